From an optimization exercise on the open Yosys and OpenROAD flow, aimed at a short achievable clock period and few clock cycles; shortcuts taken in it are not production practice. Where RTL was checked, it was by simulation tests only, not by an equivalence proof against the original. Order is by start time. A run may have started before the one above it ended, and the first run may already hold edits. Some runs may be left out. An edit can pass the tests and still lose a function that they never use. Function not checked in run 2: the RTL went through the layout flow alone. No activity file was given, so power comes from the tool's default toggle rates.

==> design.v <==
module ctrol (OPCODE, MemRead, RegWrite, RegDst, ALUSrc, Branch, Brchne, MemWrite, MemtoReg, Jump, Jal, ALUOp);
	input wire [5:0] OPCODE;
	output reg [1:0] RegDst, ALUSrc;
	output reg MemtoReg, MemRead, RegWrite, Branch, Brchne, MemWrite, Jump, Jal;
	output reg [2:0] ALUOp;
	always @(*) begin
		RegWrite <= 1'b0;
		RegDst <= 2'b00;
		ALUSrc <= 2'b00;
		Branch <= 1'b0;
		Brchne <= 1'b0;
		MemWrite <= 1'b0;
		MemtoReg <= 1'b0;
		Jump <= 1'b0;
		Jal <= 1'b0;
		ALUOp <= 3'b000;
		MemRead <= 1'b0;
		case(OPCODE)
			0: begin
                RegWrite <= 1'b1;
                RegDst <= 2'b01;
                ALUSrc <= 2'b00;
                Branch <= 1'b0;
                Brchne <= 1'b0;
                MemWrite <= 1'b0;
                MemtoReg <= 1'b0;
                Jump <= 1'b0;
                Jal <= 1'b0;
                ALUOp <= 3'b110;
                MemRead <= 1'b0;
			end
			35: begin
                RegWrite <= 1'b1;
                RegDst <= 2'b00;
                ALUSrc <= 2'b01;
                Branch <= 1'b0;
                Brchne <= 1'b0;
                MemWrite <= 1'b0;
                MemtoReg <= 1'b1;
                Jump <= 1'b0;
                Jal <= 1'b0;
                ALUOp <= 3'b000;
                MemRead <= 1'b1;
			end
			43: begin
                RegWrite <= 1'b0;
                RegDst <= 2'b00;
                ALUSrc <= 2'b01;
                Branch <= 1'b0;
                Brchne <= 1'b0;
                MemWrite <= 1'b1;
                MemtoReg <= 1'b0;
                Jump <= 1'b0;
                Jal <= 1'b0;
                ALUOp <= 3'b000;
                MemRead <= 1'b0;
			end
			4: begin
                RegWrite <= 1'b0;
                RegDst <= 2'b00;
                ALUSrc <= 2'b00;
                Branch <= 1'b1;
                Brchne <= 1'b0;
                MemWrite <= 1'b0;
                MemtoReg <= 1'b0;
                Jump <= 1'b0;
                Jal <= 1'b0;
                ALUOp <= 3'b001;
                MemRead <= 1'b0;
			end
            5: begin
                RegWrite <= 1'b0;
                RegDst <= 2'b00;
                ALUSrc <= 2'b00;
                Branch <= 1'b0;
                Brchne <= 1'b1;
                MemWrite <= 1'b0;
                MemtoReg <= 1'b0;
                Jump <= 1'b0;
                Jal <= 1'b0;
                ALUOp <= 3'b001;
                MemRead <= 1'b0;
			end
            8: begin
                RegWrite <= 1'b1;
                RegDst <= 2'b00;
                ALUSrc <= 2'b01;
                Branch <= 1'b0;
                Brchne <= 1'b0;
                MemWrite <= 1'b0;
                MemtoReg <= 1'b0;
                Jump <= 1'b0;
                Jal <= 1'b0;
                ALUOp <= 3'b000;
                MemRead <= 1'b0;
			end
            2: begin
                RegWrite <= 1'b0;
                RegDst <= 2'b00;
                ALUSrc <= 2'b00;
                Branch <= 1'b0;
                Brchne <= 1'b0;
                MemWrite <= 1'b0;
                MemtoReg <= 1'b0;
                Jump <= 1'b1;
                Jal <= 1'b0;
                ALUOp <= 3'b000;
                MemRead <= 1'b0;
			end
            3: begin
                RegWrite <= 1'b1;
                RegDst <= 2'b10;
                ALUSrc <= 2'b00;
                Branch <= 1'b0;
                Brchne <= 1'b0;
                MemWrite <= 1'b0;
                MemtoReg <= 1'b0;
                Jump <= 1'b1;
                Jal <= 1'b1;
                ALUOp <= 3'b000;
                MemRead <= 1'b0;
			end
            12: begin
                RegWrite <= 1'b1;
                RegDst <= 2'b00;
                ALUSrc <= 2'b10;
                Branch <= 1'b0;
                Brchne <= 1'b0;
                MemWrite <= 1'b0;
                MemtoReg <= 1'b0;
                Jump <= 1'b0;
                Jal <= 1'b0;
                ALUOp <= 3'b010;
                MemRead <= 1'b0;
			end
            13: begin
                RegWrite <= 1'b1;
                RegDst <= 2'b00;
                ALUSrc <= 2'b10;
                Branch <= 1'b0;
                Brchne <= 1'b0;
                MemWrite <= 1'b0;
                MemtoReg <= 1'b0;
                Jump <= 1'b0;
                Jal <= 1'b0;
                ALUOp <= 3'b011;
                MemRead <= 1'b0;
			end
            14: begin
                RegWrite <= 1'b1;
                RegDst <= 2'b00;
                ALUSrc <= 2'b10;
                Branch <= 1'b0;
                Brchne <= 1'b0;
                MemWrite <= 1'b0;
                MemtoReg <= 1'b0;
                Jump <= 1'b0;
                Jal <= 1'b0;
                ALUOp <= 3'b100;
                MemRead <= 1'b0;
			end
            10: begin
                RegWrite <= 1'b1;
                RegDst <= 2'b00;
                ALUSrc <= 2'b01;
                Branch <= 1'b0;
                Brchne <= 1'b0;
                MemWrite <= 1'b0;
                MemtoReg <= 1'b0;
                Jump <= 1'b0;
                Jal <= 1'b0;
                ALUOp <= 3'b101;
                MemRead <= 1'b0;
			end
            11: begin
                RegWrite <= 1'b1;
                RegDst <= 2'b00;
                ALUSrc <= 2'b01;
                Branch <= 1'b0;
                Brchne <= 1'b0;
                MemWrite <= 1'b0;
                MemtoReg <= 1'b0;
                Jump <= 1'b0;
                Jal <= 1'b0;
                ALUOp <= 3'b101;
                MemRead <= 1'b0;
			end
            15: begin
                RegWrite <= 1'b1;
                RegDst <= 2'b00;
                ALUSrc <= 2'b11;
                Branch <= 1'b0;
                Brchne <= 1'b0;
                MemWrite <= 1'b0;
                MemtoReg <= 1'b0;
                Jump <= 1'b0;
                Jal <= 1'b0;
                ALUOp <= 3'b000;
                MemRead <= 1'b0;
			end
			default: ;
		endcase
	end
endmodule
module ulactrol(
        input wire [5:0] funct,
        input wire [2:0] ALUOp,
        output JR, shamt,
        output reg [3:0] OP);
    reg [3:0] operational;
    always @(*) begin
        case(funct)
            6'b100000: operational = 4'b0000; 
            6'b100010: operational = 4'b0001; 
            6'b100100: operational = 4'b0011; 
            6'b100111: operational = 4'b0100; 
            6'b100101: operational = 4'b0101; 
            6'b100110: operational = 4'b0110; 
            6'b000000: operational = 4'b0111; 
            6'b000100: operational = 4'b1000; 
            6'b000010:  operational = 4'b1001; 
            6'b000110: operational = 4'b1010; 
            6'b000011: operational = 4'b1100; 
            6'b000111: operational = 4'b1101;
            6'b101010: operational = 4'b1110; 
            6'b101011: operational = 4'b1111; 
            default: operational = 4'b0000;
        endcase
    end
    always @(*) begin
        case(ALUOp)
            3'b000: OP = 4'b0000; 
            3'b001: OP = 4'b0001; 
            3'b010: OP = 4'b0011; 
            3'b011: OP = 4'b0101; 
            3'b100: OP = 4'b0110; 
            3'b110: OP = operational; 
            3'b101: OP = 4'b1110; 
            3'b111: OP = 4'b1111; 
            default: OP = 4'b0000; 
        endcase
    end
    assign JR = (ALUOp == 3'b110) ? ((funct == 6'b001000) ? 1'b1 : 1'b0) : 1'b0;
    assign shamt = (ALUOp == 3'b110) ? ((funct == 6'b000000 || funct == 6'b000010 || funct == 6'b000011) ? 1'b1 : 1'b0) : 1'b0;
endmodule
module ula(
     	input		[3:0]		OP, 
		input		[4:0] 		shamt,
		input		[31:0]		In2,
		input		[31:0]		In1,
		output reg	[31:0]		result,
		output					Zero_flag
    );
	 reg signed [31:0]signed_In2, signed_In1;
    always @(*)
    begin
	 signed_In1 = In1;
	 signed_In2 = In2;
        case(OP)
				4'b0000: result <= (In1 + In2); 
            4'b0001: result <= (In1 - In2); 
            4'b0011: result <= (In1 & In2); 
				4'b0100: result <= ~(In1 | In2); 
				4'b0101: result <= (In1 | In2); 
				4'b0110: result <= (In1 ^ In2); 
				4'b0111: result <= (In2 << (In1)); 
				4'b1000: result <= (In1 << (In2)); 
				4'b1001: result <= (In2 >> (In1)); 
				4'b1010: result <= (In1 >> (In2)); 
				4'b1110: result <=  ((signed_In1 < signed_In2) ? 32'b1 : 32'b0); 
				4'b1111: result <= ((In1 < In2) ? 32'b1 : 32'b0) ; 
            default: result <= 32'b0;
        endcase
    end
	assign Zero_flag = (result == 32'b0);
endmodule
module regfile (
    input [4:0] ReadAddr1, ReadAddr2, WriteAddr,
	 input [31:0] WriteData,
    output reg [31:0] ReadData1, ReadData2, 
    input Clock, RegWrite, Reset
);
    reg [31:0] registradores [31:0];
	 integer i;
    always @(*) begin
        ReadData1 = registradores[ReadAddr1];
    end
    always @(*) begin
        ReadData2 = registradores[ReadAddr2];
    end
    always @(posedge Clock or posedge Reset) begin
        if (Reset) begin
            for(i=0;i<32;i=i+1) begin
            registradores[i] <= 32'b0;
            end
        end else begin
            if (RegWrite && WriteAddr != 32'b0) begin
                registradores[WriteAddr] <= WriteData;
            end
        end
    end
endmodule
module PC(
	input clock, 
	input reset,
	input [31:0] nextPC, 
	output reg [31:0] PC
);
	always @(posedge clock or posedge reset) begin
		if (reset) PC <= 32'b0;
		else PC <= nextPC;
	end
endmodule
module Mux_4x1_NBits #(
    parameter Bits = 2
)
(
    input [1:0] sel,
    input [(Bits - 1):0] in_0,
    input [(Bits - 1):0] in_1,
    input [(Bits - 1):0] in_2,
    input [(Bits - 1):0] in_3,
    output reg [(Bits - 1):0] out
);
    always @ (*) begin
        case (sel)
            2'h0: out = in_0;
            2'h1: out = in_1;
            2'h2: out = in_2;
            2'h3: out = in_3;
            default:
                out = 'h0;
        endcase
    end
endmodule
module Mux_2x1_NBits #(
    parameter Bits = 2
)
(
    input [0:0] sel,
    input [(Bits - 1):0] in_0,
    input [(Bits - 1):0] in_1,
    output reg [(Bits - 1):0] out
);
    always @ (*) begin
        case (sel)
            1'h0: out = in_0;
            1'h1: out = in_1;
            default:
                out = 'h0;
        endcase
    end
endmodule
module Addr32_0(
   input [31:0] a, 
   b,
   output [31:0] out);
   assign out = a + b;
endmodule
module DIG_BitExtender #(
    parameter inputBits = 2,
    parameter outputBits = 4
)
(
    input [(inputBits-1):0] in,
    output [(outputBits - 1):0] out
);
    assign out = {{(outputBits - inputBits){in[inputBits - 1]}}, in};
endmodule
module Shift32(
   input [31:0] a, 
   shamt,
   output [31:0] out);
   assign out = a << shamt;
endmodule
module Addr32_1(
   input [31:0] a, 
   b,
   output [31:0] out);
   assign out = a + b;
endmodule
module mips_verilog (
  input CLK,
  input RST,
  output [31:0] imem_addr,
  input [31:0] imem_data,
  output [31:0] dmem_addr,
  output [31:0] dmem_wdata,
  output dmem_we,
  input [31:0] dmem_rdata
);
  wire [31:0] PC_temp;
  wire [31:0] NextPC;
  wire [5:0] opcode;
  wire MemToReg;
  wire MemRead;
  wire RegWrite;
  wire Branch;
  wire BranchNe;
  wire MemWrite;
  wire Jump;
  wire Jal;
  wire [1:0] RegDst;
  wire [1:0] ALUSrc;
  wire [2:0] ALUOp;
  wire [31:0] instr;
  wire [25:0] j_address;
  wire [15:0] immediate;
  wire [4:0] s0;
  wire [4:0] s1;
  wire [5:0] funct;
  wire [4:0] shamt;
  wire [4:0] rd;
  wire [31:0] RegWD;
  wire [4:0] RegWAddr;
  wire [31:0] RegData1;
  wire [31:0] s2;
  wire [31:0] ALUResult_temp;
  wire [31:0] MemData_temp;
  wire PCSrc;
  wire [31:0] PCPlus4;
  wire [31:0] PCBranch;
  wire [31:0] NPC0;
  wire [31:0] PCJump;
  wire [31:0] NPC1;
  wire JumpRegister;
  wire [31:0] ALUMem;
  wire [31:0] In1;
  wire [31:0] In2;
  wire [3:0] Op;
  wire zero;
  wire UseShamt;
  wire [27:0] s_j_addr;
  wire [59:0] s3;
  wire [31:0] sign_imm;
  wire [31:0] zero_imm;
  wire [31:0] branch_offset;
  wire [31:0] upper_imm;
  wire [31:0] sign_shamt;
  regfile RegFile_i0 (
    .WriteData( RegWD ),
    .ReadAddr1( s1 ),
    .ReadAddr2( s0 ),
    .WriteAddr( RegWAddr ),
    .RegWrite( RegWrite ),
    .Clock( CLK ),
    .Reset( RST ),
    .ReadData1( RegData1 ),
    .ReadData2( s2 )
  );
  assign MemData_temp = MemRead ? dmem_rdata : 32'b0;
  Mux_4x1_NBits #(
    .Bits(32)
  )
  Mux_4x1_NBits_i2 (
    .sel( ALUSrc ),
    .in_0( s2 ),
    .in_1( sign_imm ),
    .in_2( zero_imm ),
    .in_3( upper_imm ),
    .out( In2 )
  );
  Mux_2x1_NBits #(
    .Bits(32)
  )
  Mux_2x1_NBits_i3 (
    .sel( UseShamt ),
    .in_0( RegData1 ),
    .in_1( sign_shamt ),
    .out( In1 )
  );
  ula Ula_i4 (
    .In1( In1 ),
    .In2( In2 ),
    .OP( Op ),
    .result( ALUResult_temp ),
    .Zero_flag( zero )
  );
  Mux_2x1_NBits #(
    .Bits(32)
  )
  Mux_2x1_NBits_i5 (
    .sel( MemToReg ),
    .in_0( ALUResult_temp ),
    .in_1( MemData_temp ),
    .out( ALUMem )
  );
  Mux_2x1_NBits #(
    .Bits(32)
  )
  Mux_2x1_NBits_i6 (
    .sel( JumpRegister ),
    .in_0( NPC1 ),
    .in_1( ALUMem ),
    .out( NextPC )
  );
  assign PCSrc = ((~ zero & BranchNe) | (zero & Branch));
  Mux_2x1_NBits #(
    .Bits(32)
  )
  Mux_2x1_NBits_i7 (
    .sel( Jal ),
    .in_0( ALUMem ),
    .in_1( PCPlus4 ),
    .out( RegWD )
  );
  PC PC_i8 (
    .clock( CLK ),
    .reset( RST ),
    .nextPC( NextPC ),
    .PC( PC_temp )
  );
  assign instr = imem_data;
  Addr32_0 Addr32_0_i10 (
    .a( PC_temp ),
    .b( 32'b1 ),
    .out( PCPlus4 )
  );
  assign j_address = instr[25:0];
  assign opcode = instr[31:26];
  ctrol Control_i11 (
    .OPCODE( opcode ),
    .MemtoReg( MemToReg ),
    .MemRead( MemRead ),
    .RegWrite( RegWrite ),
    .Branch( Branch ),
    .Brchne( BranchNe ),
    .MemWrite( MemWrite ),
    .Jump( Jump ),
    .Jal( Jal ),
    .RegDst( RegDst ),
    .ALUSrc( ALUSrc ),
    .ALUOp( ALUOp )
  );
  assign s_j_addr[25:0] = j_address;
  assign s_j_addr[27:26] = 2'b0;
  assign immediate = j_address[15:0];
  assign s0 = j_address[20:16];
  assign s1 = j_address[25:21];
  assign s3[27:0] = s_j_addr;
  assign s3[59:28] = PCPlus4;
  DIG_BitExtender #(
    .inputBits(16),
    .outputBits(32)
  )
  DIG_BitExtender_i12 (
    .in( immediate ),
    .out( sign_imm )
  );
  assign zero_imm[15:0] = immediate;
  assign zero_imm[31:16] = 16'b0;
  assign upper_imm[15:0] = immediate;
  assign upper_imm[31:16] = 16'b0;
  assign funct = immediate[5:0];
  assign shamt = immediate[10:6];
  assign rd = immediate[15:11];
  ulactrol UlaCtrl_i13 (
    .ALUOp( ALUOp ),
    .funct( funct ),
    .OP( Op ),
    .shamt( UseShamt ),
    .JR( JumpRegister )
  );
  Mux_4x1_NBits #(
    .Bits(5)
  )
  Mux_4x1_NBits_i14 (
    .sel( RegDst ),
    .in_0( s0 ),
    .in_1( rd ),
    .in_2( 5'b1 ),
    .in_3( 5'b0 ),
    .out( RegWAddr )
  );
  DIG_BitExtender #(
    .inputBits(5),
    .outputBits(32)
  )
  DIG_BitExtender_i15 (
    .in( shamt ),
    .out( sign_shamt )
  );
  Shift32 Shift32_i16 (
    .a( sign_imm ),
    .shamt( 32'b10 ),
    .out( branch_offset )
  );
  assign PCJump = {PCPlus4[31:26], j_address};
  Addr32_1 Addr32_1_i17 (
    .a( PCPlus4 ),
    .b( branch_offset ),
    .out( PCBranch )
  );
  Mux_2x1_NBits #(
    .Bits(32)
  )
  Mux_2x1_NBits_i18 (
    .sel( PCSrc ),
    .in_0( PCPlus4 ),
    .in_1( PCBranch ),
    .out( NPC0 )
  );
  Mux_2x1_NBits #(
    .Bits(32)
  )
  Mux_2x1_NBits_i19 (
    .sel( Jump ),
    .in_0( NPC0 ),
    .in_1( PCJump ),
    .out( NPC1 )
  );
  assign imem_addr = PC_temp;
  assign dmem_addr = ALUResult_temp;
  assign dmem_wdata = s2;
  assign dmem_we = MemWrite;
endmodule
==> run.sh <==
#!/bin/bash
# synth_recipe.tcl (not shown) runs the flow's synth.tcl, then flattens the netlist and writes it again
# the make line also repeats each setting of config.mk as NAME=value (left out here)
make -C /OpenROAD-flow-scripts/flow DESIGN_CONFIG=/design/flow/config.mk WORK_HOME=/design/flow/orfs CLKGATE_MAP_FILE= SYNTH_SCRIPT=/design/flow/synth_recipe.tcl finish
==> config.mk <==
export PLATFORM = sky130hd
export DESIGN_NAME = mips_verilog
export DESIGN_NICKNAME = mips_verilog
export VERILOG_FILES = /design/flow/design.v
export SDC_FILE = /design/flow/constraint.sdc
export NUM_CORES = 4
export LEC_CHECK = 0
export CAP_MARGIN = 20
export CELL_PAD_IN_SITES_DETAIL_PLACEMENT = 2
export CELL_PAD_IN_SITES_GLOBAL_PLACEMENT = 2
export CORE_MARGIN = 2
export CORE_UTILIZATION = 25
export GPL_ROUTABILITY_DRIVEN = 1
export PLACE_DENSITY = 0.35
export SETUP_SLACK_MARGIN = 0.3
export SLEW_MARGIN = 20
==> constraint.sdc <==
create_clock -name core_clock -period 13.0 [get_ports {CLK}]
set_input_delay 2.6000 -clock core_clock [delete_from_list [all_inputs] [get_ports {CLK}]]
set_output_delay 2.6000 -clock core_clock [all_outputs]
set_load 0.01 [all_outputs]
==> impl_metrics.env, run 1 <==
export IMPL_die_h_um=534
export IMPL_synth_area_um2=70100
export IMPL_drtPass1Iterations=6
export IMPL_synth_edf_count=0
export IMPL_final_cell_mix="1242 x nand2_1, 1123 x o21ai_0, 1056 x dfrtp_1, 787 x buf_4, 604 x and3_1"
export IMPL_cpMaxStageDelayCell="o22ai_1"
export IMPL_via_per_inst=6.27
export IMPL_fin_crit_sh_pct=97.9
export IMPL_cts_htree_levels=4
export IMPL_nNetsFinal=9117
export IMPL_globalRoute_totalOverflow=0
export IMPL_setup_tns_ns=0
export IMPL_final_antenna_net_count=0
export IMPL_worst_path_max_fanout=18
export IMPL_cpLargestDelayFamily="compound AO/OA/AOI/OAI gates"
export IMPL_crit_required_ns=10.40
export IMPL_place_ws_ns=-1.05
export IMPL_maxSlewViolCount=0
export IMPL_ioPinCount=163
export IMPL_wl_per_cell_um=46.7
export IMPL_cts_hold_buf=0
export IMPL_hold_class="register to register"
export IMPL_portBuffers=162
export IMPL_vias=80100
export IMPL_synth_seq_area_share_pct=37.7
export IMPL_critPathCaptureType="output pin"
export IMPL_grt_max_degree=133
export IMPL_place_congestion=1.02
export IMPL_cts_buffers=146
export IMPL_totalWireLength_um=597000
export IMPL_dp_cells=12500
export IMPL_drive_gt1_share_pct=16.1
export IMPL_syn_to_final_growth_pct=23.3
export IMPL_synth_compound_area_share_pct=22.8
export IMPL_finClkSkew_ns=0.0685
export IMPL_peakVddDrop_v=0.0000922
export IMPL_grt_pass1_vias=81900
export IMPL_yosys_warnings=9
export IMPL_clock_root_buffer="clkbuf_16"
export IMPL_critPathLaunchType="input port"
export IMPL_critical_path_class="input port to output pin"
export IMPL_period_needed_ns=12.73
export IMPL_arrival_ns=10.13
export IMPL_clock_sinks=1056
export IMPL_core_area_um2=279000
export IMPL_p_total_mw=13.4
export IMPL_start_util_pct=25.1
export IMPL_first_iter_violations=8562
export IMPL_rsz0062_at_grt="yes"
export IMPL_max_cap_violations=0
export IMPL_yosys_area_share_simple_pct=24.6
export IMPL_critPathMaxStageDelay_ns=0.91
export IMPL_power_leakage_nw=38.8
export IMPL_grt_usage_pct=40.8
export IMPL_hold_viol_final=0
export IMPL_synth_mux_area_share_pct=5.06
export IMPL_hpwl_um=431000
export IMPL_synth_main_ff_cell="dfrtp_1"
export IMPL_ys_types=109
export IMPL_cpMostUsedCell="buf_4"
export IMPL_tightest_slew_ns=1.34
export IMPL_die_area_um2=285000
export IMPL_slew_headroom_pct=10.0
export IMPL_clk_path_buf_depth=4
export IMPL_design_area_um2=86500
export IMPL_synthArstFlopShare_pct=100
export IMPL_finalSetupViolations=0
export IMPL_synthAdderAreaFrac_pct=2.44
export IMPL_detail_route_drc_violations=0
export IMPL_die_width_um=534
export IMPL_synthXorXnorAreaFrac_pct=1.34
export IMPL_status="complete, no violations"
export IMPL_clk_pin_slew_ns=0.05
export IMPL_final_common_cell="nand2_1"
export IMPL_ys_ff_latch=1056
export IMPL_instances_no_fill=12800
export IMPL_cts_tree="built"
export IMPL_synth_top_family_by_area="simple AND/OR/NAND/NOR gates"
export IMPL_fill_cells=31500
export IMPL_grt_pass1_wl_um=791000
export IMPL_rows=194
export IMPL_crit_buf_inv=11
export IMPL_clock_latency_ns=0.87
export IMPL_powerDensity_nw_per_um2=155
export IMPL_place_area_um2=81000
export IMPL_fmax_ghz=0.0786
export IMPL_syn_inst=8586
export IMPL_syn_avg_cell_area_um2=8.17
export IMPL_grt_antenna_before_repair=75
export IMPL_worst_slack_ns=0.272
[worst paths after layout]
check                                                       startpoint                                      endpoint  slack (ns)  cells past startpoint
min reg2reg                RegFile_i0.registradores[0][18]$_DFFE_PP0P_   RegFile_i0.registradores[0][18]$_DFFE_PP0P_        0.41                      0
max in group asynchronous                                          RST  RegFile_i0.registradores[10][13]$_DFFE_PP0P_        8.35                      5
min                        RegFile_i0.registradores[0][18]$_DFFE_PP0P_   RegFile_i0.registradores[0][18]$_DFFE_PP0P_        0.41                      0
min in group asynchronous                                          RST   RegFile_i0.registradores[9][27]$_DFFE_PP0P_        2.27                      3
max                                                      imem_data[24]                                 dmem_addr[26]        0.27                     29
max reg2reg                RegFile_i0.registradores[10][2]$_DFFE_PP0P_                        PC_i8.PC[18]$_DFF_PP0_        4.20                     33
[through the flow]
step / utilization (%) / hold slack [ns]
3_5_place_dp: 29.0 / 0.394
2_1_floorplan: - / 0.444
6_report: 31.0 / 0.405
5_1_grt: 30.9 / 0.420
3_3_place_gp: 29.0 / 0.385
4_1_cts: 30.9 / 0.407
[cell usage after synthesis (all sizes together), types with 19 or more instances]
cell / n / share of area, %
o21ai: 1138 / 8.1
and3: 608 / 5.4
nand3: 467 / 3.3
a21oi: 318 / 2.4
nor2b: 44 / 0.39
a221oi: 86 / 1.2
clkbuf: 562 / 3.0
nand4: 187 / 1.7
a221o: 19 / 0.27
o211ai: 37 / 0.40
a31oi: 34 / 0.32
a22oi: 285 / 3.1
a211oi: 40 / 0.43
and4: 48 / 0.60
ha: 132 / 2.4
nand2: 1280 / 6.9
xor2: 23 / 0.29
mux2i: 290 / 4.2
mux2: 40 / 0.65
nand3b: 36 / 0.39
nor4: 76 / 0.70
o21a: 29 / 0.31
inv: 124 / 0.66
xnor2: 84 / 1.0
buf: 279 / 2.4
dfrtp: 1056 / 38
o31ai: 24 / 0.26
and2: 32 / 0.29
o22ai: 62 / 0.56
or3: 39 / 0.35
a22o: 41 / 0.51
nor3: 99 / 0.72
or2: 21 / 0.19
o221ai: 24 / 0.30
nand2b: 39 / 0.35
a32oi: 24 / 0.30
or4: 26 / 0.28
a21o: 22 / 0.24
nor2: 411 / 2.2
a2111oi: 153 / 1.9
[power by group]
group	switching [mW]	leakage, nW	internal, mW
clock	1.75	2.34	2.44
sequential	0.551	14.4	3.70
combinational	3.35	22.0	1.57
[what timing repair did]
action / CTS / global route
resized for setup: 63 / 31
cloned: 0 / 0
pin swaps: 14 / 10
setup endpoints to repair: 10 / 4
setup buffers: 19 / 8
[kinds of logic after synthesis]
| family | count (synthesis) |
|---|---|
| AOI/OAI and AO/OA | 2504 |
| xor gates and xnor gates | 107 |
| adders and majority gates | 135 |
| buffers and inverters | 966 |
| DFF | 1056 |
| muxes | 337 |
| and+or+nand+nor | 3481 |
[final cells by class]
type	count	area [um2]	area share (%)
multi-input combinational	6564	41100	47.5
timing repair buffer	1023	8970	10.4
clock inverter	38	472	0.546
clock buffer	215	4290	4.96
tap	3724	4660	5.39
sequential	1056	26400	30.6
antenna	34	85.1	0.0984
inverter	125	474	0.548
[registers in the layout (all words and copies together), names as in the netlist]
register                  cells
PC_i8.PC                     32
RegFile_i0.registradores   1024
[routing by layer]
| metal | up-vias | wire length [um] | global-route usage, % |
|---|---|---|---|
| met5 | - | 186 | 0 |
| met4 | 28 | 49300 | 28.6 |
| met3 | 1392 | 41100 | 7.57 |
| met2 | 3878 | 267000 | 64.4 |
| met1 | 42600 | 239000 | 50.1 |
| li1 | 32200 | - | - |
Testbench counts, summed over its fixed seeds: cycles 13,195.
==> run 2, diff against run 1 <==
==> design.v (replaced) <==
module ctrol (
    input  [31:0] instr,
    output        is_j,         
    output        is_jal,
    output        is_jr,
    output        is_beq,
    output        is_bne,
    output        is_lw,
    output        is_sw,
    output        writes,       
    output [4:0]  wdst,
    output        a_rt,         
    output        a_pc,         
    output        b_imm,        
    output [31:0] imm,
    output        use_a,        
    output        use_b,        
    output        op_add, op_sub, op_and, op_or, op_xor, op_nor,
    output        op_slt, op_sltu, op_shl, op_shr
);
    wire [5:0] op = instr[31:26];
    wire [5:0] fn = instr[5:0];
    wire [4:0] rt = instr[20:16];
    wire [4:0] rd = instr[15:11];
    wire [15:0] i16 = instr[15:0];
    wire r     = (op == 6'd0);
    wire addi  = (op == 6'd8);
    wire andi  = (op == 6'd12);
    wire ori   = (op == 6'd13);
    wire xori  = (op == 6'd14);
    wire slti  = (op == 6'd10) | (op == 6'd11);
    wire lui   = (op == 6'd15);
    assign is_lw  = (op == 6'd35);
    assign is_sw  = (op == 6'd43);
    assign is_beq = (op == 6'd4);
    assign is_bne = (op == 6'd5);
    assign is_jal = (op == 6'd3);
    assign is_j   = (op == 6'd2) | is_jal;
    wire f_add  = (fn == 6'b100000);
    wire f_sub  = (fn == 6'b100010);
    wire f_and  = (fn == 6'b100100);
    wire f_or   = (fn == 6'b100101);
    wire f_xor  = (fn == 6'b100110);
    wire f_nor  = (fn == 6'b100111);
    wire f_slt  = (fn == 6'b101010);
    wire f_sltu = (fn == 6'b101011);
    wire f_sll  = (fn == 6'b000000);
    wire f_srl  = (fn == 6'b000010);
    wire f_sra  = (fn == 6'b000011);
    wire f_sllv = (fn == 6'b000100);
    wire f_srlv = (fn == 6'b000110);
    wire f_srav = (fn == 6'b000111);
    wire f_known = f_sub | f_and | f_or | f_xor | f_nor | f_slt | f_sltu |
                   f_sll | f_srl | f_sra | f_sllv | f_srlv | f_srav;
    assign is_jr = r & (fn == 6'b001000);
    wire imm_i = addi | andi | ori | xori | slti | lui | is_lw | is_sw;
    assign writes = r | addi | andi | ori | xori | slti | lui | is_lw | is_jal;
    assign wdst = r ? rd : is_jal ? 5'd1 : rt;
    wire sh_imm = r & (f_sll | f_srl);
    assign a_rt  = sh_imm;
    assign a_pc  = is_jal;
    assign b_imm = imm_i | sh_imm | is_jal;
    assign imm = is_jal ? 32'b0 :
                 sh_imm ? {{27{instr[10]}}, instr[10:6]} :
                 (andi | ori | xori | lui) ? {16'b0, i16} :
                 {{16{i16[15]}}, i16};
    assign use_a = ~is_j & (r | imm_i | is_beq | is_bne);
    assign use_b = (r & ~sh_imm) | is_beq | is_bne;
    assign op_sub  = r & f_sub;
    assign op_and  = (r & f_and) | andi;
    assign op_or   = (r & f_or) | ori;
    assign op_xor  = (r & f_xor) | xori;
    assign op_nor  = r & f_nor;
    assign op_slt  = (r & f_slt) | slti;
    assign op_sltu = r & f_sltu;
    assign op_shl  = r & (f_sll | f_sllv);
    assign op_shr  = r & (f_srl | f_srlv);
    assign op_add  = (r & ~f_known) | addi | lui | is_lw | is_sw | is_jal;
endmodule
module ulactrol #(
    parameter CB = 7
)
(
    input         clock,
    input         reset,
    input  [7:0]  fill_addr,
    input  [31:0] fill_data,
    input  [7:0]  ra0,
    output        hit0,
    output [35:0] rd0,
    input  [7:0]  ra1,
    output        hit1,
    output [35:0] rd1,
    input  [7:0]  ra2,
    output        hit2,
    output [35:0] rd2
);
    localparam N = 1 << CB;
    reg          cv [0:N-1];
    reg [7-CB:0] ct [0:N-1];
    reg [35:0]   cd [0:N-1];
    integer i;
    wire [5:0] op = fill_data[31:26];
    wire p_j   = (op[5:1] == 5'b00001);
    wire p_jal = (op == 6'd3);
    wire p_jr  = (op == 6'd0) & (fill_data[5:0] == 6'b001000);
    wire p_br  = (op[5:1] == 5'b00010);
    always @(posedge clock or posedge reset) begin
        if (reset) begin
            for (i = 0; i < N; i = i + 1) begin
                cv[i] <= 1'b0;
                ct[i] <= 0;
            end
        end else begin
            for (i = 0; i < N; i = i + 1)
                if (fill_addr[CB-1:0] == i) begin
                    cv[i] <= 1'b1;
                    ct[i] <= fill_addr[7:CB];
                end
        end
    end
    always @(posedge clock) begin
        cd[fill_addr[CB-1:0]] <= {p_j, p_jal, p_jr, p_br, fill_data};
    end
    assign hit0 = cv[ra0[CB-1:0]] & (ct[ra0[CB-1:0]] == ra0[7:CB]);
    assign rd0  = cd[ra0[CB-1:0]];
    assign hit1 = cv[ra1[CB-1:0]] & (ct[ra1[CB-1:0]] == ra1[7:CB]);
    assign rd1  = cd[ra1[CB-1:0]];
    assign hit2 = cv[ra2[CB-1:0]] & (ct[ra2[CB-1:0]] == ra2[7:CB]);
    assign rd2  = cd[ra2[CB-1:0]];
endmodule
module ula (
    input  [31:0] a,
    input  [31:0] b,
    input         op_add,
    input         op_sub,
    input         op_and,
    input         op_or,
    input         op_xor,
    input         op_nor,
    input         op_slt,
    input         op_sltu,
    input         op_shl,
    input         op_shr,
    output [31:0] result,
    output [31:0] sum
);
    wire [32:0] diff = {1'b0, a} - {1'b0, b};
    wire        lt_s = (a[31] ^ b[31]) ? a[31] : diff[31];
    wire        lt_u = diff[32];
    wire        big  = |b[31:5];
    wire [31:0] shl  = big ? 32'b0 : (a << b[4:0]);
    wire [31:0] shr  = big ? 32'b0 : (a >> b[4:0]);
    assign sum = a + b;
    assign result = ({32{op_add}}  & sum)
                  | ({32{op_sub}}  & diff[31:0])
                  | ({32{op_and}}  & (a & b))
                  | ({32{op_or}}   & (a | b))
                  | ({32{op_xor}}  & (a ^ b))
                  | ({32{op_nor}}  & ~(a | b))
                  | {31'b0, (op_slt & lt_s) | (op_sltu & lt_u)}
                  | ({32{op_shl}}  & shl)
                  | ({32{op_shr}}  & shr);
endmodule
module regfile (
    input         Clock,
    input         Reset,
    input  [4:0]  ra0, ra1, ra2, ra3,
    output [31:0] rd0, rd1, rd2, rd3,
    input         we0,
    input  [4:0]  wa0,
    input  [31:0] wd0,
    input         we1,
    input  [4:0]  wa1,
    input  [31:0] wd1
);
    reg [31:0] registradores [1:31];
    integer i;
    always @(posedge Clock or posedge Reset) begin
        if (Reset) begin
            for (i = 1; i < 32; i = i + 1)
                registradores[i] <= 32'b0;
        end else begin
            for (i = 1; i < 32; i = i + 1) begin
                if (we1 && wa1 == i)
                    registradores[i] <= wd1;
                else if (we0 && wa0 == i)
                    registradores[i] <= wd0;
            end
        end
    end
    function [31:0] rd_port(input [4:0] a);
        begin
            if (a == 5'd0) rd_port = 32'b0;
            else if (we1 && wa1 == a) rd_port = wd1;
            else if (we0 && wa0 == a) rd_port = wd0;
            else rd_port = registradores[a];
        end
    endfunction
    assign rd0 = rd_port(ra0);
    assign rd1 = rd_port(ra1);
    assign rd2 = rd_port(ra2);
    assign rd3 = rd_port(ra3);
endmodule
module PC #(
    parameter IB = 4,             
    parameter TB = 8              
)
(
    input         clock,
    input         reset,
    input  [7:0]  rpc0,
    output        hit0,
    output [31:0] tgt0,
    input  [7:0]  rpc1,
    output        hit1,
    output [31:0] tgt1,
    input  [7:0]  rpc2,
    output        hit2,
    output [31:0] tgt2,
    input         w,
    input         w_v,
    input  [7:0]  w_pc,
    input  [31:0] w_tgt
);
    localparam N = 1 << IB;
    reg             v   [0:N-1];
    reg [TB-IB-1:0] tag [0:N-1];
    reg [31:0]      tgt [0:N-1];
    integer i;
    assign hit0 = v[rpc0[IB-1:0]] & (tag[rpc0[IB-1:0]] == rpc0[TB-1:IB]);
    assign tgt0 = tgt[rpc0[IB-1:0]];
    assign hit1 = v[rpc1[IB-1:0]] & (tag[rpc1[IB-1:0]] == rpc1[TB-1:IB]);
    assign tgt1 = tgt[rpc1[IB-1:0]];
    assign hit2 = v[rpc2[IB-1:0]] & (tag[rpc2[IB-1:0]] == rpc2[TB-1:IB]);
    assign tgt2 = tgt[rpc2[IB-1:0]];
    always @(posedge clock or posedge reset) begin
        if (reset) begin
            for (i = 0; i < N; i = i + 1) begin
                v[i]   <= 1'b0;
                tag[i] <= 0;
                tgt[i] <= 32'b0;
            end
        end else if (w) begin
            for (i = 0; i < N; i = i + 1) begin
                if (w_pc[IB-1:0] == i) begin
                    v[i]   <= w_v;
                    tag[i] <= w_pc[TB-1:IB];
                    tgt[i] <= w_tgt;
                end
            end
        end
    end
endmodule
module mips_verilog (
  input CLK,
  input RST,
  output [31:0] imem_addr,
  input [31:0] imem_data,
  output [31:0] dmem_addr,
  output [31:0] dmem_wdata,
  output dmem_we,
  input [31:0] dmem_rdata
);
  localparam PFW = 4;                    
  localparam QN = 6;                     
  reg [31:0] f_pc;
  reg [7:0]  pf;                          
  reg [31:0] ras;                         
  reg [2:0]  q_n;                         
  reg [31:0] q_ir [0:QN-1];
  reg [7:0]  q_pc [0:QN-1];               
  reg [31:0] q_pp [0:QN-1];               
  reg [31:0] q_pn [0:QN-1];               
  reg        e_v0, e_v1;
  reg [31:0] e_a0, e_b0, e_s0, e_a1, e_b1, e_s1;
  reg [3:0]  e_fa0, e_fb0, e_fs0, e_fa1, e_fb1, e_fs1;    
  reg [7:0]  e_pc0, e_pc1;
  reg [31:0] e_pp0, e_bt0, e_pn0, e_pp1, e_bt1, e_pn1;
  reg        e_beq0, e_bne0, e_jr0, e_lw0, e_sw0, e_wr0;
  reg        e_beq1, e_bne1, e_jr1, e_lw1, e_sw1, e_wr1;
  reg [4:0]  e_rd0, e_rd1;
  reg [9:0]  e_op0, e_op1;
  reg        e_ctl1, e_mem1;
  reg [31:0] m_res0, m_res1, m_addr, m_sd;
  reg        m_we, m_lw0, m_lw1, m_wr0, m_wr1;
  reg [4:0]  m_rd0, m_rd1;
  reg        r_v;                         
  reg [31:0] r_pc;
  reg [31:0] w_val0, w_val1;
  reg        w_wr0, w_wr1;
  reg [4:0]  w_rd0, w_rd1;
  wire [31:0] f_p1 = f_pc + 32'd1;
  wire [31:0] f_p2 = f_pc + 32'd2;
  wire [31:0] f_p3 = f_pc + 32'd3;
  wire        c_hit0, c_hit1, c_hit2;
  wire [35:0] c_w0c, c_w1, c_w2;
  ulactrol icache (
    .clock(CLK), .reset(RST),
    .fill_addr(pf), .fill_data(imem_data),
    .ra0(f_pc[7:0]), .hit0(c_hit0), .rd0(c_w0c),
    .ra1(f_p1[7:0]), .hit1(c_hit1), .rd1(c_w1),
    .ra2(f_p2[7:0]), .hit2(c_hit2), .rd2(c_w2)
  );
  assign imem_addr = {24'b0, pf};
  wire [5:0]  i_op = imem_data[31:26];
  wire [35:0] i_w = {(i_op[5:1] == 5'b00001), (i_op == 6'd3),
                     (i_op == 6'd0) & (imem_data[5:0] == 6'b001000),
                     (i_op[5:1] == 5'b00010), imem_data};
  wire        f_byp = (pf == f_pc[7:0]);
  wire [35:0] c_w0 = c_hit0 ? c_w0c : i_w;
  wire        b_hit0, b_hit1, b_hit2;
  wire [31:0] b_tgt0, b_tgt1, b_tgt2;
  wire        bw, bw_v;
  wire [7:0]  bw_pc;
  wire [31:0] bw_tgt;
  PC btb (
    .clock(CLK), .reset(RST),
    .rpc0(f_pc[7:0]), .hit0(b_hit0), .tgt0(b_tgt0),
    .rpc1(f_p1[7:0]), .hit1(b_hit1), .tgt1(b_tgt1),
    .rpc2(f_p2[7:0]), .hit2(b_hit2), .tgt2(b_tgt2),
    .w(bw), .w_v(bw_v), .w_pc(bw_pc), .w_tgt(bw_tgt)
  );
  function [31:0] fpred(input [35:0] w, input bh, input [31:0] bt,
                        input [31:0] pp);
    fpred = w[35] ? {pp[31:26], w[25:0]} : w[33] ? ras : (w[32] & bh) ? bt : pp;
  endfunction
  wire ctl0 = c_w0[35] | c_w0[33] | c_w0[32];
  wire ctl1 = c_w1[35] | c_w1[33] | c_w1[32];
  wire g0 = c_hit0 | f_byp;
  wire g1 = g0 & ~ctl0 & c_hit1;
  wire g2 = g1 & ~ctl1 & c_hit2;
  wire [31:0] pred0 = fpred(c_w0, b_hit0, b_tgt0, f_p1);
  wire [31:0] pred1 = fpred(c_w1, b_hit1, b_tgt1, f_p2);
  wire [31:0] pred2 = fpred(c_w2, b_hit2, b_tgt2, f_p3);
  wire [31:0] f_pred = g2 ? pred2 : g1 ? pred1 : pred0;
  wire [35:0] f_last = g2 ? c_w2 : g1 ? c_w1 : c_w0;
  wire f_nonseq = f_last[35] | f_last[33] |
                  (f_last[32] & (g2 ? b_hit2 : g1 ? b_hit1 : b_hit0));
  wire [31:0] f_lastp1 = g2 ? f_p3 : g1 ? f_p2 : f_p1;
  wire [1:0]  f_m = {1'b0, g0} + {1'b0, g1} + {1'b0, g2};
  wire d_v0 = (q_n != 3'd0);
  wire d_v1 = (q_n > 3'd1);
  wire [31:0] d_ir0 = q_ir[0], d_ir1 = q_ir[1];
  wire [31:0] d_pp0 = q_pp[0], d_pp1 = q_pp[1];
  wire [31:0] d_pn0 = q_pn[0], d_pn1 = q_pn[1];
  wire d0_j, d0_jal, d0_jr, d0_beq, d0_bne, d0_lw, d0_sw, d0_writes;
  wire [4:0] d0_wdst;
  wire d0_a_rt, d0_a_pc, d0_b_imm, d0_use_a, d0_use_b;
  wire [31:0] d0_imm;
  wire [9:0] d0_op;
  ctrol dec0 (
    .instr(d_ir0), .is_j(d0_j), .is_jal(d0_jal), .is_jr(d0_jr),
    .is_beq(d0_beq), .is_bne(d0_bne), .is_lw(d0_lw), .is_sw(d0_sw),
    .writes(d0_writes), .wdst(d0_wdst), .a_rt(d0_a_rt), .a_pc(d0_a_pc),
    .b_imm(d0_b_imm), .imm(d0_imm), .use_a(d0_use_a), .use_b(d0_use_b),
    .op_add(d0_op[0]), .op_sub(d0_op[1]), .op_and(d0_op[2]), .op_or(d0_op[3]),
    .op_xor(d0_op[4]), .op_nor(d0_op[5]), .op_slt(d0_op[6]),
    .op_sltu(d0_op[7]), .op_shl(d0_op[8]), .op_shr(d0_op[9])
  );
  wire d1_j, d1_jal, d1_jr, d1_beq, d1_bne, d1_lw, d1_sw, d1_writes;
  wire [4:0] d1_wdst;
  wire d1_a_rt, d1_a_pc, d1_b_imm, d1_use_a, d1_use_b;
  wire [31:0] d1_imm;
  wire [9:0] d1_op;
  ctrol dec1 (
    .instr(d_ir1), .is_j(d1_j), .is_jal(d1_jal), .is_jr(d1_jr),
    .is_beq(d1_beq), .is_bne(d1_bne), .is_lw(d1_lw), .is_sw(d1_sw),
    .writes(d1_writes), .wdst(d1_wdst), .a_rt(d1_a_rt), .a_pc(d1_a_pc),
    .b_imm(d1_b_imm), .imm(d1_imm), .use_a(d1_use_a), .use_b(d1_use_b),
    .op_add(d1_op[0]), .op_sub(d1_op[1]), .op_and(d1_op[2]), .op_or(d1_op[3]),
    .op_xor(d1_op[4]), .op_nor(d1_op[5]), .op_slt(d1_op[6]),
    .op_sltu(d1_op[7]), .op_shl(d1_op[8]), .op_shr(d1_op[9])
  );
  wire [4:0] d0_rt = d_ir0[20:16];
  wire [4:0] d0_ra = d0_a_rt ? d0_rt : d_ir0[25:21];
  wire [4:0] d1_rt = d_ir1[20:16];
  wire [4:0] d1_ra = d1_a_rt ? d1_rt : d_ir1[25:21];
  wire d0_br = d0_beq | d0_bne;
  wire d1_br = d1_beq | d1_bne;
  wire d0_ctl = d0_j | d0_jr | d0_br;
  wire d1_ctl = d1_j | d1_jr | d1_br;
  wire d0_wr = d0_writes & (d0_wdst != 5'd0);
  wire d1_wr = d1_writes & (d1_wdst != 5'd0);
  wire d0_ub = d0_use_b | d0_sw;         
  wire d1_ub = d1_use_b | d1_sw;
  wire [31:0] rf_a0, rf_b0, rf_a1, rf_b1;
  regfile rf (
    .Clock(CLK), .Reset(RST),
    .ra0(d0_ra), .rd0(rf_a0), .ra1(d0_rt), .rd1(rf_b0),
    .ra2(d1_ra), .rd2(rf_a1), .ra3(d1_rt), .rd3(rf_b1),
    .we0(w_wr0), .wa0(w_rd0), .wd0(w_val0),
    .we1(w_wr1), .wa1(w_rd1), .wd1(w_val1)
  );
  function ld_hz(input [4:0] r);
    ld_hz = (e_v0 & e_lw0 & e_wr0 & (e_rd0 == r)) |
            (e_v1 & e_lw1 & e_wr1 & (e_rd1 == r));
  endfunction
  wire hz0 = (d0_use_a & ld_hz(d0_ra)) | (d0_ub & ld_hz(d0_rt));
  wire hz1 = (d1_use_a & ld_hz(d1_ra)) | (d1_ub & ld_hz(d1_rt));
  wire split = (d0_wr & ((d1_use_a & (d1_ra == d0_wdst)) | (d1_ub & (d1_rt == d0_wdst)))) |
               ((d0_lw | d0_sw) & (d1_lw | d1_sw)) | (d0_ctl & d1_ctl);
  wire [31:0] d_bt0 = d_pp0 + {d0_imm[29:0], 2'b00};
  wire [31:0] d_bt1 = d_pp1 + {d1_imm[29:0], 2'b00};
  wire [31:0] d_jt0 = {d_pp0[31:26], d_ir0[25:0]};
  wire [31:0] d_jt1 = {d_pp1[31:26], d_ir1[25:0]};
  wire d_st0 = d0_br & (d_pn0 == d_pp0) & d_ir0[15];
  wire d_st1 = d1_br & (d_pn1 == d_pp1) & d_ir1[15];
  wire need0 = d_st0 | (d0_j & (d_pn0 != d_jt0)) | (d0_jr & (d_pn0 != ras));
  wire need1 = d_st1 | (d1_j & (d_pn1 != d_jt1)) | (d1_jr & (d_pn1 != ras));
  wire [31:0] d_exp0 = d0_j ? d_jt0 : d0_jr ? ras : d_st0 ? d_bt0 : d_pp0;
  wire [31:0] d_exp1 = d1_j ? d_jt1 : d1_jr ? ras : d_st1 ? d_bt1 : d_pp1;
  wire iss0 = d_v0 & ~hz0;
  wire iss1 = iss0 & d_v1 & ~hz1 & ~split & ~need0;
  wire [1:0] d_n = {1'b0, iss0} + {1'b0, iss1};
  wire redir_e = r_v;
  wire [31:0] redir_e_pc = r_pc;
  wire redir_d = ~redir_e & ((iss0 & need0) | (iss1 & need1));
  wire [31:0] redir_d_pc = need0 ? d_exp0 : d_exp1;
  function [3:0] fsel(input [4:0] r, input u);
    reg a, b, c, d;
    begin
      a = e_v1 & e_wr1 & (e_rd1 == r);
      b = e_v0 & e_wr0 & (e_rd0 == r);
      c = m_wr1 & (m_rd1 == r);
      d = m_wr0 & (m_rd0 == r);
      fsel = u ? {a, b & ~a, c & ~a & ~b, d & ~a & ~b & ~c} : 4'b0;
    end
  endfunction
  function [31:0] fwd(input [3:0] s, input [31:0] v);
    fwd = s[3] ? m_res1 : s[2] ? m_res0 : s[1] ? w_val1 : s[0] ? w_val0 : v;
  endfunction
  wire [31:0] ea0 = fwd(e_fa0, e_a0), eb0 = fwd(e_fb0, e_b0), es0 = fwd(e_fs0, e_s0);
  wire [31:0] ea1 = fwd(e_fa1, e_a1), eb1 = fwd(e_fb1, e_b1), es1 = fwd(e_fs1, e_s1);
  wire [31:0] e_res0, e_sum0, e_res1, e_sum1;
  ula alu0 (
    .a(ea0), .b(eb0),
    .op_add(e_op0[0]), .op_sub(e_op0[1]), .op_and(e_op0[2]), .op_or(e_op0[3]),
    .op_xor(e_op0[4]), .op_nor(e_op0[5]), .op_slt(e_op0[6]),
    .op_sltu(e_op0[7]), .op_shl(e_op0[8]), .op_shr(e_op0[9]),
    .result(e_res0), .sum(e_sum0)
  );
  ula alu1 (
    .a(ea1), .b(eb1),
    .op_add(e_op1[0]), .op_sub(e_op1[1]), .op_and(e_op1[2]), .op_or(e_op1[3]),
    .op_xor(e_op1[4]), .op_nor(e_op1[5]), .op_slt(e_op1[6]),
    .op_sltu(e_op1[7]), .op_shl(e_op1[8]), .op_shr(e_op1[9]),
    .result(e_res1), .sum(e_sum1)
  );
  function add_eq(input [31:0] a, input [31:0] b, input [31:0] k);
    reg [31:0] co;
    begin
      co = (a & b) | ((a ^ b) & ~k);
      add_eq = ((a ^ b ^ k) == {co[30:0], 1'b0});
    end
  endfunction
  wire e_eq0 = (ea0 == eb0);
  wire e_tk0 = (e_beq0 & e_eq0) | (e_bne0 & ~e_eq0);
  wire e_ok0 = (e_beq0 | e_bne0) ? (e_tk0 ? (e_bt0 == e_pn0) : (e_pp0 == e_pn0)) :
               e_jr0 ? add_eq(ea0, eb0, e_pn0) : 1'b1;
  wire e_eq1 = (ea1 == eb1);
  wire e_tk1 = (e_beq1 & e_eq1) | (e_bne1 & ~e_eq1);
  wire e_ok1 = (e_beq1 | e_bne1) ? (e_tk1 ? (e_bt1 == e_pn1) : (e_pp1 == e_pn1)) :
               e_jr1 ? add_eq(ea1, eb1, e_pn1) : 1'b1;
  wire ev0 = e_v0 & ~r_v;
  wire ev1 = e_v1 & ~r_v;
  wire e_r0 = ev0 & ~e_ok0;              
  wire e_r1 = ev1 & ~e_ok1;
  wire [31:0] e_rpc = e_ctl1 ? (e_jr1 ? e_sum1 : e_tk1 ? e_bt1 : e_pp1)
                             : (e_jr0 ? e_sum0 : e_tk0 ? e_bt0 : e_pp0);
  assign bw = e_ctl1 ? (ev1 & (e_beq1 | e_bne1)) : (ev0 & (e_beq0 | e_bne0));
  assign bw_v = e_ctl1 ? e_tk1 : e_tk0;
  assign bw_pc = e_ctl1 ? e_pc1 : e_pc0;
  assign bw_tgt = e_ctl1 ? e_bt1 : e_bt0;
  wire f_take = g0 & (q_n <= QN - 3);    
  wire [31:0] f_next = redir_e ? redir_e_pc : redir_d ? redir_d_pc :
                       f_take ? f_pred : f_pc;
  wire [7:0] pf_d = pf - f_pc[7:0];
  wire [7:0] pf_next = redir_e ? redir_e_pc[7:0] :
                       redir_d ? redir_d_pc[7:0] :
                       (f_take & f_nonseq) ? f_pred[7:0] :
                       (~g0) ? f_pc[7:0] :
                       pf_d[7] ? f_p3[7:0] :
                       (pf_d < PFW) ? pf + 8'd1 : pf;
  reg [31:0] nq_ir [0:QN-1];
  reg [7:0]  nq_pc [0:QN-1];
  reg [31:0] nq_pp [0:QN-1];
  reg [31:0] nq_pn [0:QN-1];
  reg [2:0]  nq_n;
  integer i, j, k;
  always @(*) begin
    for (i = 0; i < QN; i = i + 1) begin
      j = i + d_n;
      k = i + d_n - q_n;
      nq_ir[i] = q_ir[i]; nq_pc[i] = q_pc[i]; nq_pp[i] = q_pp[i]; nq_pn[i] = q_pn[i];
      if (j < q_n) begin
        nq_ir[i] = q_ir[j]; nq_pc[i] = q_pc[j]; nq_pp[i] = q_pp[j]; nq_pn[i] = q_pn[j];
      end else if (k == 0) begin
        nq_ir[i] = c_w0[31:0]; nq_pc[i] = f_pc[7:0]; nq_pp[i] = f_p1;
        nq_pn[i] = g1 ? f_p1 : pred0;
      end else if (k == 1) begin
        nq_ir[i] = c_w1[31:0]; nq_pc[i] = f_p1[7:0]; nq_pp[i] = f_p2;
        nq_pn[i] = g2 ? f_p2 : pred1;
      end else if (k == 2) begin
        nq_ir[i] = c_w2[31:0]; nq_pc[i] = f_p2[7:0]; nq_pp[i] = f_p3;
        nq_pn[i] = pred2;
      end
    end
    nq_n = (redir_e | redir_d) ? 3'd0 :
           q_n - {1'b0, d_n} + (f_take ? {1'b0, f_m} : 3'd0);
  end
  always @(posedge CLK) begin
    for (i = 0; i < QN; i = i + 1) begin
      q_ir[i] <= nq_ir[i]; q_pc[i] <= nq_pc[i]; q_pp[i] <= nq_pp[i]; q_pn[i] <= nq_pn[i];
    end
  end
  always @(posedge CLK or posedge RST) begin
    if (RST) begin
      f_pc <= 32'b0; ras <= 32'b0; q_n <= 3'd0; r_v <= 1'b0; r_pc <= 32'b0;
      e_v0 <= 1'b0; e_v1 <= 1'b0;
      e_a0 <= 32'b0; e_b0 <= 32'b0; e_s0 <= 32'b0;
      e_a1 <= 32'b0; e_b1 <= 32'b0; e_s1 <= 32'b0;
      e_fa0 <= 4'b0; e_fb0 <= 4'b0; e_fs0 <= 4'b0;
      e_fa1 <= 4'b0; e_fb1 <= 4'b0; e_fs1 <= 4'b0;
      e_pc0 <= 8'b0; e_pp0 <= 32'b0; e_bt0 <= 32'b0; e_pn0 <= 32'b0;
      e_pc1 <= 8'b0; e_pp1 <= 32'b0; e_bt1 <= 32'b0; e_pn1 <= 32'b0;
      e_beq0 <= 1'b0; e_bne0 <= 1'b0; e_jr0 <= 1'b0; e_lw0 <= 1'b0; e_sw0 <= 1'b0; e_wr0 <= 1'b0;
      e_beq1 <= 1'b0; e_bne1 <= 1'b0; e_jr1 <= 1'b0; e_lw1 <= 1'b0; e_sw1 <= 1'b0; e_wr1 <= 1'b0;
      e_rd0 <= 5'b0; e_rd1 <= 5'b0; e_op0 <= 10'b0; e_op1 <= 10'b0;
      e_ctl1 <= 1'b0; e_mem1 <= 1'b0;
      m_res0 <= 32'b0; m_res1 <= 32'b0;
      m_lw0 <= 1'b0; m_lw1 <= 1'b0; m_wr0 <= 1'b0; m_wr1 <= 1'b0;
      m_rd0 <= 5'b0; m_rd1 <= 5'b0;
      w_val0 <= 32'b0; w_val1 <= 32'b0; w_wr0 <= 1'b0; w_wr1 <= 1'b0;
      w_rd0 <= 5'b0; w_rd1 <= 5'b0;
    end else begin
      f_pc <= f_next;
      q_n <= nq_n;
      r_v <= e_r0 | e_r1;
      r_pc <= e_rpc;
      if (f_take & f_last[34] & ~redir_e & ~redir_d) ras <= f_lastp1;
      e_v0 <= iss0 & ~redir_e;
      e_a0 <= d0_a_pc ? d_pp0 : rf_a0;
      e_b0 <= d0_b_imm ? d0_imm : rf_b0;
      e_s0 <= rf_b0;
      e_fa0 <= fsel(d0_ra, d0_use_a);
      e_fb0 <= fsel(d0_rt, d0_use_b);
      e_fs0 <= fsel(d0_rt, d0_sw);
      e_pc0 <= q_pc[0]; e_pp0 <= d_pp0; e_bt0 <= d_bt0;
      e_pn0 <= need0 ? d_exp0 : d_pn0;
      e_beq0 <= d0_beq; e_bne0 <= d0_bne; e_jr0 <= d0_jr;
      e_lw0 <= d0_lw; e_sw0 <= d0_sw; e_wr0 <= d0_wr; e_rd0 <= d0_wdst;
      e_op0 <= d0_op;
      e_v1 <= iss1 & ~redir_e;
      e_a1 <= d1_a_pc ? d_pp1 : rf_a1;
      e_b1 <= d1_b_imm ? d1_imm : rf_b1;
      e_s1 <= rf_b1;
      e_fa1 <= fsel(d1_ra, d1_use_a);
      e_fb1 <= fsel(d1_rt, d1_use_b);
      e_fs1 <= fsel(d1_rt, d1_sw);
      e_pc1 <= q_pc[1]; e_pp1 <= d_pp1; e_bt1 <= d_bt1;
      e_pn1 <= need1 ? d_exp1 : d_pn1;
      e_beq1 <= d1_beq; e_bne1 <= d1_bne; e_jr1 <= d1_jr;
      e_lw1 <= d1_lw; e_sw1 <= d1_sw; e_wr1 <= d1_wr; e_rd1 <= d1_wdst;
      e_op1 <= d1_op;
      e_ctl1 <= iss1 & d1_ctl;
      e_mem1 <= d1_lw | d1_sw;
      m_res0 <= e_res0; m_res1 <= e_res1;
      m_lw0 <= e_lw0; m_lw1 <= e_lw1;
      m_wr0 <= ev0 & e_wr0; m_wr1 <= ev1 & e_wr1 & ~e_r0;
      m_rd0 <= e_rd0; m_rd1 <= e_rd1;
      w_val0 <= m_lw0 ? dmem_rdata : m_res0;
      w_val1 <= m_lw1 ? dmem_rdata : m_res1;
      w_wr0 <= m_wr0; w_wr1 <= m_wr1;
      w_rd0 <= m_rd0; w_rd1 <= m_rd1;
    end
  end
  always @(posedge CLK) begin
    pf <= RST ? 8'b0 : pf_next;
    m_we <= ~RST & ((ev0 & e_sw0) | (ev1 & e_sw1 & ~e_r0));
    m_addr <= (e_v1 & e_mem1) ? e_res1 : e_res0;
    m_sd <= (e_v1 & e_mem1) ? es1 : es0;
  end
  assign dmem_addr = m_addr;
  assign dmem_wdata = m_sd;
  assign dmem_we = m_we;
endmodule
==> flow/run.sh (new file) <==
#!/bin/bash
bash standard.sh SETUP_SLACK_MARGIN=8.8 finish > standard_flow.log 2>&1
==> standard.sh (new file) <==
#!/bin/bash
# synth_recipe.tcl (not shown) runs the flow's synth.tcl, then flattens the netlist and writes it again
# the make line also repeats each setting of config.mk as NAME=value (left out here)
make -C /OpenROAD-flow-scripts/flow DESIGN_CONFIG=/design/flow/config.mk WORK_HOME=/design/flow/orfs CLKGATE_MAP_FILE= SYNTH_SCRIPT=/design/flow/synth_recipe.tcl "${@:-finish}"
==> config.mk (replaced) <==
export PLATFORM = sky130hd
export DESIGN_NAME = mips_verilog
export DESIGN_NICKNAME = mips_verilog
export VERILOG_FILES = /design/flow/design.v
export SDC_FILE = /design/flow/constraint.sdc
export NUM_CORES = 4
export LEC_CHECK = 0
export ABC_CLOCK_PERIOD_IN_PS = 3000
export CAP_MARGIN = 20
export CORE_MARGIN = 2
export CORE_UTILIZATION = 35
export GPL_ROUTABILITY_DRIVEN = 1
export GPL_TIMING_DRIVEN = 1
export PLACE_DENSITY = 0.5
export SETUP_SLACK_MARGIN = 0.3
export SLEW_MARGIN = 20
export SYNTH_MEMORY_MAX_BITS = 8192
removed: run.sh
==> impl_metrics.env, run 2 <==
export IMPL_ys_types=113
export IMPL_ys_ff_latch=7865
export IMPL_error="[ERROR GRT-0232] Routing congestion too high. Check the congestion heatmap in the GUI."
export IMPL_clock_root_buffer="clkbuf_16"
export IMPL_synth_seq_area_share_pct=46.0
export IMPL_clock_sinks=7865
export IMPL_yosys_area_top_type="edfxtp_1"
export IMPL_cts_hold_buf=0
export IMPL_portBuffers=138
export IMPL_synth_area_leaders="edfxtp_1 32%, mux4_2 16%, dfrtp_1 13%, mux2i_1 5.6%, a21oi_1 3.0%"
export IMPL_grt_usage_pct=48.6
export IMPL_syn_inst=41600
export IMPL_yosysTopAreaCellShare_pct=32.5
export IMPL_yosys_cell_count_top_type="edfxtp_1"
export IMPL_place_congestion=1.08
export IMPL_hpwl_um=2010000
export IMPL_syn_avg_cell_area_um2=11.6
export IMPL_stop_stage="global routing (5_1_grt)"
export IMPL_status="did not finish"
export IMPL_rows=432
export IMPL_clk_path_buf_depth=5
export IMPL_place_ws_ns=2.30
export IMPL_yosys_warnings=50
export IMPL_synth_area_um2=484000
export IMPL_die_h_um=1180
export IMPL_cts_htree_levels=6
export IMPL_dp_cells=58100
export IMPL_grt_max_degree=177
export IMPL_ioPinCount=163
export IMPL_synth_common_cells="5232 x edfxtp_1, 3551 x nand2_1, 3507 x mux4_2"
export IMPL_cts_buffers=923
export IMPL_start_util_pct=35.1
export IMPL_place_area_um2=515000
export IMPL_synth_edf_count=5232
export IMPL_globalRoute_totalOverflow=3
export IMPL_synthArstFlopShare_pct=32.5
export IMPL_die_width_um=1180
export IMPL_synth_main_ff_cell="edfxtp_1"
-- run 2: cell count changes after synthesis, moves of 2192 or more --
cell / delta
mux4_2: +3500
edfxtp_1: +5232
clkbuf_1: +2192
nand2_1: +2273
mux2i_1: +2414
a21oi_1: +2631
nor2_1: +2772
-- run 2: what timing repair did --
action	4_1_cts
gates cloned	516
hold endpoints to repair	0
buffers inserted	2033
pin swaps	1484
setup endpoints to repair	4475
gates resized for setup	6779
-- run 2: worst min path at each step --
stage | to | slack (ns) | cells past startpoint
2_1_floorplan | m_rd0[0]$_DFF_PP0_ | 0.35 | 0
3_5_place_dp | e_pc1[7]$_DFF_PP0_ | 0.39 | 0
4_1_cts | e_pc1[7]$_DFF_PP0_ | 0.40 | 0
3_3_place_gp | e_pc1[7]$_DFF_PP0_ | 0.39 | 0
-- run 2: cells by family after synthesis --
| family | count (synthesis) | share of synthesized area (%) |
|---|---|---|
| AOI/OAI and AO/OA | 11600 | 15.7 |
| xor gates and xnor gates | 726 | 1.32 |
| adders and majority gates | 370 | 1.08 |
| buffers and inverters | 4658 | 4.03 |
| DFF | 7865 | 46.0 |
| muxes | 6666 | 23.0 |
| other | 1 | 0.000775 |
| and+or+nand+nor | 9704 | 8.87 |
-- run 2: power groups by stage --
| stage | Combinational [mW] | Clock [mW] | Sequential, mW |
|---|---|---|---|
| CTS | 169 | 27.7 | 39.7 |
| detailed placement | 125 | 0 | 40.5 |
| global placement | 125 | 0 | 40.5 |
| floorplan | 66.7 | 0 | 37.0 |
-- run 2: routing by layer --
metal / global-route usage [%] / overflow
met3: 26.9 / 1
met5: 8.01 / 0
met2: 63.8 / 0
met4: 47.7 / 2
met1: 53.6 / 0
==> run 3, diff against run 2 <==
==> design.v (replaced) <==
module ctrol (
    input  [31:0] instr,
    output        is_j,         
    output        is_jal,
    output        is_jr,
    output        is_beq,
    output        is_bne,
    output        is_lw,
    output        is_sw,
    output        writes,       
    output [4:0]  wdst,
    output        a_rt,         
    output        a_pc,         
    output        b_imm,        
    output [31:0] imm,
    output        use_a,        
    output        use_b,        
    output        op_add, op_sub, op_and, op_or, op_xor, op_nor,
    output        op_slt, op_sltu, op_shl, op_shr
);
    wire [5:0] op = instr[31:26];
    wire [5:0] fn = instr[5:0];
    wire [4:0] rt = instr[20:16];
    wire [4:0] rd = instr[15:11];
    wire [15:0] i16 = instr[15:0];
    wire r     = (op == 6'd0);
    wire addi  = (op == 6'd8);
    wire andi  = (op == 6'd12);
    wire ori   = (op == 6'd13);
    wire xori  = (op == 6'd14);
    wire slti  = (op == 6'd10) | (op == 6'd11);
    wire lui   = (op == 6'd15);
    assign is_lw  = (op == 6'd35);
    assign is_sw  = (op == 6'd43);
    assign is_beq = (op == 6'd4);
    assign is_bne = (op == 6'd5);
    assign is_jal = (op == 6'd3);
    assign is_j   = (op == 6'd2) | is_jal;
    wire f_add  = (fn == 6'b100000);
    wire f_sub  = (fn == 6'b100010);
    wire f_and  = (fn == 6'b100100);
    wire f_or   = (fn == 6'b100101);
    wire f_xor  = (fn == 6'b100110);
    wire f_nor  = (fn == 6'b100111);
    wire f_slt  = (fn == 6'b101010);
    wire f_sltu = (fn == 6'b101011);
    wire f_sll  = (fn == 6'b000000);
    wire f_srl  = (fn == 6'b000010);
    wire f_sra  = (fn == 6'b000011);
    wire f_sllv = (fn == 6'b000100);
    wire f_srlv = (fn == 6'b000110);
    wire f_srav = (fn == 6'b000111);
    wire f_known = f_sub | f_and | f_or | f_xor | f_nor | f_slt | f_sltu |
                   f_sll | f_srl | f_sra | f_sllv | f_srlv | f_srav;
    assign is_jr = r & (fn == 6'b001000);
    wire imm_i = addi | andi | ori | xori | slti | lui | is_lw | is_sw;
    assign writes = r | addi | andi | ori | xori | slti | lui | is_lw | is_jal;
    assign wdst = r ? rd : is_jal ? 5'd1 : rt;
    wire sh_imm = r & (f_sll | f_srl);
    assign a_rt  = sh_imm;
    assign a_pc  = is_jal;
    assign b_imm = imm_i | sh_imm | is_jal;
    assign imm = is_jal ? 32'b0 :
                 sh_imm ? {{27{instr[10]}}, instr[10:6]} :
                 (andi | ori | xori | lui) ? {16'b0, i16} :
                 {{16{i16[15]}}, i16};
    assign use_a = ~is_j & (r | imm_i | is_beq | is_bne);
    assign use_b = (r & ~sh_imm) | is_beq | is_bne;
    assign op_sub  = r & f_sub;
    assign op_and  = (r & f_and) | andi;
    assign op_or   = (r & f_or) | ori;
    assign op_xor  = (r & f_xor) | xori;
    assign op_nor  = r & f_nor;
    assign op_slt  = (r & f_slt) | slti;
    assign op_sltu = r & f_sltu;
    assign op_shl  = r & (f_sll | f_sllv);
    assign op_shr  = r & (f_srl | f_srlv);
    assign op_add  = (r & ~f_known) | addi | lui | is_lw | is_sw | is_jal;
endmodule
module ula (
    input  [31:0] a,
    input  [31:0] b,
    input         op_add,
    input         op_sub,
    input         op_and,
    input         op_or,
    input         op_xor,
    input         op_nor,
    input         op_slt,
    input         op_sltu,
    input         op_shl,
    input         op_shr,
    output [31:0] result,
    output [31:0] sum
);
    wire [32:0] diff = {1'b0, a} - {1'b0, b};
    wire        lt_s = (a[31] ^ b[31]) ? a[31] : diff[31];
    wire        lt_u = diff[32];
    wire        big  = |b[31:5];
    wire [31:0] shl  = big ? 32'b0 : (a << b[4:0]);
    wire [31:0] shr  = big ? 32'b0 : (a >> b[4:0]);
    assign sum = a + b;
    assign result = ({32{op_add}}  & sum)
                  | ({32{op_sub}}  & diff[31:0])
                  | ({32{op_and}}  & (a & b))
                  | ({32{op_or}}   & (a | b))
                  | ({32{op_xor}}  & (a ^ b))
                  | ({32{op_nor}}  & ~(a | b))
                  | {31'b0, (op_slt & lt_s) | (op_sltu & lt_u)}
                  | ({32{op_shl}}  & shl)
                  | ({32{op_shr}}  & shr);
endmodule
module regfile (
    input         Clock,
    input         Reset,
    input  [4:0]  ReadAddr1,
    input  [4:0]  ReadAddr2,
    input  [4:0]  WriteAddr,
    input  [31:0] WriteData,
    input         RegWrite,
    output [31:0] ReadData1,
    output [31:0] ReadData2
);
    reg [31:0] registradores [1:31];
    integer i;
    always @(posedge Clock or posedge Reset) begin
        if (Reset) begin
            for (i = 1; i < 32; i = i + 1)
                registradores[i] <= 32'b0;
        end else if (RegWrite && WriteAddr != 5'd0) begin
            registradores[WriteAddr] <= WriteData;
        end
    end
    function [31:0] rd_port(input [4:0] a);
        begin
            if (a == 5'd0) rd_port = 32'b0;
            else if (RegWrite && WriteAddr == a) rd_port = WriteData;
            else rd_port = registradores[a];
        end
    endfunction
    assign ReadData1 = rd_port(ReadAddr1);
    assign ReadData2 = rd_port(ReadAddr2);
endmodule
module PC #(
    parameter IB = 5,             
    parameter TB = 8              
)
(
    input         clock,
    input         reset,
    input  [31:0] fpc,            
    output        hit,
    output [31:0] hit_tgt,
    input         w0,
    input         w0_v,
    input  [31:0] w0_pc,
    input  [31:0] w0_tgt,
    input         w1,
    input         w1_v,
    input  [31:0] w1_pc,
    input  [31:0] w1_tgt
);
    localparam N = 1 << IB;
    reg            v   [0:N-1];
    reg [TB-IB-1:0] tag [0:N-1];
    reg [31:0]     tgt [0:N-1];
    integer i;
    wire [IB-1:0] fi = fpc[IB-1:0];
    assign hit     = v[fi] & (tag[fi] == fpc[TB-1:IB]);
    assign hit_tgt = tgt[fi];
    always @(posedge clock or posedge reset) begin
        if (reset) begin
            for (i = 0; i < N; i = i + 1) begin
                v[i]   <= 1'b0;
                tag[i] <= 0;
                tgt[i] <= 32'b0;
            end
        end else begin
            for (i = 0; i < N; i = i + 1) begin
                if (w0 && w0_pc[IB-1:0] == i) begin
                    v[i]   <= w0_v;
                    tag[i] <= w0_pc[TB-1:IB];
                    tgt[i] <= w0_tgt;
                end else if (w1 && w1_pc[IB-1:0] == i) begin
                    v[i]   <= w1_v;
                    tag[i] <= w1_pc[TB-1:IB];
                    tgt[i] <= w1_tgt;
                end
            end
        end
    end
endmodule
module mips_verilog (
  input CLK,
  input RST,
  output [31:0] imem_addr,
  input [31:0] imem_data,
  output [31:0] dmem_addr,
  output [31:0] dmem_wdata,
  output dmem_we,
  input [31:0] dmem_rdata
);
  reg [31:0] f_pc;
  reg        d_v;
  reg [31:0] d_ir, d_pc, d_pcp1, d_pred;
  reg        e_v;
  reg [31:0] e_a, e_b, e_sd, e_pcp1, e_bt, e_pred, e_pc;
  reg [1:0]  e_fa, e_fb, e_fs;           
  reg        e_beq, e_bne, e_jr, e_lw, e_sw, e_wr;
  reg [4:0]  e_rd;
  reg        e_op_add, e_op_sub, e_op_and, e_op_or, e_op_xor, e_op_nor;
  reg        e_op_slt, e_op_sltu, e_op_shl, e_op_shr;
  reg [31:0] m_res, m_sd;
  reg        m_we, m_lw, m_wr;
  reg [4:0]  m_rd;
  reg [31:0] w_val;
  reg        w_wr;
  reg [4:0]  w_rd;
  reg [31:0] ras;
  reg        r_v;                         
  reg [31:0] r_pc;
  reg [31:0] f_pco;                       
  wire [31:0] f_pcp1 = f_pc + 32'd1;
  wire        btb_hit;
  wire [31:0] btb_tgt;
  wire [5:0]  f_op = imem_data[31:26];
  wire        f_isj = (f_op[5:1] == 5'b00001);
  wire        f_isjr = (f_op == 6'd0) & (imem_data[5:0] == 6'b001000);
  wire [31:0] f_bpred = btb_hit ? btb_tgt : f_pcp1;
  wire [31:0] f_pred = f_isj ? {f_pcp1[31:26], imem_data[25:0]} :
                       f_isjr ? ras : f_bpred;
  assign imem_addr = f_pco;
  wire d_is_j, d_is_jal, d_is_jr, d_beq, d_bne, d_lw, d_sw, d_writes;
  wire [4:0] d_wdst;
  wire d_a_rt, d_a_pc, d_b_imm, d_use_a, d_use_b;
  wire [31:0] d_imm;
  wire d_op_add, d_op_sub, d_op_and, d_op_or, d_op_xor, d_op_nor;
  wire d_op_slt, d_op_sltu, d_op_shl, d_op_shr;
  ctrol dec (
    .instr(d_ir), .is_j(d_is_j), .is_jal(d_is_jal), .is_jr(d_is_jr),
    .is_beq(d_beq), .is_bne(d_bne), .is_lw(d_lw), .is_sw(d_sw),
    .writes(d_writes), .wdst(d_wdst), .a_rt(d_a_rt), .a_pc(d_a_pc),
    .b_imm(d_b_imm), .imm(d_imm), .use_a(d_use_a), .use_b(d_use_b),
    .op_add(d_op_add), .op_sub(d_op_sub), .op_and(d_op_and), .op_or(d_op_or),
    .op_xor(d_op_xor), .op_nor(d_op_nor), .op_slt(d_op_slt),
    .op_sltu(d_op_sltu), .op_shl(d_op_shl), .op_shr(d_op_shr)
  );
  wire [4:0] d_rs = d_ir[25:21];
  wire [4:0] d_rt = d_ir[20:16];
  wire [4:0] d_ra = d_a_rt ? d_rt : d_rs;      
  wire [31:0] rf_a, rf_b;
  regfile rf (
    .Clock(CLK), .Reset(RST),
    .ReadAddr1(d_ra), .ReadAddr2(d_rt),
    .WriteAddr(w_rd), .WriteData(w_val), .RegWrite(w_wr),
    .ReadData1(rf_a), .ReadData2(rf_b)
  );
  wire d_br = d_beq | d_bne;
  wire d_wr = d_writes & (d_wdst != 5'd0);
  wire d_use_s = d_sw;                           
  wire e_ld_hz = e_v & e_lw & e_wr;
  wire stall = d_v & e_ld_hz &
               ((d_use_a & (d_ra == e_rd)) |
                ((d_use_b | d_use_s) & (d_rt == e_rd)));
  wire [31:0] d_jt = {d_pcp1[31:26], d_ir[25:0]};
  wire        d_st = d_br & (d_pred == d_pcp1) & d_ir[15];
  wire [31:0] d_bt = d_pcp1 + {d_imm[29:0], 2'b00};
  wire [31:0] d_exp = d_is_j ? d_jt : d_is_jr ? ras : d_st ? d_bt : d_pcp1;
  wire        d_miss = d_st | (d_is_j ? (d_pred != d_jt) :
                               d_is_jr ? (d_pred != ras) : (~d_br & (d_pred != d_pcp1)));
  wire redir_e = r_v;
  wire [31:0] redir_e_pc = r_pc;
  wire redir_d = d_v & ~stall & ~redir_e & d_miss;
  wire [31:0] w_fwd = w_val;
  wire [31:0] ea = e_fa[1] ? m_res : e_fa[0] ? w_fwd : e_a;
  wire [31:0] eb = e_fb[1] ? m_res : e_fb[0] ? w_fwd : e_b;
  wire [31:0] es = e_fs[1] ? m_res : e_fs[0] ? w_fwd : e_sd;
  wire [31:0] e_res, e_sum;
  ula alu (
    .a(ea), .b(eb),
    .op_add(e_op_add), .op_sub(e_op_sub), .op_and(e_op_and), .op_or(e_op_or),
    .op_xor(e_op_xor), .op_nor(e_op_nor), .op_slt(e_op_slt),
    .op_sltu(e_op_sltu), .op_shl(e_op_shl), .op_shr(e_op_shr),
    .result(e_res), .sum(e_sum)
  );
  wire e_eq = (ea == eb);
  wire e_taken = (e_beq & e_eq) | (e_bne & ~e_eq);
  wire [31:0] e_k = e_pred;
  wire [31:0] e_co = (ea & eb) | (~(ea ^ eb) & 32'b0) | ((ea ^ eb) & ~e_k);
  wire [31:0] e_req = ea ^ eb ^ e_k;             
  wire e_jr_ok = (e_req == {e_co[30:0], 1'b0});
  wire e_br_ok = e_taken ? (e_bt == e_pred) : (e_pcp1 == e_pred);
  wire ev = e_v & ~r_v;
  wire e_redir = ev & (((e_beq | e_bne) & ~e_br_ok) | (e_jr & ~e_jr_ok));
  wire [31:0] e_rpc = e_jr ? e_sum : e_taken ? e_bt : e_pcp1;
  wire bw0 = ev & (e_beq | e_bne);
  wire bw1 = d_v & ~d_br & d_miss;
  PC btb (
    .clock(CLK), .reset(RST), .fpc(f_pc),
    .hit(btb_hit), .hit_tgt(btb_tgt),
    .w0(bw0), .w0_v(e_taken), .w0_pc(e_pc), .w0_tgt(e_bt),
    .w1(bw1), .w1_v(1'b0), .w1_pc(d_pc), .w1_tgt(d_jt)
  );
  wire [31:0] f_next = redir_e ? redir_e_pc : redir_d ? d_exp : stall ? f_pc : f_pred;
  always @(posedge CLK or posedge RST) begin
    if (RST) begin
      f_pc <= 32'b0;
      d_v <= 1'b0; d_ir <= 32'b0; d_pc <= 32'b0; d_pcp1 <= 32'b0; d_pred <= 32'b0;
      e_v <= 1'b0; e_a <= 32'b0; e_b <= 32'b0; e_sd <= 32'b0; e_pcp1 <= 32'b0;
      e_bt <= 32'b0; e_pred <= 32'b0; e_pc <= 32'b0;
      e_fa <= 2'b0; e_fb <= 2'b0; e_fs <= 2'b0;
      e_beq <= 1'b0; e_bne <= 1'b0; e_jr <= 1'b0; e_lw <= 1'b0; e_sw <= 1'b0;
      e_wr <= 1'b0; e_rd <= 5'b0;
      e_op_add <= 1'b0; e_op_sub <= 1'b0; e_op_and <= 1'b0; e_op_or <= 1'b0;
      e_op_xor <= 1'b0; e_op_nor <= 1'b0; e_op_slt <= 1'b0; e_op_sltu <= 1'b0;
      e_op_shl <= 1'b0; e_op_shr <= 1'b0;
      m_res <= 32'b0; m_lw <= 1'b0; m_wr <= 1'b0;
      m_rd <= 5'b0;
      w_val <= 32'b0; w_wr <= 1'b0; w_rd <= 5'b0;
      ras <= 32'b0;
      r_v <= 1'b0; r_pc <= 32'b0;
    end else begin
      r_v <= e_redir;
      r_pc <= e_rpc;
      f_pc <= f_next;
      if (redir_e | redir_d) d_v <= 1'b0;
      else if (~stall) d_v <= 1'b1;
      if (~stall) begin
        d_ir <= imem_data;
        d_pc <= f_pc;
        d_pcp1 <= f_pcp1;
        d_pred <= f_pred;
      end
      if (d_v & d_is_jal & ~redir_e & ~stall) ras <= d_pcp1;
      e_v <= d_v & ~stall & ~redir_e;
      e_a <= d_a_pc ? d_pcp1 : rf_a;
      e_b <= d_b_imm ? d_imm : rf_b;
      e_sd <= rf_b;
      e_fa <= {d_use_a & m_wr_n(d_ra, 1'b1), d_use_a & m_wr_n(d_ra, 1'b0)};
      e_fb <= {d_use_b & m_wr_n(d_rt, 1'b1), d_use_b & m_wr_n(d_rt, 1'b0)};
      e_fs <= {d_use_s & m_wr_n(d_rt, 1'b1), d_use_s & m_wr_n(d_rt, 1'b0)};
      e_pcp1 <= d_pcp1;
      e_bt <= d_bt;
      e_pred <= (d_br & ~d_st) ? d_pred : d_exp;
      e_pc <= d_pc;
      e_beq <= d_beq; e_bne <= d_bne; e_jr <= d_is_jr;
      e_lw <= d_lw; e_sw <= d_sw;
      e_wr <= d_wr; e_rd <= d_wdst;
      e_op_add <= d_op_add; e_op_sub <= d_op_sub; e_op_and <= d_op_and;
      e_op_or <= d_op_or; e_op_xor <= d_op_xor; e_op_nor <= d_op_nor;
      e_op_slt <= d_op_slt; e_op_sltu <= d_op_sltu;
      e_op_shl <= d_op_shl; e_op_shr <= d_op_shr;
      m_res <= e_res;
      m_lw <= e_lw;
      m_wr <= ev & e_wr;
      m_rd <= e_rd;
      w_val <= m_lw ? dmem_rdata : m_res;
      w_wr <= m_wr;
      w_rd <= m_rd;
    end
  end
  function m_wr_n(input [4:0] r, input from_e);
    begin
      if (from_e) m_wr_n = e_v & e_wr & (e_rd == r);
      else        m_wr_n = m_wr & (m_rd == r) & ~(e_v & e_wr & (e_rd == r));
    end
  endfunction
  reg [31:0] m_addr;
  always @(posedge CLK) begin
    f_pco <= RST ? 32'b0 : f_next;
    m_we <= ~RST & ev & e_sw;
    m_addr <= e_res;
    m_sd <= es;
  end
  assign dmem_addr = m_addr;
  assign dmem_wdata = m_sd;
  assign dmem_we = m_we;
endmodule
==> flow/run.sh (replaced) <==
#!/bin/bash
bash standard.sh SETUP_SLACK_MARGIN=8.7 ROUTING_LAYER_ADJUSTMENT=0.4 finish > standard_flow.log 2>&1
--- a/config.mk
+++ b/config.mk
@@ -14,4 +14,3 @@
 export PLACE_DENSITY = 0.5
 export SETUP_SLACK_MARGIN = 0.3
 export SLEW_MARGIN = 20
-export SYNTH_MEMORY_MAX_BITS = 8192
==> impl_metrics.env, run 3 <==
export IMPL_ff2ff_path_depth=22
export IMPL_largest_register="btb.tgt"
export IMPL_synth_area_leaders="dfrtp_1 45%, mux2_2 8.8%, mux2i_1 8.2%, a22oi_1 3.9%, nor2_1 3.8%"
export IMPL_reg_top3="btb.tgt (1024), rf.registradores (992), btb.tag (96)"
export IMPL_rsz0062_at_grt="yes"
export IMPL_fin_crit_sh_pct=37.5
export IMPL_wl_per_cell_um=40.4
export IMPL_place_ws_ns=6.19
export IMPL_yosys_cell_count_top_type="dfrtp_1"
export IMPL_period_needed_ns=4.87
export IMPL_grt_max_degree=158
export IMPL_fill_cells=40900
export IMPL_rr_startpoint="e_fb[0]$_DFF_PP0_"
export IMPL_clock_latency_ns=1.02
export IMPL_max_cap_violations=0
export IMPL_hold_viol_final=0
export IMPL_tightest_slew_ns=1.31
export IMPL_largest_register_ffs=1024
export IMPL_synth_common_cells="2649 x dfrtp_1, 1488 x nor2_1, 1225 x clkbuf_1"
export IMPL_fmax_ghz=0.205
export IMPL_ys_ff_latch=2746
export IMPL_place_area_um2=156000
export IMPL_synth_seq_area_share_pct=46.1
export IMPL_rows=238
export IMPL_die_h_um=654
export IMPL_seq_area_um2=68400
export IMPL_grt_antenna_before_repair=59
export IMPL_drtPass1Iterations=9
export IMPL_dp_cells=19600
export IMPL_grt_pass1_vias=128000
export IMPL_clock_sinks=2746
export IMPL_clock_root_buffer="clkbuf_16"
export IMPL_power_leakage_nw=79.6
export IMPL_hpwl_um=494000
export IMPL_via_per_inst=6.69
export IMPL_worstSetupStartpoint="e_fb[0]$_DFF_PP0_"
export IMPL_critPathCaptureType="register"
export IMPL_cts_buffers=328
export IMPL_syn_avg_cell_area_um2=9.98
export IMPL_synth_mux_area_share_pct=17.3
export IMPL_yosysTopAreaCellShare_pct=44.8
export IMPL_synthAdderAreaFrac_pct=1.59
export IMPL_reg2reg_to="m_res[30]$_DFF_PP0_"
export IMPL_final_common_cell="dfrtp_1"
export IMPL_fin_util_pct=42.2
export IMPL_syn_to_final_growth_pct=19.9
export IMPL_place_congestion=1.00
export IMPL_synth_compound_area_share_pct=18.0
export IMPL_first_iter_violations=22600
export IMPL_drive_gt1_share_pct=23.5
export IMPL_ys_types=117
export IMPL_yosys_warnings=7
export IMPL_final_cell_mix="2602 x dfrtp_1, 1402 x nor2_1, 1157 x mux2i_1, 1146 x mux2_2, 984 x nand2_1"
export IMPL_arrival_ns=5.76
export IMPL_core_area_um2=420000
export IMPL_synth_main_ff_cell="dfrtp_1"
export IMPL_cts_htree_levels=5
export IMPL_multi_input_area_um2=78200
export IMPL_nNetsFinal=15000
export IMPL_detail_route_drc_violations=0
export IMPL_setup_worst_path_end="m_res[30]$_DFF_PP0_"
export IMPL_synth_top_family_by_area="compound AO/OA/AOI/OAI gates"
export IMPL_totalWireLength_um=836000
export IMPL_synthArstFlopShare_pct=96.5
export IMPL_status="complete, no violations"
export IMPL_ioPinCount=163
export IMPL_worst_slack_ns=8.13
export IMPL_vias=138000
export IMPL_die_area_um2=428000
export IMPL_yosys_area_share_simple_pct=10.7
export IMPL_maxSlewViolCount=0
export IMPL_yosys_area_top_type="dfrtp_1"
export IMPL_grt_usage_pct=37.3
export IMPL_portBuffers=162
export IMPL_synth_area_um2=148000
export IMPL_hold_class="register to register"
export IMPL_syn_inst=14800
export IMPL_synthXorXnorAreaFrac_pct=1.66
export IMPL_start_util_pct=35.2
export IMPL_r2r_slack_ns=8.13
export IMPL_globalRoute_totalOverflow=0
export IMPL_peakVddDrop_v=0.000237
export IMPL_grt_pass1_wl_um=1110000
export IMPL_crit_required_ns=13.89
export IMPL_synth_edf_count=0
export IMPL_worst_path_max_fanout=6
export IMPL_clk_path_buf_depth=4
export IMPL_clk_pin_slew_ns=0.06
export IMPL_finClkSkew_ns=0.0840
export IMPL_powerDensity_nw_per_um2=192
export IMPL_instances_no_fill=20700
export IMPL_critical_path_class="register to register"
export IMPL_critPathLaunchType="register"
export IMPL_die_width_um=654
export IMPL_slew_headroom_pct=12.5
export IMPL_setup_tns_ns=0
export IMPL_finalSetupViolations=0
export IMPL_design_area_um2=177000
export IMPL_final_antenna_net_count=0
export IMPL_cts_tree="built"
[run 3: worst min path at each step]
stage	cells after the start	from	end	slack, ns
2_1_floorplan	0	d_pc[4]$_DFFE_PP0N_	e_pc[4]$_DFF_PP0_	0.35
3_3_place_gp	0	e_lw$_DFF_PP0_	m_lw$_DFF_PP0_	0.40
3_5_place_dp	0	e_lw$_DFF_PP0_	m_lw$_DFF_PP0_	0.39
4_1_cts	0	e_lw$_DFF_PP0_	m_lw$_DFF_PP0_	0.41
5_1_grt	0	e_lw$_DFF_PP0_	m_lw$_DFF_PP0_	0.42
6_report	0	e_lw$_DFF_PP0_	m_lw$_DFF_PP0_	0.40
[run 3: cells by family (layout without fill, tap and decap cells)]
family,after synthesis,count (layout)
multiplexers,2406,2407
adder cells (fa/ha/maj),167,167
other,0,61
AO/OA/AOI/OAI,3932,3936
flip-flops,2746,2746
AND/OR/NAND/NOR,3526,3531
buffers and inverters,1757,1920
XOR/XNOR,279,279
[run 3: layout make-up]
cell class | count | area share, %
antenna | 61 | 0.0861
clock inverter | 111 | 0.741
inverter | 207 | 0.461
multi-input combinational | 10300 | 44.1
sequential | 2746 | 38.5
clock buffer | 476 | 5.42
tap | 5640 | 3.98
timing repair buffer | 1126 | 6.66
[run 3: per-layer routing]
layer | share of wire [%] | track usage, % | vias up
met5 | 0.035 | 0 | -
met4 | 8.1 | 23.8 | 42
met3 | 14 | 13.4 | 3013
met2 | 40 | 51.9 | 11000
met1 | 38 | 48.7 | 70300
li1 | - | - | 54100
[run 3: what timing repair did]
item                       in CTS  in global routing
gates cloned                   27                 19
hold endpoints to repair        0                  0
setup buffers                 208                186
resized for setup             903                526
setup endpoints to repair    1818               1878
pin swaps                     134                225
hold buffers                    0                  0
[run 3: through the flow]
step | hold slack, ns | power [mW]
floorplan | 0.352 | 17.4
global placement | 0.397 | 22.2
detailed placement | 0.386 | 22.3
CTS | 0.405 | 32.7
global route | 0.419 | 34.7
finish | 0.401 | 34.0
[run 3: critical path, cell delays in order, from the launching register on]
cell and delay (ns):
dfrtp_2 0.46, buf_12 0.16, mux2_4 0.30, mux2i_4 0.22, buf_12 0.16, clkinvlp_4 0.10, buf_12 0.14, buf_6 0.13
ha_4 0.17, fa_2 0.36, a21o_1 0.22, a21o_1 0.19, a2111oi_4 0.47, o311ai_4 0.18, a221oi_4 0.31, buf_12 0.16
o31ai_2 0.07, buf_4 0.17, o41ai_4 0.24, buf_4 0.18, nand4_1 0.12, o41ai_2 0.10, or3_1 0.18
[run 3: power breakdown]
group / total, mW / switching [mW] / internal (mW) / leakage (nW)
clock: 9.68 / 4.09 / 5.59 / 5.41
sequential: 12.4 / 1.73 / 10.7 / 35.4
combinational: 11.9 / 7.99 / 3.89 / 38.8
Testbench counts for the RTL of run 3, summed over its fixed seeds: cycles 13,684.
==> run 4, diff against run 3 <==
--- a/design.v
+++ b/design.v
@@ -77,6 +77,35 @@
     assign op_shr  = r & (f_srl | f_srlv);
     assign op_add  = (r & ~f_known) | addi | lui | is_lw | is_sw | is_jal;
 endmodule
+module ks_add (
+    input  [31:0] a,
+    input  [31:0] b,
+    input         cin,
+    output [31:0] s,
+    output        cout
+);
+    reg [31:0] g, p;
+    reg [31:0] gn, pn;
+    reg [32:0] c;
+    integer i, d;
+    always @(*) begin
+        g = a & b;
+        p = a ^ b;
+        g[0] = g[0] | (p[0] & cin);
+        for (d = 1; d < 32; d = d * 2) begin
+            gn = g; pn = p;
+            for (i = d; i < 32; i = i + 1) begin
+                gn[i] = g[i] | (p[i] & g[i - d]);
+                pn[i] = p[i] & p[i - d];
+            end
+            g = gn; p = pn;
+        end
+        c[0] = cin;
+        for (i = 1; i <= 32; i = i + 1) c[i] = g[i - 1];
+    end
+    assign s = a ^ b ^ c[31:0];
+    assign cout = c[32];
+endmodule
 module ula (
     input  [31:0] a,
     input  [31:0] b,
@@ -93,22 +122,23 @@
     output [31:0] result,
     output [31:0] sum
 );
-    wire [32:0] diff = {1'b0, a} - {1'b0, b};
+    wire [32:0] d33 = {1'b0, a} - {1'b0, b};
+    wire [31:0] diff = d33[31:0];
+    wire        no_borrow = ~d33[32];
+    assign sum = a + b;
     wire        lt_s = (a[31] ^ b[31]) ? a[31] : diff[31];
-    wire        lt_u = diff[32];
+    wire        lt_u = ~no_borrow;
     wire        big  = |b[31:5];
     wire [31:0] shl  = big ? 32'b0 : (a << b[4:0]);
     wire [31:0] shr  = big ? 32'b0 : (a >> b[4:0]);
-    assign sum = a + b;
-    assign result = ({32{op_add}}  & sum)
-                  | ({32{op_sub}}  & diff[31:0])
-                  | ({32{op_and}}  & (a & b))
-                  | ({32{op_or}}   & (a | b))
-                  | ({32{op_xor}}  & (a ^ b))
-                  | ({32{op_nor}}  & ~(a | b))
-                  | {31'b0, (op_slt & lt_s) | (op_sltu & lt_u)}
-                  | ({32{op_shl}}  & shl)
-                  | ({32{op_shr}}  & shr);
+    wire [31:0] quick = ({32{op_and}}  & (a & b))
+                      | ({32{op_or}}   & (a | b))
+                      | ({32{op_xor}}  & (a ^ b))
+                      | ({32{op_nor}}  & ~(a | b))
+                      | ({32{op_shl}}  & shl)
+                      | ({32{op_shr}}  & shr);
+    assign result = ({32{op_add}} & sum) | ({32{op_sub}} & diff)
+                  | {31'b0, (op_slt & lt_s) | (op_sltu & lt_u)} | quick;
 endmodule
 module regfile (
     input         Clock,
@@ -205,7 +235,8 @@
   reg [31:0] d_ir, d_pc, d_pcp1, d_pred;
   reg        e_v;
   reg [31:0] e_a, e_b, e_sd, e_pcp1, e_bt, e_pred, e_pc;
-  reg [1:0]  e_fa, e_fb, e_fs;           
+  reg        e_fa, e_fb, e_fs;           
+  reg        e_eqt, e_eqn;               
   reg        e_beq, e_bne, e_jr, e_lw, e_sw, e_wr;
   reg [4:0]  e_rd;
   reg        e_op_add, e_op_sub, e_op_and, e_op_or, e_op_xor, e_op_nor;
@@ -220,7 +251,8 @@
   reg        r_v;                         
   reg [31:0] r_pc;
   reg [31:0] f_pco;                       
-  wire [31:0] f_pcp1 = f_pc + 32'd1;
+  wire [31:0] f_pcp1;
+  ks_add inc1 (.a(f_pc), .b(32'd1), .cin(1'b0), .s(f_pcp1), .cout());
   wire        btb_hit;
   wire [31:0] btb_tgt;
   wire [5:0]  f_op = imem_data[31:26];
@@ -264,17 +296,17 @@
                 ((d_use_b | d_use_s) & (d_rt == e_rd)));
   wire [31:0] d_jt = {d_pcp1[31:26], d_ir[25:0]};
   wire        d_st = d_br & (d_pred == d_pcp1) & d_ir[15];
-  wire [31:0] d_bt = d_pcp1 + {d_imm[29:0], 2'b00};
+  wire [31:0] d_bt;
+  ks_add bta (.a(d_pcp1), .b({d_imm[29:0], 2'b00}), .cin(1'b0), .s(d_bt), .cout());
   wire [31:0] d_exp = d_is_j ? d_jt : d_is_jr ? ras : d_st ? d_bt : d_pcp1;
   wire        d_miss = d_st | (d_is_j ? (d_pred != d_jt) :
                                d_is_jr ? (d_pred != ras) : (~d_br & (d_pred != d_pcp1)));
   wire redir_e = r_v;
   wire [31:0] redir_e_pc = r_pc;
   wire redir_d = d_v & ~stall & ~redir_e & d_miss;
-  wire [31:0] w_fwd = w_val;
-  wire [31:0] ea = e_fa[1] ? m_res : e_fa[0] ? w_fwd : e_a;
-  wire [31:0] eb = e_fb[1] ? m_res : e_fb[0] ? w_fwd : e_b;
-  wire [31:0] es = e_fs[1] ? m_res : e_fs[0] ? w_fwd : e_sd;
+  wire [31:0] ea = e_fa ? m_res : e_a;
+  wire [31:0] eb = e_fb ? m_res : e_b;
+  wire [31:0] es = e_fs ? m_res : e_sd;
   wire [31:0] e_res, e_sum;
   ula alu (
     .a(ea), .b(eb),
@@ -289,7 +321,7 @@
   wire [31:0] e_co = (ea & eb) | (~(ea ^ eb) & 32'b0) | ((ea ^ eb) & ~e_k);
   wire [31:0] e_req = ea ^ eb ^ e_k;             
   wire e_jr_ok = (e_req == {e_co[30:0], 1'b0});
-  wire e_br_ok = e_taken ? (e_bt == e_pred) : (e_pcp1 == e_pred);
+  wire e_br_ok = e_taken ? e_eqt : e_eqn;
   wire ev = e_v & ~r_v;
   wire e_redir = ev & (((e_beq | e_bne) & ~e_br_ok) | (e_jr & ~e_jr_ok));
   wire [31:0] e_rpc = e_jr ? e_sum : e_taken ? e_bt : e_pcp1;
@@ -308,7 +340,8 @@
       d_v <= 1'b0; d_ir <= 32'b0; d_pc <= 32'b0; d_pcp1 <= 32'b0; d_pred <= 32'b0;
       e_v <= 1'b0; e_a <= 32'b0; e_b <= 32'b0; e_sd <= 32'b0; e_pcp1 <= 32'b0;
       e_bt <= 32'b0; e_pred <= 32'b0; e_pc <= 32'b0;
-      e_fa <= 2'b0; e_fb <= 2'b0; e_fs <= 2'b0;
+      e_fa <= 1'b0; e_fb <= 1'b0; e_fs <= 1'b0;
+      e_eqt <= 1'b0; e_eqn <= 1'b0;
       e_beq <= 1'b0; e_bne <= 1'b0; e_jr <= 1'b0; e_lw <= 1'b0; e_sw <= 1'b0;
       e_wr <= 1'b0; e_rd <= 5'b0;
       e_op_add <= 1'b0; e_op_sub <= 1'b0; e_op_and <= 1'b0; e_op_or <= 1'b0;
@@ -333,15 +366,17 @@
       end
       if (d_v & d_is_jal & ~redir_e & ~stall) ras <= d_pcp1;
       e_v <= d_v & ~stall & ~redir_e;
-      e_a <= d_a_pc ? d_pcp1 : rf_a;
-      e_b <= d_b_imm ? d_imm : rf_b;
-      e_sd <= rf_b;
-      e_fa <= {d_use_a & m_wr_n(d_ra, 1'b1), d_use_a & m_wr_n(d_ra, 1'b0)};
-      e_fb <= {d_use_b & m_wr_n(d_rt, 1'b1), d_use_b & m_wr_n(d_rt, 1'b0)};
-      e_fs <= {d_use_s & m_wr_n(d_rt, 1'b1), d_use_s & m_wr_n(d_rt, 1'b0)};
+      e_a <= d_a_pc ? d_pcp1 : m_wr_n(d_ra, 1'b0) ? m_val : rf_a;
+      e_b <= d_b_imm ? d_imm : m_wr_n(d_rt, 1'b0) ? m_val : rf_b;
+      e_sd <= m_wr_n(d_rt, 1'b0) ? m_val : rf_b;
+      e_fa <= d_use_a & m_wr_n(d_ra, 1'b1);
+      e_fb <= d_use_b & m_wr_n(d_rt, 1'b1);
+      e_fs <= d_use_s & m_wr_n(d_rt, 1'b1);
       e_pcp1 <= d_pcp1;
       e_bt <= d_bt;
       e_pred <= (d_br & ~d_st) ? d_pred : d_exp;
+      e_eqt <= d_st | add_eq(d_pcp1, {d_imm[29:0], 2'b00}, d_pred);
+      e_eqn <= ~d_st & (d_pcp1 == d_pred);
       e_pc <= d_pc;
       e_beq <= d_beq; e_bne <= d_bne; e_jr <= d_is_jr;
       e_lw <= d_lw; e_sw <= d_sw;
@@ -354,11 +389,19 @@
       m_lw <= e_lw;
       m_wr <= ev & e_wr;
       m_rd <= e_rd;
-      w_val <= m_lw ? dmem_rdata : m_res;
+      w_val <= m_val;
       w_wr <= m_wr;
       w_rd <= m_rd;
     end
   end
+  function add_eq(input [31:0] a, input [31:0] b, input [31:0] k);
+    reg [31:0] co;
+    begin
+      co = (a & b) | ((a ^ b) & ~k);
+      add_eq = ((a ^ b ^ k) == {co[30:0], 1'b0});
+    end
+  endfunction
+  wire [31:0] m_val = m_lw ? dmem_rdata : m_res;
   function m_wr_n(input [4:0] r, input from_e);
     begin
       if (from_e) m_wr_n = e_v & e_wr & (e_rd == r);
@@ -369,7 +412,7 @@
   always @(posedge CLK) begin
     f_pco <= RST ? 32'b0 : f_next;
     m_we <= ~RST & ev & e_sw;
-    m_addr <= e_res;
+    m_addr <= e_sum;                      
     m_sd <= es;
   end
   assign dmem_addr = m_addr;
--- a/config.mk
+++ b/config.mk
@@ -5,6 +5,7 @@
 export SDC_FILE = /design/flow/constraint.sdc
 export NUM_CORES = 4
 export LEC_CHECK = 0
+export ABC_AREA = 1
 export ABC_CLOCK_PERIOD_IN_PS = 3000
 export CAP_MARGIN = 20
 export CORE_MARGIN = 2
==> impl_metrics.env, run 4 <==
export IMPL_fill_cells=45700
export IMPL_critPathLaunchType="register"
export IMPL_synth_main_ff_cell="dfrtp_1"
export IMPL_rows=243
export IMPL_grt_usage_pct=37.9
export IMPL_rr_startpoint="d_pcp1[31]$_DFFE_PP0N_"
export IMPL_grt_pass1_vias=144000
export IMPL_seqPwrFrac_pct=36.1
export IMPL_finalSetupViolations=0
export IMPL_synthAdderAreaFrac_pct=1.93
export IMPL_yosys_warnings=8
export IMPL_hp_start="e_lw$_DFF_PP0_"
export IMPL_ioPinCount=163
export IMPL_syn_to_final_growth_pct=15.1
export IMPL_clock_root_buffer="clkbuf_16"
export IMPL_wl_per_cell_um=31.9
export IMPL_p_int_mw=18.9
export IMPL_portBuffers=162
export IMPL_maxSlewViolCount=0
export IMPL_critPathCaptureType="register"
export IMPL_clock_sinks=2745
export IMPL_switching_share_pct=41.0
export IMPL_die_width_um=666
export IMPL_cts_tree="built"
export IMPL_hold_end="m_lw$_DFF_PP0_"
export IMPL_final_cell_mix="6874 x nand2_1, 3737 x o21ai_0, 2595 x dfrtp_1, 1902 x inv_1, 1111 x nor2_1"
export IMPL_core_area_um2=437000
export IMPL_critical_path_class="register to register"
export IMPL_synth_area_um2=153000
export IMPL_worst_path_max_fanout=34
export IMPL_design_area_um2=177000
export IMPL_synth_edf_count=0
export IMPL_largest_register_ffs=1024
export IMPL_vias=160000
export IMPL_synth_area_leaders="dfrtp_1 43%, nand2_1 17%, o21ai_0 12%, inv_1 4.8%, nor2_1 3.0%"
export IMPL_synthXorXnorAreaFrac_pct=0.919
export IMPL_die_area_um2=444000
export IMPL_peakVddDrop_v=0.000134
export IMPL_reg_top3="btb.tgt (1024), rf.registradores (992), btb.tag (96)"
export IMPL_via_per_inst=5.88
export IMPL_globalRoute_totalOverflow=0
export IMPL_place_ws_ns=7.11
export IMPL_nNetsFinal=21300
export IMPL_ff2ff_path_depth=12
export IMPL_start_util_pct=35.1
export IMPL_synth_seq_area_share_pct=44.4
export IMPL_instances_no_fill=27200
export IMPL_largest_register="btb.tgt"
export IMPL_rsz0062_at_grt="yes"
export IMPL_finClkSkew_ns=0.118
export IMPL_clk_pin_slew_ns=0.06
export IMPL_yosysTopAreaCellShare_pct=43.2
export IMPL_cts_htree_levels=5
export IMPL_clkPwrFrac_pct=31.3
export IMPL_synth_compound_area_share_pct=18.7
export IMPL_synth_top_family_by_area="simple AND/OR/NAND/NOR gates"
export IMPL_synthArstFlopShare_pct=96.5
export IMPL_totalWireLength_um=868000
export IMPL_whs_path_depth=0
export IMPL_worstSetupStartpoint="d_pcp1[31]$_DFFE_PP0N_"
export IMPL_die_h_um=666
export IMPL_power_frac_comb_pct=32.7
export IMPL_worst_slack_ns=8.32
export IMPL_reg2reg_to="e_pred[4]$_DFF_PP0_"
export IMPL_p_switching_mw=13.2
export IMPL_syn_avg_cell_area_um2=7.13
export IMPL_tightest_slew_ns=1.32
export IMPL_hold_viol_final=0
export IMPL_fmax_ghz=0.214
export IMPL_synth_mux_area_share_pct=0.0130
export IMPL_powerDensity_nw_per_um2=182
export IMPL_fin_crit_sh_pct=36.0
export IMPL_yosys_area_share_simple_pct=24.8
export IMPL_drtPass1Iterations=9
export IMPL_yosys_cell_count_top_type="nand2_1"
export IMPL_dp_cells=26400
export IMPL_place_area_um2=160000
export IMPL_final_antenna_net_count=0
export IMPL_grt_pass1_wl_um=1190000
export IMPL_r2r_slack_ns=8.32
export IMPL_arrival_ns=5.46
export IMPL_setup_tns_ns=0
export IMPL_clock_latency_ns=1.07
export IMPL_first_iter_violations=25000
export IMPL_drive_gt1_share_pct=8.78
export IMPL_detail_route_drc_violations=0
export IMPL_yosys_area_top_type="dfrtp_1"
export IMPL_crit_required_ns=13.79
export IMPL_place_congestion=1.03
export IMPL_period_needed_ns=4.68
export IMPL_ys_types=76
export IMPL_hpwl_um=547000
export IMPL_slew_headroom_pct=11.8
export IMPL_synth_common_cells="7018 x nand2_1, 3816 x o21ai_0, 2648 x dfrtp_1"
export IMPL_grt_max_degree=152
export IMPL_cts_buffers=331
export IMPL_hold_class="register to register"
export IMPL_final_common_cell="nand2_1"
export IMPL_syn_inst=21500
export IMPL_power_leakage_nw=82.2
export IMPL_clk_path_buf_depth=4
export IMPL_ys_ff_latch=2745
export IMPL_status="complete, no violations"
export IMPL_grt_antenna_before_repair=103
export IMPL_max_cap_violations=0
## run 4: routing by layer
metal	vias up	global-route usage, %	part of all wire [%]
met5	-	0	0.024
met4	26	27.6	8.8
met3	2965	11.4	12
met2	11100	53.9	41
met1	76700	48.5	38
li1	69000	-	-
## run 4: kinds of logic after synthesis
family | count (synthesis)
simple gates | 9531
compound gates | 5298
buf+inv | 3597
flops | 2745
fa+ha+maj | 198
xor+xnor | 161
mux | 2
## run 4: final cells by class
class / instances / area, um2 / share of cell area [%]
multi-input combinational: 15200 / 74100 / 41.9
antenna: 98 / 245 / 0.139
clock inverter: 127 / 1770 / 1.00
tap: 5757 / 7200 / 4.08
clock buffer: 483 / 9690 / 5.48
sequential: 2745 / 68300 / 38.7
inverter: 2024 / 7730 / 4.38
timing repair buffer: 747 / 7620 / 4.31
## run 4: worst max path at each step
| stage | endpoint | slack, ns | cells past startpoint |
|---|---|---|---|
| after floorplan | f_pco[27]$_SDFF_PP0_ | -27.51 | 4 |
| after global placement | rf.registradores[23][17]$_DFFE_PP0P_ | 7.10 | 6 |
| after detailed placement | rf.registradores[3][18]$_DFFE_PP0P_ | 7.11 | 6 |
| after CTS | f_pco[30]$_SDFF_PP0_ | 8.62 | 23 |
| after global routing | e_pred[3]$_DFF_PP0_ | 8.42 | 12 |
| final | e_pred[4]$_DFF_PP0_ | 8.32 | 12 |
## run 4: power by group through the flow
stage	registers (mW)	logic, mW	clock network [mW]
3_5_place_dp	11.7	9.56	0
4_1_cts	11.5	9.86	10.1
5_1_grt	11.7	11.1	10.4
2_1_floorplan	11.5	5.36	0
6_report	11.6	10.5	10.0
3_3_place_gp	11.6	9.53	0
## run 4: repair_timing
item	4_1_cts	5_1_grt
setup buffers	48	47
pin swaps	34	35
setup endpoints to repair	3212	2201
hold buffers	0	0
cloned	17	10
resized for setup	633	328
## run 4: critical path: stages, from the launching register on
cell        delay (ns)
dfrtp_2           0.50
xor2_1            0.61
nor2_1            0.08
nand2_1           0.28
inv_1             0.16
nand2_1           0.10
nor2_1            0.05
nand4_1           0.16
inv_1             0.13
nor2_2            0.09
buf_4             0.42
clkinvlp_4        0.70
o21ai_0           1.14
## run 4: stage by stage
stage / hold WS [ns] / util [%] / power (mW)
after detailed placement: 0.381 / 36.7 / 21.2
after global routing: 0.410 / 40.4 / 33.2
after CTS: 0.405 / 39.9 / 31.5
after global placement: 0.383 / 36.6 / 21.2
after floorplan: 0.349 / - / 16.8
final: 0.414 / 40.4 / 32.1
Testbench counts for the RTL of run 4, summed over its fixed seeds: cycles 13,684.
==> run 5, diff against run 4 <==
--- a/design.v
+++ b/design.v
@@ -374,7 +374,7 @@
       e_fs <= d_use_s & m_wr_n(d_rt, 1'b1);
       e_pcp1 <= d_pcp1;
       e_bt <= d_bt;
-      e_pred <= (d_br & ~d_st) ? d_pred : d_exp;
+      e_pred <= ras;
       e_eqt <= d_st | add_eq(d_pcp1, {d_imm[29:0], 2'b00}, d_pred);
       e_eqn <= ~d_st & (d_pcp1 == d_pred);
       e_pc <= d_pc;
==> impl_metrics.env, run 5 <==
export IMPL_status="complete, no violations"
export IMPL_worst_path_max_fanout=38
export IMPL_synth_edf_count=0
export IMPL_wl_per_cell_um=32.0
export IMPL_p_int_mw=18.8
export IMPL_synthArstFlopShare_pct=96.5
export IMPL_clkPwrFrac_pct=30.5
export IMPL_critPathMaxStageDelay_ns=0.65
export IMPL_die_h_um=663
export IMPL_cts_tree="built"
export IMPL_clk_pin_slew_ns=0.06
export IMPL_fin_util_pct=41.0
export IMPL_first_iter_violations=24700
export IMPL_design_area_um2=177000
export IMPL_arrival_ns=5.35
export IMPL_reg_top3="btb.tgt (1024), rf.registradores (992), btb.tag (96)"
export IMPL_instances_no_fill=26900
export IMPL_core_area_um2=432000
export IMPL_tightest_slew_ns=1.32
export IMPL_final_cell_mix="6221 x nand2_1, 3829 x o21ai_0, 2599 x dfrtp_1, 2124 x inv_1, 1103 x nor2_1"
export IMPL_grt_max_degree=132
export IMPL_power_frac_comb_pct=33.2
export IMPL_yosys_area_top_type="dfrtp_1"
export IMPL_die_area_um2=439000
export IMPL_hpwl_um=546000
export IMPL_cpMaxStageDelayCell="inv_1"
export IMPL_place_congestion=1.02
export IMPL_maxSlewViolCount=0
export IMPL_globalRoute_totalOverflow=0
export IMPL_critPathCaptureType="register"
export IMPL_ioPinCount=163
export IMPL_fmax_ghz=0.222
export IMPL_largest_register="btb.tgt"
export IMPL_nNetsFinal=21100
export IMPL_setup_tns_ns=0
export IMPL_seqPwrFrac_pct=36.3
export IMPL_syn_inst=21100
export IMPL_finalSetupViolations=0
export IMPL_place_area_um2=159000
export IMPL_cts_buffers=328
export IMPL_clock_latency_ns=1.05
export IMPL_powerDensity_nw_per_um2=181
export IMPL_crit_chain="buf_12 -> nand2_1 -> nor2_1 -> nand2_1 -> inv_1 -> buf_4 -> nand2_1 -> o2111ai_1 -> nor2_1 -> nand4_1 -> o22ai_1 -> a21oi_1 -> o21ai_0 -> buf_4 -> nand2_1 -> nand2_2 -> o21ai_4"
export IMPL_synth_area_um2=152000
export IMPL_syn_to_final_growth_pct=16.5
export IMPL_rsz0062_at_grt="yes"
export IMPL_place_ws_ns=6.52
export IMPL_grt_antenna_before_repair=92
export IMPL_drtPass1Iterations=9
export IMPL_synth_seq_area_share_pct=44.9
export IMPL_max_cap_violations=0
export IMPL_clk_path_buf_depth=4
export IMPL_dp_cells=26000
export IMPL_final_common_cell="nand2_1"
export IMPL_detail_route_drc_violations=0
export IMPL_critPathLaunchType="register"
export IMPL_cpLargestDelayFamily="buffers and inverters"
export IMPL_ys_types=69
export IMPL_period_needed_ns=4.50
export IMPL_rows=241
export IMPL_yosys_warnings=8
export IMPL_final_antenna_net_count=0
export IMPL_critical_path_class="register to register"
export IMPL_ys_ff_latch=2745
export IMPL_worst_slack_ns=8.50
export IMPL_synth_common_cells="6371 x nand2_1, 3912 x o21ai_0, 2648 x dfrtp_1"
export IMPL_p_total_mw=32.0
export IMPL_peakVddDrop_v=0.000156
export IMPL_synth_main_ff_cell="dfrtp_1"
export IMPL_yosysTopAreaCellShare_pct=43.6
export IMPL_syn_avg_cell_area_um2=7.19
export IMPL_crit_required_ns=13.85
export IMPL_hold_viol_final=0
export IMPL_drive_gt1_share_pct=9.66
export IMPL_start_util_pct=35.2
export IMPL_vias=158000
export IMPL_via_per_inst=5.89
export IMPL_cpMostUsedCell="nand2_1"
export IMPL_slew_headroom_pct=11.6
export IMPL_grt_pass1_vias=143000
export IMPL_switching_share_pct=41.2
export IMPL_cts_hold_buf=0
export IMPL_clock_sinks=2745
export IMPL_clock_root_buffer="clkbuf_16"
export IMPL_hold_class="register to register"
export IMPL_yosys_cell_count_top_type="nand2_1"
export IMPL_power_leakage_nw=80.8
export IMPL_whs_ns=0.437
export IMPL_crit_buf_inv=4
export IMPL_synth_area_leaders="dfrtp_1 44%, nand2_1 16%, o21ai_0 13%, inv_1 5.4%, o22ai_1 3.2%"
export IMPL_finClkSkew_ns=0.0773
export IMPL_p_switching_mw=13.2
export IMPL_portBuffers=162
export IMPL_fin_crit_sh_pct=34.6
export IMPL_grt_pass1_wl_um=1170000
export IMPL_cts_htree_levels=5
export IMPL_grt_usage_pct=37.6
export IMPL_totalWireLength_um=861000
export IMPL_largest_register_ffs=1024
export IMPL_die_width_um=663
run 5: power groups by stage:
stage / logic (mW) / clock network (mW) / registers (mW)
floorplan: 5.27 / 0 / 11.4
detailed placement: 9.56 / 0 / 11.7
finish: 10.6 / 9.78 / 11.6
global placement: 9.55 / 0 / 11.7
global route: 11.2 / 10.2 / 11.8
CTS: 9.93 / 9.84 / 11.6
run 5: repair_timing:
action	CTS	global route
gates cloned	20	18
setup buffers	90	115
pin swaps	36	80
resized for setup	762	415
endpoints found under the setup margin	3223	1981
run 5: worst reg2reg max path, cell delays in order (launching register included):
cell,delay (ns)
dfrtp_2,0.56
buf_12,0.42
nand2_1,0.21
nor2_1,0.28
nand2_1,0.12
inv_1,0.65
buf_4,0.39
nand2_1,0.09
o2111ai_1,0.10
nor2_1,0.06
nand4_1,0.11
o22ai_1,0.10
a21oi_1,0.14
o21ai_0,0.09
buf_4,0.20
nand2_1,0.25
nand2_2,0.28
o21ai_4,0.29
run 5: final timing paths:
kind / slack [ns] / to / startpoint / cells after the start
setup / recovery: 8.50 / e_b[4]$_DFF_PP0_ / d_ir[18]$_DFFE_PP0N_ / 17
hold / removal: 0.44 / w_rd[1]$_DFF_PP0_ / m_rd[1]$_DFF_PP0_ / 0
setup reg to reg: 8.50 / e_b[4]$_DFF_PP0_ / d_ir[18]$_DFFE_PP0N_ / 17
hold reg to reg: 0.44 / w_rd[1]$_DFF_PP0_ / m_rd[1]$_DFF_PP0_ / 0
max in group asynchronous: 8.79 / btb.tgt[4][9]$_DFFE_PP0P_ / RST / 7
min in group asynchronous: 2.35 / f_pc[17]$_DFF_PP0_ / RST / 4
run 5: cell type report:
type	count	area (um2)
clock inverter	118	1470
fill	45000	255000
inverter	2242	8620
sequential	2745	68300
antenna	62	155
tap	5710	7140
multi-input combinational	14600	72300
clock buffer	474	9630
timing repair buffer	900	9310
run 5: cell families after synthesis:
logic type / synth area share [%]
XOR/XNOR: 0.922
multiplexers: 0.0461
buffers and inverters: 9.63
adder cells (fa/ha/maj): 1.95
flip-flops: 44.9
AO/OA/AOI/OAI: 19.9
AND/OR/NAND/NOR: 22.6
run 5: metal layers:
layer / global-route usage, % / vias to the layer above / part of all wire [%]
met5: 0.0217 / - / 0.061
met4: 25.3 / 40 / 8.4
met3: 10.9 / 2693 / 12
met2: 53.0 / 10800 / 40
met1: 49.5 / 76500 / 39
li1: - / 68000 / -
Testbench counts for the RTL of run 5, summed over its fixed seeds: cycles 13,684.
==> run 6, diff against run 5 <==
==> flow/run.sh (replaced) <==
#!/bin/bash
bash standard.sh SETUP_SLACK_MARGIN=9.1 ROUTING_LAYER_ADJUSTMENT=0.4 finish > standard_flow.log 2>&1
==> impl_metrics.env, run 6 <==
export IMPL_ys_types=69
export IMPL_whs_ns=0.436
export IMPL_grt_antenna_before_repair=96
export IMPL_maxSlewViolCount=0
export IMPL_hpwl_um=546000
export IMPL_synth_common_cells="6371 x nand2_1, 3912 x o21ai_0, 2648 x dfrtp_1"
export IMPL_via_per_inst=5.91
export IMPL_core_area_um2=432000
export IMPL_final_cell_mix="6145 x nand2_1, 3788 x o21ai_0, 2587 x dfrtp_1, 2067 x inv_1, 1037 x nor2_1"
export IMPL_cts_buffers=328
export IMPL_ioPinCount=163
export IMPL_hold_class="register to register"
export IMPL_synth_area_um2=152000
export IMPL_die_area_um2=439000
export IMPL_slew_headroom_pct=12.1
export IMPL_synthArstFlopShare_pct=96.5
export IMPL_powerDensity_nw_per_um2=180
export IMPL_yosys_cell_count_top_type="nand2_1"
export IMPL_critPathMaxStageDelay_ns=0.40
export IMPL_syn_to_final_growth_pct=21.1
export IMPL_place_area_um2=159000
export IMPL_detail_route_drc_violations=0
export IMPL_die_h_um=663
export IMPL_yosysTopAreaCellShare_pct=43.6
export IMPL_grt_pass1_wl_um=1200000
export IMPL_peakVddDrop_v=0.000165
export IMPL_start_util_pct=35.2
export IMPL_cts_hold_buf=0
export IMPL_cpMaxStageDelayCell="dfxtp_4"
export IMPL_clock_latency_ns=1.04
export IMPL_grt_max_degree=104
export IMPL_crit_chain="buf_6"
export IMPL_clock_root_buffer="clkbuf_16"
export IMPL_r2r_slack_ns=8.91
export IMPL_fin_crit_sh_pct=31.6
export IMPL_critPathLaunchType="register"
export IMPL_yosys_area_top_type="dfrtp_1"
export IMPL_largest_register_ffs=1024
export IMPL_critical_path_class="register to output pin"
export IMPL_vias=160000
export IMPL_syn_avg_cell_area_um2=7.19
export IMPL_crit_required_ns=10.40
export IMPL_yosys_warnings=8
export IMPL_crit_buf_inv=1
export IMPL_synth_edf_count=0
export IMPL_worst_path_max_fanout=1
export IMPL_reg2reg_to="m_res[31]$_DFF_PP0_"
export IMPL_final_common_cell="nand2_1"
export IMPL_multi_input_area_um2=74800
export IMPL_portBuffers=162
export IMPL_largest_register="btb.tgt"
export IMPL_syn_inst=21100
export IMPL_rsz0062_at_grt="yes"
export IMPL_cpLargestDelayFamily="flip-flops"
export IMPL_critPathCaptureType="output pin"
export IMPL_period_needed_ns=4.11
export IMPL_globalRoute_totalOverflow=0
export IMPL_tightest_slew_ns=1.31
export IMPL_rows=241
export IMPL_finalSetupViolations=0
export IMPL_drtPass1Iterations=9
export IMPL_clk_path_buf_depth=4
export IMPL_instances_no_fill=27100
export IMPL_grt_pass1_vias=145000
export IMPL_dp_cells=26000
export IMPL_clock_sinks=2745
export IMPL_reg_top3="btb.tgt (1024), rf.registradores (992), btb.tag (96)"
export IMPL_cts_tree="built"
export IMPL_synth_main_ff_cell="dfrtp_1"
export IMPL_hold_viol_final=0
export IMPL_power_leakage_nw=83.6
export IMPL_synth_seq_area_share_pct=44.9
export IMPL_design_area_um2=184000
export IMPL_ys_ff_latch=2745
export IMPL_arrival_ns=1.51
export IMPL_first_iter_violations=25500
export IMPL_setup_tns_ns=0
export IMPL_status="complete, no violations"
export IMPL_whs_path_depth=0
export IMPL_place_congestion=1.02
export IMPL_hold_end="w_rd[1]$_DFF_PP0_"
export IMPL_drive_gt1_share_pct=13.3
export IMPL_clk_pin_slew_ns=0.07
export IMPL_grt_usage_pct=38.4
export IMPL_synth_area_leaders="dfrtp_1 44%, nand2_1 16%, o21ai_0 13%, inv_1 5.4%, o22ai_1 3.2%"
export IMPL_totalWireLength_um=884000
export IMPL_seq_area_um2=68500
export IMPL_finClkSkew_ns=0.0809
export IMPL_final_antenna_net_count=0
export IMPL_nNetsFinal=21400
export IMPL_ff2ff_path_depth=19
export IMPL_fill_cells=44300
export IMPL_wl_per_cell_um=32.6
export IMPL_cts_htree_levels=5
export IMPL_max_cap_violations=0
export IMPL_die_width_um=663
export IMPL_fmax_ghz=0.243
export IMPL_rr_startpoint="e_fb$_DFF_PP0_"
export IMPL_hp_start="m_rd[1]$_DFF_PP0_"
-- run 6: cell counts after synthesis --
Identical to the previous run, type by type.
-- run 6: report_power, final --
part / switching [mW] / internal, mW / leakage (nW)
Combinational: 8.35 / 3.36 / 42.1
Clock: 4.17 / 5.63 / 5.44
Sequential: 1.21 / 10.4 / 36.1
Total: 13.7 / 19.4 / 83.6
-- run 6: final cells by class --
type,count,share of cell area [%]
Multi-Input combinational cell,14600,40.6
Sequential cell,2745,37.2
Timing Repair Buffer,1174,7.38
Clock buffer,474,5.24
Inverter,2242,4.76
Tap cell,5710,3.88
Clock inverter,118,0.798
Antenna cell,62,0.0844
-- run 6: kinds of logic after synthesis --
logic type	synth area share, %
AO/OA/AOI/OAI	19.9
XOR/XNOR	0.922
adder cells (fa/ha/maj)	1.95
buffers and inverters	9.63
flip-flops	44.9
multiplexers	0.0461
AND/OR/NAND/NOR	22.6
-- run 6: metal layers --
| layer | vias to the layer above | share of wire, % | wire length, um | track usage, % |
|---|---|---|---|---|
| li1 | 68600 | - | - | - |
| met1 | 77800 | 39 | 341000 | 50.3 |
| met2 | 11300 | 40 | 354000 | 53.9 |
| met3 | 2825 | 13 | 112000 | 11.6 |
| met4 | 45 | 8.7 | 76500 | 27.2 |
| met5 | - | 0.078 | 690 | 0.184 |
-- run 6: timing repair --
item	4_1_cts	5_1_grt
pin swaps	159	252
gates cloned	58	32
gates resized for setup	1790	661
setup endpoints to repair	3727	2055
buffers inserted	227	205
-- run 6: how the worst max path moves through the flow --
stage,slack (ns),cells past startpoint,to,from
floorplan,-26.92,3,f_pco[29]$_SDFF_PP0_,RST
global placement,6.49,6,btb.tgt[23][10]$_DFFE_PP0P_,RST
detailed placement,6.52,6,btb.tgt[24][29]$_DFFE_PP0P_,RST
CTS,8.86,1,imem_addr[23],f_pco[23]$_SDFF_PP0_
global route,8.89,1,imem_addr[23],f_pco[23]$_SDFF_PP0_
finish,8.89,1,dmem_wdata[11],m_sd[11]$_DFF_P_
-- run 6: per-stage QoR --
step	setup slack (ns)	total power [mW]	utilization, %
floorplan	-26.92	16.7	-
finish	8.89	33.2	42.6
CTS	8.86	31.9	41.4
detailed placement	6.52	21.3	36.9
global placement	6.49	21.2	36.9
global route	8.89	34.2	42.6

[static timing again, ports no longer ideal]
In the flow no input, the clock included, has a driving cell. The finished layouts below were timed again as built, in two steps.
Step 1 (the two cells are an assumption about what drives the block):
set clk [get_ports {CLK}]
set_driving_cell -lib_cell sky130_fd_sc_hd__clkbuf_16 $clk
set_driving_cell -lib_cell sky130_fd_sc_hd__buf_2 [delete_from_list [all_inputs] $clk]
Step 2 adds t to the input delays and takes it off the output delays; t is the mean of the earliest and latest rising clock arrival at the registers after step 1. Input paths then give back, and output paths get back, about the clock's delay inside the block.
a / b / c = ideal / step 1 / step 2; a / b = the first two.
run | shift t [ns] | setup WS [ns] | worst setup path after step 2 | clock arrival spread, ns | worst register clock-pin slew, ns
run 1 | 0.938 | 0.272 / 0.161 / 0.161 | input to output | 0.068 / 0.069 | 0.07 / 0.07
run 3 | 1.101 | 8.125 / 8.125 / 7.687 | input to register | 0.101 / 0.101 | 0.08 / 0.08
run 4 | 1.139 | 8.322 / 8.322 / 7.720 | input, reset recovery | 0.120 / 0.121 | 0.08 / 0.08
run 5 | 1.140 | 8.499 / 8.499 / 7.752 | input, reset recovery | 0.082 / 0.082 | 0.07 / 0.07
run 6 | 1.131 | 8.887 / 8.752 / 8.091 | input, reset recovery | 0.085 / 0.086 | 0.07 / 0.07
After both steps every run listed still meets setup and hold. For run 6, which loses most, drivers alone change the setup slack by -0.135 ns; drivers and shift together by -0.796 ns. The worst setup slack also covers recovery checks on asynchronous resets.
